Source: an optimization exercise on an open RTL-to-GDS flow (aim: small area, a short achievable clock period and few clock cycles per item). Production flows keep margins and buffers that such runs may drop.
RTL that was checked went through simulation tests only; none was proved equivalent to the original.
Runs are listed by start time; runs that overlapped did not see each other's results, and the first one shown may already differ from the original design.
Some runs may be left out. An edit can pass the tests and still lose a function that they never use.
Function not checked in run 2: the RTL went through the layout flow alone.
No activity file was given, so power comes from the tool's default toggle rates.

==> flow/design.v <==
module processing_element #(
    parameter DATA_WIDTH = 16,
    parameter ACCUM_WIDTH = 40
) (
    input clk,
    input reset,
    input clear,
    input pe_enable,
    input signed [DATA_WIDTH-1:0] data_in_a,
    input signed [DATA_WIDTH-1:0] data_in_b,
    output reg signed [DATA_WIDTH-1:0] data_out_a,
    output reg signed [DATA_WIDTH-1:0] data_out_b,
    output [ACCUM_WIDTH-1:0] accum_out
);
    reg signed [ACCUM_WIDTH-1:0] accum_reg;
    wire signed [(2*DATA_WIDTH)-1:0] product;
    assign product = data_in_a * data_in_b;
    always @(posedge clk or posedge reset) begin
        if (reset) begin
            accum_reg <= 0;
        end else if (clear) begin
            accum_reg <= 0;
        end else if (pe_enable) begin
            accum_reg <= accum_reg + product;
        end
    end
    always @(posedge clk) begin
        data_out_a <= data_in_a;
        data_out_b <= data_in_b;
    end
    assign accum_out = accum_reg;
endmodule
module systolic_array #(
    parameter N = 4,
    parameter DATA_WIDTH = 16,
    parameter ACCUM_WIDTH = 40
) (
    input clk,
    input reset,
    input clear,
    input pe_enable,
    input signed [N*DATA_WIDTH-1:0] array_in_a_flat,
    input signed [N*DATA_WIDTH-1:0] array_in_b_flat,
    output signed [N*N*ACCUM_WIDTH-1:0] result_c_flat
);
    wire signed [DATA_WIDTH-1:0] array_in_a [0:N-1];
    wire signed [DATA_WIDTH-1:0] array_in_b [0:N-1];
    wire signed [ACCUM_WIDTH-1:0] result_c [0:N-1][0:N-1];
    wire signed [DATA_WIDTH-1:0] a_wires [0:N-1][0:N];
    wire signed [DATA_WIDTH-1:0] b_wires [0:N][0:N-1];
    genvar i, j;
    generate
        for (i = 0; i < N; i = i + 1) begin : unpack_inputs
            assign array_in_a[i] = array_in_a_flat[(i+1)*DATA_WIDTH-1 -: DATA_WIDTH];
            assign array_in_b[i] = array_in_b_flat[(i+1)*DATA_WIDTH-1 -: DATA_WIDTH];
        end
        for (i = 0; i < N; i = i + 1) begin : pack_outputs_rows
            for (j = 0; j < N; j = j + 1) begin : pack_outputs_cols
                assign result_c_flat[((i*N+j)+1)*ACCUM_WIDTH-1 -: ACCUM_WIDTH] = result_c[i][j];
            end
        end
    endgenerate
    genvar k;
    for (k = 0; k < N; k = k + 1) begin : assign_inputs
        assign a_wires[k][0] = array_in_a[k];
        assign b_wires[0][k] = array_in_b[k];
    end
    genvar row, col;
    generate
        for (row = 0; row < N; row = row + 1) begin : pe_rows
            for (col = 0; col < N; col = col + 1) begin : pe_cols
                processing_element #(
                    .DATA_WIDTH(DATA_WIDTH),
                    .ACCUM_WIDTH(ACCUM_WIDTH)
                ) pe_inst (
                    .clk(clk),
                    .reset(reset),
                    .clear(clear),
                    .pe_enable(pe_enable),
                    .data_in_a(a_wires[row][col]),
                    .data_in_b(b_wires[row][col]),
                    .data_out_a(a_wires[row][col+1]),
                    .data_out_b(b_wires[row+1][col]),
                    .accum_out(result_c[row][col])
                );
            end
        end
    endgenerate
endmodule
module control_unit #(
    parameter N = 4
) (
    input clk,
    input reset,
    input start,
    output reg done,
    output reg load_enable,
    output reg pe_enable,
    output reg [31:0] cycle_counter
);
    localparam S_IDLE      = 3'b001;
    localparam S_LOADING   = 3'b010;
    localparam S_COMPUTING = 3'b100;
    reg [2:0] current_state, next_state;
    reg [31:0] counter;
    localparam LOADING_CYCLES = (2 * N) - 1;
    localparam COMPUTING_CYCLES = N;
    always @(*) begin
        next_state = current_state;
        case (current_state)
            S_IDLE:      if (start) next_state = S_LOADING;
            S_LOADING:   if (counter == LOADING_CYCLES - 1) next_state = S_COMPUTING;
            S_COMPUTING: if (counter == COMPUTING_CYCLES - 1) next_state = S_IDLE;
            default:     next_state = S_IDLE;
        endcase
    end
    always @(posedge clk or posedge reset) begin
        if (reset) begin
            current_state <= S_IDLE;
            counter <= 0;
        end else begin
            current_state <= next_state;
            if ((current_state == S_IDLE && next_state == S_LOADING) ||
                (current_state == S_LOADING && next_state == S_COMPUTING)) begin
                counter <= 0;
            end else begin
                counter <= counter + 1;
            end
        end
    end
    always @(*) begin
        load_enable   = (current_state == S_LOADING);
        pe_enable     = (current_state == S_LOADING || current_state == S_COMPUTING);
        done          = (current_state == S_COMPUTING && counter == COMPUTING_CYCLES - 1);
        cycle_counter = counter;
    end
endmodule
module top_level_accelerator #(
    parameter N = 4,
    parameter DATA_WIDTH = 16,
    parameter ACCUM_WIDTH = 40
) (
    input clk,
    input reset,
    input start,
    input load_a_b,
    input [7:0] write_addr,
    input signed [DATA_WIDTH-1:0] write_data_a,
    input signed [DATA_WIDTH-1:0] write_data_b,
    input [7:0] read_addr,
    output signed [ACCUM_WIDTH-1:0] read_data_c,
    output done
);
    reg signed [DATA_WIDTH-1:0] mem_a [0:N-1][0:N-1];
    reg signed [DATA_WIDTH-1:0] mem_b [0:N-1][0:N-1];
    wire signed [DATA_WIDTH-1:0] array_in_a [0:N-1];
    wire signed [DATA_WIDTH-1:0] array_in_b [0:N-1];
    wire signed [ACCUM_WIDTH-1:0] result_c [0:N-1][0:N-1];
    wire signed [N*DATA_WIDTH-1:0] array_in_a_flat;
    wire signed [N*DATA_WIDTH-1:0] array_in_b_flat;
    wire signed [N*N*ACCUM_WIDTH-1:0] result_c_flat;
    wire load_enable, pe_enable, pe_reset;
    wire [31:0] cycle_counter;
    control_unit #(.N(N)) ctrl_inst (
        .clk(clk),
        .reset(reset),
        .start(start),
        .done(done),
        .load_enable(load_enable),
        .pe_enable(pe_enable),
        .cycle_counter(cycle_counter)
    );
    assign pe_reset = reset;
    systolic_array #(.N(N), .DATA_WIDTH(DATA_WIDTH), .ACCUM_WIDTH(ACCUM_WIDTH)) sa_inst (
        .clk(clk), .reset(pe_reset), .clear(start), .pe_enable(pe_enable),
        .array_in_a_flat(array_in_a_flat),
        .array_in_b_flat(array_in_b_flat),
        .result_c_flat(result_c_flat)
    );
    always @(posedge clk) begin
        if (load_a_b) begin
            mem_a[write_addr / N][write_addr % N] <= write_data_a;
            mem_b[write_addr / N][write_addr % N] <= write_data_b;
        end
    end
    assign read_data_c = result_c[read_addr / N][read_addr % N];
    genvar row_s, col_s;
    generate
        for (row_s = 0; row_s < N; row_s = row_s + 1) begin : a_input_gen
            reg signed [DATA_WIDTH-1:0] a_input_reg;
            always @(posedge clk) begin
                if (load_enable && cycle_counter >= row_s && cycle_counter < (row_s + N))
                    a_input_reg <= mem_a[row_s][cycle_counter - row_s];
                else a_input_reg <= 0;
            end
            assign array_in_a[row_s] = a_input_reg;
        end
        for (col_s = 0; col_s < N; col_s = col_s + 1) begin : b_input_gen
            reg signed [DATA_WIDTH-1:0] b_input_reg;
             always @(posedge clk) begin
                if (load_enable && cycle_counter >= col_s && cycle_counter < (col_s + N))
                    b_input_reg <= mem_b[cycle_counter - col_s][col_s];
                else b_input_reg <= 0;
            end
            assign array_in_b[col_s] = b_input_reg;
        end
    endgenerate
    genvar i, j;
    generate
        for (i = 0; i < N; i = i + 1) begin : pack_inputs
            assign array_in_a_flat[(i+1)*DATA_WIDTH-1 -: DATA_WIDTH] = array_in_a[i];
            assign array_in_b_flat[(i+1)*DATA_WIDTH-1 -: DATA_WIDTH] = array_in_b[i];
        end
        for (i = 0; i < N; i = i + 1) begin : unpack_outputs_rows
            for (j = 0; j < N; j = j + 1) begin : unpack_outputs_cols
                assign result_c[i][j] = result_c_flat[((i*N+j)+1)*ACCUM_WIDTH-1 -: ACCUM_WIDTH];
            end
        end
    endgenerate
endmodule
==> flow/run.sh <==
#!/bin/bash
# synth_recipe.tcl (not shown) runs the flow's synth.tcl, then flattens the netlist and writes it again
# the make line also repeats each setting of config.mk as NAME=value (left out here)
make -C /OpenROAD-flow-scripts/flow DESIGN_CONFIG=/design/flow/config.mk WORK_HOME=/design/flow/orfs CLKGATE_MAP_FILE= SYNTH_SCRIPT=/design/flow/synth_recipe.tcl finish
==> flow/config.mk <==
export PLATFORM = sky130hd
export DESIGN_NAME = top_level_accelerator
export DESIGN_NICKNAME = top_level_accelerator
export VERILOG_FILES = /design/flow/design.v
export SDC_FILE = /design/flow/constraint.sdc
export NUM_CORES = 4
export LEC_CHECK = 0
export CAP_MARGIN = 20
export CORE_MARGIN = 2
export CORE_UTILIZATION = 40
export PLACE_DENSITY = 0.6
export SLEW_MARGIN = 20
==> flow/constraint.sdc <==
create_clock -name core_clock -period 10.0 [get_ports {clk}]
set_input_delay 2.0000 -clock core_clock [delete_from_list [all_inputs] [get_ports {clk}]]
set_output_delay 2.0000 -clock core_clock [all_outputs]
set_load 0.01 [all_outputs]
==> flow_metrics.env, run 1 <==
export IMPL_dr_wl_met3_um=75410
export IMPL_dr_wl_met2_um=362400
export IMPL_route_detailed_drc=0
export IMPL_cts_num_sinks=1699
export IMPL_die_h_um=805.3
export IMPL_r2r_slack_ns=1.97
export IMPL_htreeDepth=4
export IMPL_fmax_ghz=0.1200
export IMPL_r2r_start="sa_inst.pe_rows[0].pe_cols[2].pe_inst.data_out_b[1]$_DFF_P_"
export IMPL_yosysSeqAreaShare=0.1655
export IMPL_synth_edf_count=512
export IMPL_cap_violations=0
export IMPL_layout_drive_gt1_share=0.04117
export IMPL_min_from="sa_inst.pe_rows[1].pe_cols[0].pe_inst.data_out_b[15]$_DFF_P_"
export IMPL_grt_util_all_layers=0.2566
export IMPL_power_switching_mw=11.86
export IMPL_syn_nets=32870
export IMPL_via_per_inst=5.184
export IMPL_worstSetupPathType="in2out"
export IMPL_grt_overflow_total=0
export IMPL_largest_reg_flops=640
export IMPL_layout_common_cells="inv_1 (6586), fa_1 (5280), nand2_1 (2773)"
export IMPL_grt_max_degree=167
export IMPL_crit_path_cell_trace="clkdlybuf4s50_1, nand2_1, nor2_4, a22oi_1, nand4_1, o22a_1, clkdlybuf4s50_1"
export IMPL_rsz0062_at_grt="false"
export IMPL_antenna_left=0
export IMPL_power_density_nw_per_um2=102.9
export IMPL_synth_ff_type="dfrtp_1"
export IMPL_num_io_pins=93
export IMPL_worst_pin_slew_ns=1.295
export IMPL_synth_distinct_cells=86
export IMPL_synthArstFlopShare=0.3973
export IMPL_cts_root_buffer="clkbuf_16"
export IMPL_vdd_drop_max_mv=0.2641
export IMPL_holdPathEnd="sa_inst.pe_rows[2].pe_cols[0].pe_inst.data_out_b[15]$_DFF_P_"
export IMPL_outcome="complete, no violations"
export IMPL_yosys_area_top_type="fa_1"
export IMPL_fin_skew_ns=0.1083
export IMPL_syn_area_um2=256900
export IMPL_antenna_found_initial=93
export IMPL_synth_ff_latch_count=1699
export IMPL_cts_resized=0
export IMPL_p_seq_frac=0.338
export IMPL_wl_um=815500
export IMPL_slew_viol_final=0
export IMPL_crit_fanout=28
export IMPL_layout_nets=32610
export IMPL_critPathMostFrequentCell="clkdlybuf4s50_1"
export IMPL_synth_top_area_frac=0.4115
export IMPL_critPathLaunchType="primary input"
export IMPL_slowest_delay_ns=0.94
export IMPL_grt_pass1_vias=191300
export IMPL_dr_first_iter_drc_count=12830
export IMPL_synth_area_top_cells="fa_1 (41%), inv_1 (9.6%), ha_1 (9.0%)"
export IMPL_core_um2=640400
export IMPL_portBuffers=84
export IMPL_cts_made_buffers=216
export IMPL_vias=177500
export IMPL_critical_path_slowest_cell="nor2_4"
export IMPL_fp_dieW_um=805.3
export IMPL_pwr_share_clk=0.296
export IMPL_p_leak_nw=143.9
export IMPL_period_needed_ns=8.332
export IMPL_row_count=294
export IMPL_timing_hold_ws_ns=0.4114
export IMPL_fin_crit_sh=0.8332
export IMPL_min_delay_path_class="reg2reg"
export IMPL_top_layer_used="met5"
export IMPL_layout_commonest_cell="inv_1"
export IMPL_post_synth_cell_area_avg_um2=9.997
export IMPL_wl_met1_um=329900
export IMPL_clkSlewWorstSetupHoldPaths_ns=0.06
export IMPL_setup_viol=0
export IMPL_intPower_mw=16.48
export IMPL_wl_per_cell_um=23.81
export IMPL_start_util=0.4011
export IMPL_dieArea_um2=648600
export IMPL_postCtsHoldBufs=0
export IMPL_reg2regPathDepth=23
export IMPL_clk_insertion_delay_late_ns=1.02
export IMPL_syn_inst=25690
export IMPL_cts_setup_buffers=0
export IMPL_area_growth_pct=7.255
export IMPL_dr_pass1_iters=10
export IMPL_critPathCaptureType="output pin"
export IMPL_crit_arrival_ns=6.33
export IMPL_holdPathStages=0
export IMPL_cts_tree="built"
export IMPL_max_slew_margin_rel=0.1368
export IMPL_place_congestion=1.009
export IMPL_cts_buffer_depth=4
export IMPL_finalHoldViolCount=0
export IMPL_swShare=0.4185
export IMPL_dpl_cell_area_um2=267900
export IMPL_finalInstanceArea_um2=275500
export IMPL_grt_pass1_wl_um=1243000
export IMPL_hpwl_um=665900
export IMPL_ys_warnings_count=4
export IMPL_pwr_share_comb=0.366
export IMPL_worstPathRequired_ns=8.00
==> logic make-up (layout without fill, tap and decap cells) <==
logic type | Yosys count | count (layout) | synth area share
flops | 1699 | 1699 | 0.1655
buf+inv | 7444 | 7375 | 0.1088
compound gates | 2580 | 2580 | 0.06580
mux | 310 | 310 | 0.02529
xor+xnor | 696 | 696 | 0.02373
fa+ha+maj | 7127 | 7127 | 0.5015
other cells | 0 | 41 | 0
simple gates | 5837 | 5837 | 0.1093
==> layer usage <==
| metal | track usage | vias up |
|---|---|---|
| met5 | 0 | - |
| met4 | 0.1180 | 10 |
| met3 | 0.06430 | 1262 |
| met2 | 0.4001 | 6137 |
| met1 | 0.3379 | 92870 |
| li1 | - | 77260 |
==> critical path: cells and delay by family <==
family / cells / cell delay [ns]
compound gates: 2 / 1.30
buf+inv: 2 / 1.47
simple gates: 3 / 1.51
==> per-stage QoR <==
| step | utilization | setup TNS, ns | setup WS, ns | power [mW] | instances |
|---|---|---|---|---|---|
| global route | 0.4300 | 0 | 1.525 | 29.82 | 34210 |
| detailed placement | 0.4183 | 0 | 1.761 | 19.96 | 33800 |
| CTS | 0.4300 | 0 | 1.753 | 28.48 | 34210 |
| finish | 0.4302 | 0 | 1.668 | 28.34 | 34250 |
| floorplan | - | -830.01 | -1.231 | 15.77 | 25690 |
| global placement | 0.4183 | 0 | 1.817 | 19.86 | 33800 |
==> final cells by class <==
type | instances | area [um2]
Antenna cell | 41 | 102.6
Sequential cell | 1699 | 42540
Clock inverter | 126 | 1394
Inverter | 6588 | 24730
Multi-Input combinational cell | 16550 | 186700
Timing Repair Buffer | 380 | 3196
Clock buffer | 281 | 6082
Tap cell | 8584 | 10740
Fill cell | 61380 | 364900
==> power by group through the flow <==
stage / clock network (mW) / registers [mW] / logic, mW
5_1_grt: 8.78 / 9.59 / 11.4
6_report: 8.39 / 9.57 / 10.4
3_5_place_dp: 0 / 9.64 / 10.3
2_1_floorplan: 0 / 8.16 / 7.62
3_3_place_gp: 0 / 9.62 / 10.2
4_1_cts: 8.55 / 9.50 / 10.4
==> cell usage after synthesis (226+ instances only) <==
library cell and instances:
xor2_1 294, a21o_1 317, nor2_1 539, a22oi_1 226
inv_1 6588, mux4_2 271, dfrtp_1 674, xnor2_1 402
fa_1 5280, ha_1 1847, o21ai_0 732, edfxtp_1 512
a21oi_1 494, nand2_1 2774, and2_1 1835, dfxtp_1 512
clkbuf_1 783
==> worst max path at each step <==
stage                                                                start                              to  slack [ns]
6_report                                                      read_addr[2]                 read_data_c[16]        1.67
5_1_grt        sa_inst.pe_rows[0].pe_cols[2].pe_inst.data_out_b[1]$_DFF_P_                       flip-flop        1.53
4_1_cts                                                       read_addr[2]                 read_data_c[37]        1.75
3_5_place_dp                                                  read_addr[2]                 read_data_c[37]        1.76
3_3_place_gp                                                  read_addr[2]                 read_data_c[37]        1.82
2_1_floorplan                                                        reset  ctrl_inst.counter[0]$_DFF_PP0_       -1.23
Testbench counts, summed over its fixed seeds: cycles 9,088, items 320.
==> run 2: too many edits to list; what changed since run 1 <==
flow/design.v: 220 -> 6095 lines; modules unchanged: 0
  dot4_tree: new, 5968 lines, shown in part
  systolic_array: edited, 57 -> 19 lines
  control_unit: edited, 48 -> 28 lines
  top_level_accelerator: edited, 83 -> 80 lines
  removed: processing_element
==> module dot4_tree as of run 2, first 74 of 5968 lines <==
module dot4_tree(input [15:0] a0, input [15:0] b0, input [15:0] a1, input [15:0] b1, input [15:0] a2, input [15:0] b2, input [15:0] a3, input [15:0] b3, output [33:0] r0, output [33:0] r1);
  wire pp1;
  assign pp1 = a0[0] & b0[0];
  wire pp2;
  assign pp2 = a0[0] & b0[1];
  wire pp3;
  assign pp3 = a0[0] & b0[2];
  wire pp4;
  assign pp4 = a0[0] & b0[3];
  wire pp5;
  assign pp5 = a0[0] & b0[4];
  wire pp6;
  assign pp6 = a0[0] & b0[5];
  wire pp7;
  assign pp7 = a0[0] & b0[6];
  wire pp8;
  assign pp8 = a0[0] & b0[7];
  wire pp9;
  assign pp9 = a0[0] & b0[8];
  wire pp10;
  assign pp10 = a0[0] & b0[9];
  wire pp11;
  assign pp11 = a0[0] & b0[10];
  wire pp12;
  assign pp12 = a0[0] & b0[11];
  wire pp13;
  assign pp13 = a0[0] & b0[12];
  wire pp14;
  assign pp14 = a0[0] & b0[13];
  wire pp15;
  assign pp15 = a0[0] & b0[14];
  wire pp16;
  assign pp16 = ~(a0[0] & b0[15]);
  wire pp17;
  assign pp17 = a0[1] & b0[0];
  wire pp18;
  assign pp18 = a0[1] & b0[1];
  wire pp19;
  assign pp19 = a0[1] & b0[2];
  wire pp20;
  assign pp20 = a0[1] & b0[3];
  wire pp21;
  assign pp21 = a0[1] & b0[4];
  wire pp22;
  assign pp22 = a0[1] & b0[5];
  wire pp23;
  assign pp23 = a0[1] & b0[6];
  wire pp24;
  assign pp24 = a0[1] & b0[7];
  wire pp25;
  assign pp25 = a0[1] & b0[8];
  wire pp26;
  assign pp26 = a0[1] & b0[9];
  wire pp27;
  assign pp27 = a0[1] & b0[10];
  wire pp28;
  assign pp28 = a0[1] & b0[11];
  wire pp29;
  assign pp29 = a0[1] & b0[12];
  wire pp30;
  assign pp30 = a0[1] & b0[13];
  wire pp31;
  assign pp31 = a0[1] & b0[14];
  wire pp32;
  assign pp32 = ~(a0[1] & b0[15]);
  wire pp33;
  assign pp33 = a0[2] & b0[0];
  wire pp34;
  assign pp34 = a0[2] & b0[1];
  wire pp35;
  assign pp35 = a0[2] & b0[2];
  wire pp36;
  assign pp36 = a0[2] & b0[3];
  wire pp37;
==> module systolic_array as of run 2 <==
module systolic_array (
    input             clk,
    input      [15:0] a0, a1, a2, a3,
    input      [15:0] b0, b1, b2, b3,
    output     [33:0] c_out
);
    wire [33:0] r0, r1;
    reg  [33:0] s0, s1;
    dot4_tree tree (
        .a0(a0), .b0(b0), .a1(a1), .b1(b1),
        .a2(a2), .b2(b2), .a3(a3), .b3(b3),
        .r0(r0), .r1(r1)
    );
    always @(posedge clk) begin
        s0 <= r0;
        s1 <= r1;
    end
    assign c_out = s0 + s1;
endmodule
==> module control_unit as of run 2 <==
module control_unit (
    input            clk,
    input            reset,
    input            start,
    output           active,     
    output reg [3:0] idx,        
    output reg       wr_en,      
    output reg [1:0] wr_row,     
    output reg       done
);
    reg busy;
    assign active = start | busy;
    always @(posedge clk or posedge reset) begin
        if (reset) begin
            busy   <= 1'b0;
            idx    <= 4'd0;
            wr_en  <= 1'b0;
            wr_row <= 2'd0;
            done   <= 1'b0;
        end else begin
            if (active) idx <= idx + 4'd1;
            busy   <= active & (idx != 4'd15);
            wr_en  <= active;
            wr_row <= idx[3:2];
            done   <= active & (idx == 4'd15);
        end
    end
endmodule
==> module top_level_accelerator as of run 2 <==
module top_level_accelerator #(
    parameter N = 4,
    parameter DATA_WIDTH = 16,
    parameter ACCUM_WIDTH = 40
) (
    input clk,
    input reset,
    input start,
    input load_a_b,
    input [7:0] write_addr,
    input signed [DATA_WIDTH-1:0] write_data_a,
    input signed [DATA_WIDTH-1:0] write_data_b,
    input [7:0] read_addr,
    output signed [ACCUM_WIDTH-1:0] read_data_c,
    output done
);
    localparam CW = 34;
    reg [15:0]   ap [0:3][0:3];
    reg [15:0]   bp [0:3][0:3];
    reg [CW-1:0] cp [0:3][0:3];
    reg [1:0]    m;
    wire          active;
    wire [3:0]    t;
    wire          wr_en;
    wire [1:0]    wr_row;
    wire [CW-1:0] c_new;
    control_unit ctrl_inst (
        .clk(clk), .reset(reset), .start(start),
        .active(active), .idx(t), .wr_en(wr_en), .wr_row(wr_row),
        .done(done)
    );
    systolic_array dot_inst (
        .clk(clk),
        .a0(ap[0][0]), .a1(ap[0][1]), .a2(ap[0][2]), .a3(ap[0][3]),
        .b0(bp[0][0]), .b1(bp[1][0]), .b2(bp[2][0]), .b3(bp[3][0]),
        .c_out(c_new)
    );
    always @(posedge clk or posedge reset) begin
        if (reset) m <= 2'd0;
        else       m <= m + 2'd1;
    end
    wire       wr_ok  = load_a_b && (write_addr[7:4] == 4'd0);
    wire [1:0] wr_i   = write_addr[3:2];
    wire [1:0] wr_j   = write_addr[1:0];
    wire [1:0] wr_bp  = wr_j - m - 2'd1;      
    wire       rot_a  = active && (t[1:0] == 2'd3);
    integer p, k;
    always @(posedge clk) begin
        for (p = 0; p < 4; p = p + 1)
            for (k = 0; k < 4; k = k + 1) begin
                if (wr_ok && wr_i == p && wr_j == k)
                    ap[p][k] <= write_data_a;
                else if (rot_a)
                    ap[p][k] <= ap[(p + 1) % 4][k];
                if (wr_ok && wr_i == k && wr_bp == p)
                    bp[k][p] <= write_data_b;
                else
                    bp[k][p] <= bp[k][(p + 1) % 4];
            end
        for (p = 0; p < 4; p = p + 1) begin
            cp[p][0] <= cp[p][1];
            cp[p][1] <= cp[p][2];
            cp[p][3] <= cp[p][0];
            if (wr_en && wr_row == p)
                cp[p][2] <= c_new;
            else
                cp[p][2] <= cp[p][3];
        end
    end
    wire [1:0]    rd_p = read_addr[1:0] - m;
    wire [CW-1:0] c_row [0:3];
    genvar q;
    generate
        for (q = 0; q < 4; q = q + 1) begin : rd_row
            assign c_row[q] = cp[read_addr[3:2]][q];
        end
    endgenerate
    wire [CW-1:0] c_rd = c_row[rd_p];
    assign read_data_c = {{(ACCUM_WIDTH-CW){c_rd[CW-1]}}, c_rd};
endmodule
--- a/flow/config.mk
+++ b/flow/config.mk
@@ -11,2 +11,3 @@
 export PLACE_DENSITY = 0.6
+export SETUP_SLACK_MARGIN = 4.0
 export SLEW_MARGIN = 20
==> run 2 against run 1 <==
  * Setup slack gained 2.4 ns
  * Largest power group unchanged
  * Register-to-register slack improved by 2.1 ns
  * Final cell count is 76% lower
  * Synthesized cell count decreased by 78%
  * Maximum frequency rose by 40%
  * Non-clock buffer count decreased by 134
  * Die area is 73% lower
  * First-iteration DRC count down 69%
  * Largest cell class unchanged
==> flow_metrics.env, run 2 <==
export IMPL_synth_area_top_cells="fa_1 (28%), dfxtp_1 (25%), edfxtp_1 (11%)"
export IMPL_core_um2=169300
export IMPL_intPower_mw=13.01
export IMPL_worst_pin_slew_ns=1.173
export IMPL_finalHoldViolCount=0
export IMPL_layout_common_cells="fa_1 (959), inv_1 (929), dfxtp_1 (864)"
export IMPL_synthSimpleGateAreaFrac=0.09826
export IMPL_p_total_mw=21.97
export IMPL_syn_nets=6797
export IMPL_clk_insertion_delay_late_ns=0.77
export IMPL_power_density_nw_per_um2=289.3
export IMPL_fin_cells=8107
export IMPL_route_detailed_drc=0
export IMPL_cts_made_buffers=109
export IMPL_setup_viol=0
export IMPL_synth_top_family_by_area="adder cells"
export IMPL_outcome="complete, no violations"
export IMPL_fin_setup_tns_ns=0
export IMPL_place_congestion=0.9403
export IMPL_layout_commonest_cell="fa_1"
export IMPL_yosysSeqAreaShare=0.3710
export IMPL_critical_path_slowest_cell="fa_1"
export IMPL_pwr_share_clk=0.191
export IMPL_fin_crit_sh=0.5970
export IMPL_max_slew_margin_rel=0.2158
export IMPL_worstSetupPathType="reg2reg"
export IMPL_syn_inst=5729
export IMPL_cts_num_sinks=1133
export IMPL_postCtsHoldBufs=0
export IMPL_crit_path_cell_trace="buf_4, nand2_1, fa_1, fa_1, fa_1, fa_1, fa_1, inv_1, fa_1, inv_1, fa_1, fa_1, inv_1, fa_1"
export IMPL_antenna_found_initial=19
export IMPL_hpwl_um=139400
export IMPL_fp_dieW_um=416.9
export IMPL_fin_ws_ns=4.030
export IMPL_clkSlewWorstSetupHoldPaths_ns=0.06
export IMPL_p_leak_nw=31.22
export IMPL_dr_first_iter_drc_count=3945
export IMPL_cts_buffer_depth=3
export IMPL_synthArstFlopShare=0.009709
export IMPL_syn_area_um2=68190
export IMPL_synthXorXnorAreaFrac=0.004734
export IMPL_via_per_inst=5.316
export IMPL_layout_nets=6862
export IMPL_vias=43100
export IMPL_grt_util_all_layers=0.2367
export IMPL_slowest_delay_ns=0.72
export IMPL_htreeDepth=3
export IMPL_crit_arrival_ns=6.57
export IMPL_start_util=0.4028
export IMPL_power_switching_mw=8.962
export IMPL_cap_violations=0
export IMPL_critPathLaunchType="flip-flop"
export IMPL_die_h_um=416.9
export IMPL_cts_root_buffer="clkbuf_16"
export IMPL_yosys_area_share_adder=0.2920
export IMPL_cts_tree="built"
export IMPL_wl_per_cell_um=25.11
export IMPL_synth_top_area_frac=0.2815
export IMPL_placedCellCount=7880
export IMPL_min_delay_path_class="reg2reg"
export IMPL_wl_um=203600
export IMPL_area_growth_pct=11.35
export IMPL_crit_fanout=10
export IMPL_pre_cts_slack_ns=2.864
export IMPL_synth_distinct_cells=74
export IMPL_fmax_ghz=0.1675
export IMPL_pwr_share_comb=0.472
export IMPL_synth_mux_area_frac=0.1420
export IMPL_synth_most_common_cell="fa_1"
export IMPL_num_io_pins=93
export IMPL_synth_ff_latch_count=1133
export IMPL_synth_edf_count=256
export IMPL_synth_common_cells="fa_1 (959), inv_1 (930), dfxtp_1 (866)"
export IMPL_largest_reg_flops=544
export IMPL_vdd_drop_max_mv=0.3027
export IMPL_rsz0062_at_grt="true"
export IMPL_synth_ff_type="dfxtp_1"
export IMPL_reg2regPathDepth=14
export IMPL_period_needed_ns=5.970
export IMPL_grt_pass1_wl_um=301600
export IMPL_layout_drive_gt1_share=0.1656
export IMPL_dieArea_um2=173800
export IMPL_dr_pass1_iters=5
export IMPL_row_count=151
export IMPL_critPathCaptureType="flip-flop"
export IMPL_grt_pass1_vias=45800
export IMPL_slew_viol_final=0
export IMPL_antenna_left=0
export IMPL_holdPathStages=0
export IMPL_fin_skew_ns=0.05540
export IMPL_yosys_area_top_type="fa_1"
export IMPL_worstPathRequired_ns=10.60
export IMPL_grt_max_degree=70
export IMPL_grt_overflow_total=0
export IMPL_critPathMostFrequentCell="fa_1"
export IMPL_ys_warnings_count=9
export IMPL_swShare=0.4079
export IMPL_p_seq_frac=0.337
export IMPL_post_synth_cell_area_avg_um2=11.90
export IMPL_portBuffers=88
export IMPL_synth_compound_area_frac=0.02314
[run 2: cell count changes after synthesis, moves of 663 or more]
cell / change
nand2_1: -2065
dfrtp_1: -663
fa_1: -4321
and2_1: -1317
ha_1: -1790
inv_1: -5658
[run 2: layer usage]
metal  vias up  global-route usage  part of all wire
met5         -            0.003334           0.00055
met4         6             0.09783             0.051
met3       652             0.07158              0.11
met2      2237              0.3650              0.44
met1     22100              0.3103              0.40
li1      18100                   -                 -
[run 2: power by group through the flow]
stage                     clock network (mW)  registers [mW]  logic (mW)
after floorplan                            0            7.24        6.36
after global placement                     0            7.47        10.1
after detailed placement                   0            7.53        10.2
after CTS                               4.28            7.43        10.2
after global routing                    4.45            7.57        11.6
final                                   4.19            7.40        10.4
[run 2: what timing repair did]
action,in CTS,in global routing
buffers inserted,12,3
cloned,5,1
pin swaps,1,0
setup endpoints to repair,44,20
resized for setup,113,5
[run 2: logic make-up after synthesis]
kind of cell / count (synthesis)
xor+xnor: 36
buf+inv: 1222
compound gates: 266
mux: 684
flops: 1133
simple gates: 1372
fa+ha+maj: 1016
[run 2: layout make-up]
class	count	area (um2)
diodes	8	20.02
repair buffers	246	2342
clock inverters	43	513.0
multi-input cells	3374	38300
fillers	15550	93350
inverters	930	3493
clock buffers	155	3183
well taps	2218	2775
flip-flops and latches	1133	25300
[run 2: stage by stage]
stage | utilization | instance area, um2 | hold WS [ns]
after CTS | 0.4478 | 75810 | 0.3208
after floorplan | - | 68200 | 0.3259
after global routing | 0.4484 | 75910 | 0.3378
final | 0.4486 | 75930 | 0.3285
after detailed placement | 0.4238 | 71750 | 0.3309
after global placement | 0.4237 | 71730 | 0.3285
[run 2: worst max-delay path, delay by kind of cell, from the launching register on]
kind / cells / cell delay (ns)
simple gates: 1 / 0.11
buf+inv: 4 / 0.56
flops: 1 / 0.70
fa+ha+maj: 9 / 4.47
[run 2: final timing paths]
kind / startpoint / endpoint / slack, ns
setup / recovery: bp[8][13]$_DFF_P_ / dot_inst.s1[16]$_DFF_P_ / 4.03
hold / removal: cp[9][24]$_DFF_P_ / cp[8][24]$_DFF_P_ / 0.33
setup reg to reg: bp[8][13]$_DFF_P_ / dot_inst.s1[16]$_DFF_P_ / 4.03
hold reg to reg: cp[9][24]$_DFF_P_ / cp[8][24]$_DFF_P_ / 0.33
max in group asynchronous: reset / ctrl_inst.wr_row[1]$_DFF_PP0_ / 8.11
min in group asynchronous: reset / ctrl_inst.idx[0]$_DFFE_PP0N_ / 1.61
==> inputs of run 3 (changes only) <==
--- a/flow/design.v
+++ b/flow/design.v
@@ -1,2 +1,2 @@
-module dot4_tree(input [15:0] a0, input [15:0] b0, input [15:0] a1, input [15:0] b1, input [15:0] a2, input [15:0] b2, input [15:0] a3, input [15:0] b3, output [33:0] r0, output [33:0] r1);
+module dot4_tree(input [15:0] a0, input [15:0] b0, input [15:0] a1, input [15:0] b1, input [15:0] a2, input [15:0] b2, input [15:0] a3, input [15:0] b3, output [33:0] r0, output [33:0] r1, output [33:0] r2);
   wire pp1;
@@ -5837,132 +5837,5 @@
   assign c2918 = (c2734 & c2736) | (c2734 & c2852) | (c2736 & c2852);
-  wire s2919;
-  wire c2920;
-  assign s2919 = pp513 ^ pp769;
-  assign c2920 = pp513 & pp769;
-  wire s2921;
-  wire c2922;
-  assign s2921 = c2856 ^ s2737 ^ s2857;
-  assign c2922 = (c2856 & s2737) | (c2856 & s2857) | (s2737 & s2857);
-  wire s2923;
-  wire c2924;
-  assign s2923 = s2739 ^ c2858 ^ s2859;
-  assign c2924 = (s2739 & c2858) | (s2739 & s2859) | (c2858 & s2859);
-  wire s2925;
-  wire c2926;
-  assign s2925 = c2860 ^ s2745 ^ s2861;
-  assign c2926 = (c2860 & s2745) | (c2860 & s2861) | (s2745 & s2861);
-  wire s2927;
-  wire c2928;
-  assign s2927 = c2862 ^ s2749 ^ s2863;
-  assign c2928 = (c2862 & s2749) | (c2862 & s2863) | (s2749 & s2863);
-  wire s2929;
-  wire c2930;
-  assign s2929 = c2864 ^ s2753 ^ s2865;
-  assign c2930 = (c2864 & s2753) | (c2864 & s2865) | (s2753 & s2865);
-  wire s2931;
-  wire c2932;
-  assign s2931 = c2866 ^ s2757 ^ s2867;
-  assign c2932 = (c2866 & s2757) | (c2866 & s2867) | (s2757 & s2867);
-  wire s2933;
-  wire c2934;
-  assign s2933 = c2868 ^ s2761 ^ s2869;
-  assign c2934 = (c2868 & s2761) | (c2868 & s2869) | (s2761 & s2869);
-  wire s2935;
-  wire c2936;
-  assign s2935 = s2765 ^ c2870 ^ s2871;
-  assign c2936 = (s2765 & c2870) | (s2765 & s2871) | (c2870 & s2871);
-  wire s2937;
-  wire c2938;
-  assign s2937 = c2872 ^ s2769 ^ s2873;
-  assign c2938 = (c2872 & s2769) | (c2872 & s2873) | (s2769 & s2873);
-  wire s2939;
-  wire c2940;
-  assign s2939 = c2874 ^ s2773 ^ s2875;
-  assign c2940 = (c2874 & s2773) | (c2874 & s2875) | (s2773 & s2875);
-  wire s2941;
-  wire c2942;
-  assign s2941 = s2777 ^ c2876 ^ s2877;
-  assign c2942 = (s2777 & c2876) | (s2777 & s2877) | (c2876 & s2877);
-  wire s2943;
-  wire c2944;
-  assign s2943 = s2781 ^ c2878 ^ s2879;
-  assign c2944 = (s2781 & c2878) | (s2781 & s2879) | (c2878 & s2879);
-  wire s2945;
-  wire c2946;
-  assign s2945 = s2785 ^ c2880 ^ s2881;
-  assign c2946 = (s2785 & c2880) | (s2785 & s2881) | (c2880 & s2881);
-  wire s2947;
-  wire c2948;
-  assign s2947 = c2882 ^ s2789 ^ s2883;
-  assign c2948 = (c2882 & s2789) | (c2882 & s2883) | (s2789 & s2883);
-  wire s2949;
-  wire c2950;
-  assign s2949 = s2793 ^ c2884 ^ s2885;
-  assign c2950 = (s2793 & c2884) | (s2793 & s2885) | (c2884 & s2885);
-  wire s2951;
-  wire c2952;
-  assign s2951 = s2797 ^ c2886 ^ s2887;
-  assign c2952 = (s2797 & c2886) | (s2797 & s2887) | (c2886 & s2887);
-  wire s2953;
-  wire c2954;
-  assign s2953 = s2801 ^ c2888 ^ s2889;
-  assign c2954 = (s2801 & c2888) | (s2801 & s2889) | (c2888 & s2889);
-  wire s2955;
-  wire c2956;
-  assign s2955 = s2805 ^ c2890 ^ s2891;
-  assign c2956 = (s2805 & c2890) | (s2805 & s2891) | (c2890 & s2891);
-  wire s2957;
-  wire c2958;
-  assign s2957 = s2809 ^ c2892 ^ s2893;
-  assign c2958 = (s2809 & c2892) | (s2809 & s2893) | (c2892 & s2893);
-  wire s2959;
-  wire c2960;
-  assign s2959 = s2813 ^ c2894 ^ s2895;
-  assign c2960 = (s2813 & c2894) | (s2813 & s2895) | (c2894 & s2895);
-  wire s2961;
-  wire c2962;
-  assign s2961 = s2817 ^ c2896 ^ s2897;
-  assign c2962 = (s2817 & c2896) | (s2817 & s2897) | (c2896 & s2897);
-  wire s2963;
-  wire c2964;
-  assign s2963 = s2821 ^ c2898 ^ s2899;
-  assign c2964 = (s2821 & c2898) | (s2821 & s2899) | (c2898 & s2899);
-  wire s2965;
-  wire c2966;
-  assign s2965 = s2825 ^ c2900 ^ s2901;
-  assign c2966 = (s2825 & c2900) | (s2825 & s2901) | (c2900 & s2901);
-  wire s2967;
-  wire c2968;
-  assign s2967 = s2829 ^ c2902 ^ s2903;
-  assign c2968 = (s2829 & c2902) | (s2829 & s2903) | (c2902 & s2903);
-  wire s2969;
-  wire c2970;
-  assign s2969 = c2830 ^ s2905 ^ c2904;
-  assign c2970 = (c2830 & s2905) | (c2830 & c2904) | (s2905 & c2904);
-  wire s2971;
-  wire c2972;
-  assign s2971 = s2837 ^ c2906 ^ s2907;
-  assign c2972 = (s2837 & c2906) | (s2837 & s2907) | (c2906 & s2907);
-  wire s2973;
-  wire c2974;
-  assign s2973 = s2841 ^ c2908 ^ s2909;
-  assign c2974 = (s2841 & c2908) | (s2841 & s2909) | (c2908 & s2909);
-  wire s2975;
-  wire c2976;
-  assign s2975 = s2845 ^ c2910 ^ s2911;
-  assign c2976 = (s2845 & c2910) | (s2845 & s2911) | (c2910 & s2911);
-  wire s2977;
-  wire c2978;
-  assign s2977 = c2846 ^ s2913 ^ c2912;
-  assign c2978 = (c2846 & s2913) | (c2846 & c2912) | (s2913 & c2912);
-  wire s2979;
-  wire c2980;
-  assign s2979 = s2853 ^ c2914 ^ s2915;
-  assign c2980 = (s2853 & c2914) | (s2853 & s2915) | (c2914 & s2915);
-  wire s2981;
-  wire c2982;
-  assign s2981 = s2917 ^ c2854 ^ c2916;
-  assign c2982 = (s2917 & c2854) | (s2917 & c2916) | (c2854 & c2916);
-  assign r0 = {1'b1, c2918, c2980, c2978, c2976, c2974, c2972, c2970, c2968, c2966, c2964, c2962, c2960, c2958, c2956, c2954, c2952, c2950, c2948, c2946, c2944, c2942, c2940, c2938, c2936, c2934, c2932, c2930, c2928, c2926, c2924, c2922, c2920, s2855};
-  assign r1 = {1'b0, c2982, s2981, s2979, s2977, s2975, s2973, s2971, s2969, s2967, s2965, s2963, s2961, s2959, s2957, s2955, s2953, s2951, s2949, s2947, s2945, s2943, s2941, s2939, s2937, s2935, s2933, s2931, s2929, s2927, s2925, s2923, s2921, s2919};
+  assign r0 = {1'b1, c2918, c2854, s2853, c2846, s2845, s2841, s2837, c2830, s2829, s2825, s2821, s2817, s2813, s2809, s2805, s2801, s2797, s2793, s2789, s2785, s2781, s2777, s2773, s2769, s2765, s2761, s2757, s2753, s2749, s2745, s2739, s2737, pp513};
+  assign r1 = {1'b0, 1'b0, c2916, c2914, c2912, c2910, c2908, c2906, c2904, c2902, c2900, c2898, c2896, c2894, c2892, c2890, c2888, c2886, c2884, c2882, c2880, c2878, c2876, c2874, c2872, c2870, c2868, c2866, c2864, c2862, c2860, c2858, c2856, pp769};
+  assign r2 = {1'b0, 1'b0, s2917, s2915, s2913, s2911, s2909, s2907, s2905, s2903, s2901, s2899, s2897, s2895, s2893, s2891, s2889, s2887, s2885, s2883, s2881, s2879, s2877, s2875, s2873, s2871, s2869, s2867, s2865, s2863, s2861, s2859, s2857, s2855};
 endmodule
@@ -5974,4 +5847,4 @@
 );
-    wire [33:0] r0, r1;
-    reg  [33:0] s0, s1;
+    wire [33:0] r0, r1, r2;
+    reg  [33:0] s0, s1, s2;
     dot4_tree tree (
@@ -5979,3 +5852,3 @@
         .a2(a2), .b2(b2), .a3(a3), .b3(b3),
-        .r0(r0), .r1(r1)
+        .r0(r0), .r1(r1), .r2(r2)
     );
@@ -5984,4 +5857,7 @@
         s1 <= r1;
+        s2 <= r2;
     end
-    assign c_out = s0 + s1;
+    wire [33:0] u = s0 ^ s1 ^ s2;
+    wire [33:0] v = (s0 & s1) | (s0 & s2) | (s1 & s2);
+    assign c_out = u + {v[32:0], 1'b0};
 endmodule
@@ -6084,11 +5960,19 @@
     end
-    wire [1:0]    rd_p = read_addr[1:0] - m;
-    wire [CW-1:0] c_row [0:3];
+    wire [3:0]    rd_j = 4'b0001 << read_addr[1:0];
+    wire [CW-1:0] c_ring [0:3];
+    wire [3:0]    rd_sel;
+    reg  [CW-1:0] c_rd;
+    integer       r;
     genvar q;
     generate
-        for (q = 0; q < 4; q = q + 1) begin : rd_row
-            assign c_row[q] = cp[read_addr[3:2]][q];
+        for (q = 0; q < 4; q = q + 1) begin : rd
+            assign c_ring[q] = cp[read_addr[3:2]][q];
+            assign rd_sel[q] = rd_j[(q + m) % 4];
         end
     endgenerate
-    wire [CW-1:0] c_rd = c_row[rd_p];
+    always @(*) begin
+        c_rd = {CW{1'b0}};
+        for (r = 0; r < 4; r = r + 1)
+            c_rd = c_rd | ({CW{rd_sel[r]}} & c_ring[r]);
+    end
     assign read_data_c = {{(ACCUM_WIDTH-CW){c_rd[CW-1]}}, c_rd};
--- a/flow/config.mk
+++ b/flow/config.mk
@@ -11,3 +11,3 @@
 export PLACE_DENSITY = 0.6
-export SETUP_SLACK_MARGIN = 4.0
+export SETUP_SLACK_MARGIN = 4.6
 export SLEW_MARGIN = 20
==> run 3 against run 2 <==
  * Synthesized area up 0.68%
  * Count of clock-buffer cells in the layout rose by 14
  * Die area grew 0.68%
  * Core utilization is 0.61 points higher
  * Power shrank 0.56%
  * Largest cell class unchanged
  * Setup slack gained 0.40 ns
  * Still clean
  * Highest routed layer unchanged
  * Clock skew up 0.012 ns
==> flow_metrics.env, run 3 <==
export IMPL_outcome="complete, no violations"
export IMPL_p_leak_nw=32.26
export IMPL_pwr_share_comb=0.447
export IMPL_critPathBufInv=4
export IMPL_start_util=0.4015
export IMPL_crit_arrival_ns=3.57
export IMPL_rsz0062_at_grt="true"
export IMPL_holdPathStages=0
export IMPL_yosysSeqAreaShare=0.3775
export IMPL_synth_ff_type="dfxtp_1"
export IMPL_synth_mux_area_frac=0.1297
export IMPL_grt_overflow_total=0
export IMPL_synth_top_area_frac=0.2799
export IMPL_worst_pin_slew_ns=1.135
export IMPL_fmax_ghz=0.1795
export IMPL_setup_viol=0
export IMPL_layout_nets=6995
export IMPL_antenna_found_initial=24
export IMPL_timing_hold_ws_ns=0.3353
export IMPL_htreeDepth=3
export IMPL_grt_pass1_wl_um=307900
export IMPL_hpwl_um=141900
export IMPL_cts_buffer_depth=3
export IMPL_crit_fanout=7
export IMPL_largest_reg_flops=544
export IMPL_met2_usage=0.3839
export IMPL_num_io_pins=93
export IMPL_layout_drive_gt1_share=0.2026
export IMPL_worstSetupPathType="in2out"
export IMPL_antenna_left=0
export IMPL_multiInputGateArea_um2=38500
export IMPL_vdd_drop_max_mv=0.1887
export IMPL_portBuffers=88
export IMPL_grt_busiest_layer="met2"
export IMPL_synth_distinct_cells=68
export IMPL_syn_inst=5801
export IMPL_synth_top_family_by_area="adder cells"
export IMPL_grt_pass1_vias=46660
export IMPL_synth_area_top_cells="fa_1 (28%), dfxtp_1 (26%), edfxtp_1 (11%)"
export IMPL_row_count=152
export IMPL_grt_use_met3=0.05995
export IMPL_syn_area_um2=68650
export IMPL_clk_insertion_delay_late_ns=0.78
export IMPL_vias=43970
export IMPL_regArea_um2=25940
export IMPL_area_growth_pct=13.22
export IMPL_layout_common_cells="fa_1 (960), inv_1 (907), dfxtp_1 (881)"
export IMPL_fin_crit_sh=0.5571
export IMPL_cts_root_buffer="clkbuf_16"
export IMPL_nFillCells=15500
export IMPL_intPower_mw=13.07
export IMPL_clkSlewWorstSetupHoldPaths_ns=0.06
export IMPL_wl_um=208400
export IMPL_swShare=0.4019
export IMPL_r2r_slack_ns=4.71
export IMPL_critPathCaptureType="output pin"
export IMPL_grt_max_degree=71
export IMPL_max_slew_margin_rel=0.2431
export IMPL_cp_depth=8
export IMPL_reg2regPathDepth=12
export IMPL_syn_nets=6867
export IMPL_layout_commonest_cell="fa_1"
export IMPL_grt_util_all_layers=0.2408
export IMPL_core_um2=171000
export IMPL_synth_compound_area_frac=0.03111
export IMPL_grtUsageMet1=0.3085
export IMPL_synth_common_cells="fa_1 (960), inv_1 (908), dfxtp_1 (897)"
export IMPL_dr_first_iter_drc_count=3945
export IMPL_power_density_nw_per_um2=281.1
export IMPL_post_synth_cell_area_avg_um2=11.83
export IMPL_critical_path_slowest_cell="mux2_4"
export IMPL_via_per_inst=5.320
export IMPL_p_seq_frac=0.348
export IMPL_wl_per_cell_um=25.22
export IMPL_cts_num_sinks=1164
export IMPL_ys_warnings_count=9
export IMPL_dr_pass1_iters=5
export IMPL_slowest_delay_ns=0.41
export IMPL_power_switching_mw=8.781
export IMPL_crit_path_cell_trace="buf_12, xor2_4, mux2_4, buf_12, a22oi_2, nand2_4, buf_6, buf_6"
export IMPL_cts_tree="built"
export IMPL_synthSimpleGateAreaFrac=0.1012
export IMPL_cts_made_buffers=114
export IMPL_synthArstFlopShare=0.009450
export IMPL_postCtsHoldBufs=0
export IMPL_critPathLaunchType="primary input"
export IMPL_min_delay_path_class="reg2reg"
export IMPL_synthXorXnorAreaFrac=0.003189
export IMPL_period_needed_ns=5.571
export IMPL_place_congestion=0.9509
export IMPL_cap_violations=0
export IMPL_slew_viol_final=0
export IMPL_finalHoldViolCount=0
export IMPL_worstPathRequired_ns=8.00
export IMPL_yosys_area_top_type="fa_1"
export IMPL_fp_dieW_um=418.3
export IMPL_cp_top_family="buffers and inverters"
export IMPL_synth_ff_latch_count=1164
export IMPL_fin_skew_ns=0.06710
export IMPL_route_detailed_drc=0
export IMPL_synth_most_common_cell="fa_1"
export IMPL_yosys_area_share_adder=0.2898
export IMPL_synth_edf_count=256
export IMPL_pwr_share_clk=0.205
export IMPL_dieArea_um2=175000
export IMPL_die_h_um=418.3
export IMPL_fin_setup_tns_ns=0
run 3: changes by cell type after synthesis, moves of 31 or more:
cell     delta
mux2_1    -105
a22oi_1    +67
mux4_2     -34
o21ai_1    -48
o31ai_1    +33
mux2_2    +125
dfxtp_1    +31
run 3: final cells by class:
class / instances / share of cell area
diodes: 8 / 0.0002576
clock buffers: 169 / 0.04359
clock inverters: 41 / 0.007598
inverters: 908 / 0.04385
multi-input cells: 3433 / 0.4953
flip-flops and latches: 1164 / 0.3337
well taps: 2233 / 0.03594
repair buffers: 308 / 0.03976
run 3: per-layer routing:
layer	wire (um)	up-vias
met1	82750	22700
li1	-	18560
met3	19720	572
met5	103	-
met2	95120	2127
met4	10700	6
run 3: metrics by stage:
step | worst slack, ns | instance area, um2 | utilization | total power, mW | cells
floorplan | 4.611 | 68730 | - | 13.33 | 5801
global placement | 2.921 | 72200 | 0.4223 | 16.91 | 7959
detailed placement | 2.896 | 72200 | 0.4223 | 17.16 | 7959
CTS | 4.441 | 77440 | 0.4529 | 21.77 | 8240
global route | 4.405 | 77710 | 0.4545 | 23.25 | 8258
finish | 4.429 | 77730 | 0.4546 | 21.85 | 8264
run 3: path summary, 6_finish.rpt:
kind / startpoint / endpoint
worst max-delay path: read_addr[1] / read_data_c[33]
worst min-delay path: cp[6][30]$_DFF_P_ / cp[5][30]$_DFF_P_
worst max register to register: bp[8][1]$_DFF_P_ / dot_inst.s2[18]$_DFF_P_
worst min register to register: cp[6][30]$_DFF_P_ / cp[5][30]$_DFF_P_
min in group asynchronous: reset / ctrl_inst.done$_DFF_PP0_
max in group asynchronous: reset / ctrl_inst.idx[1]$_DFFE_PP0N_
run 3: cell families after synthesis:
logic type               count (synthesis)
AO/OA/AOI/OAI                          324
XOR/XNOR                                25
adder cells (fa/ha/maj)               1014
buffers and inverters                 1206
flip-flops                            1164
multiplexers                           655
AND/OR/NAND/NOR                       1413
run 3: worst reg2reg max path, stage by stage (launching register included):
cell and delay [ns]:
dfxtp_1 1.02, nand2_1 0.18, fa_1 0.50, fa_1 0.39
fa_1 0.49, inv_1 0.05, fa_1 0.50, inv_1 0.06
fa_1 0.47, inv_1 0.05, fa_1 0.50, fa_1 0.54
fa_1 0.44
run 3: repair_timing:
action,CTS,global route
cloned,19,1
setup endpoints to repair,50,57
setup buffers,52,15
resized for setup,280,44
pin swaps,32,24
run 3: power groups by stage:
stage               Combinational [mW]  Clock (mW)  Sequential, mW
floorplan                         5.93           0            7.40
global placement                  9.24           0            7.67
detailed placement                9.44           0            7.72
CTS                               9.60        4.57            7.60
global route                      10.7        4.76            7.76
finish                            9.76        4.49            7.60
Testbench counts for the RTL of run 3, summed over its fixed seeds: cycles 10,688, items 320.
==> inputs of run 4 (changes only) <==
==> flow/flow/run.sh (new file) <==
#!/bin/bash
# Own layout flow: the standard flow, with one step between synthesis and
# floorplan: flow/polarity.py picks the polarity of the full adders and simple
# gates in the synthesized netlist so that fewer inverters are needed (the
# netlist's function, registers and ports are unchanged).
set -euo pipefail
R=orfs/results/${FLOW_PLATFORM}/top_level_accelerator/base

bash standard.sh synth > synth.log 2>&1
cp $R/1_2_yosys.v $R/1_2_yosys.orig.v
python3 flow/polarity.py $R/1_2_yosys.orig.v $R/1_2_yosys.v > polarity.log 2>&1
bash standard.sh > layout.log 2>&1
==> flow/flow/polarity.py (new file) <==
#!/usr/bin/env python3
"""Remove inverters from a sky130hd gate netlist by choosing the polarity of
full adders and of simple gates.

A full adder is self-dual: FA(~a, ~b, ~c) = (~sum, ~carry). So each full adder
may work on complemented inputs and give complemented outputs. A 2-input AND
may become a NAND (and so on) and give its output complemented. This script
collapses every inverter between internal nets, picks a polarity for every
full adder and such gate by local search to need as few inverters as
possible, and writes the netlist back with the inverters that remain needed.
Flip-flops, ports and all other cells keep their names and functions.

usage: polarity.py IN.v OUT.v
"""
import re
import sys
from collections import defaultdict

INV_COST = 3.7536
# cell base -> (complement base, area of base, area of complement) for _1 drive
FLIP = {
    "and2": ("nand2", 6.256, 3.7536), "nand2": ("and2", 3.7536, 6.256),
    "or2": ("nor2", 6.256, 3.7536), "nor2": ("or2", 3.7536, 6.256),
    "and3": ("nand3", 6.256, 5.0048), "nand3": ("and3", 5.0048, 6.256),
    "or3": ("nor3", 6.256, 5.0048), "nor3": ("or3", 5.0048, 6.256),
    "and4": ("nand4", 7.5072, 6.256), "nand4": ("and4", 6.256, 7.5072),
    "or4": ("nor4", 7.5072, 6.256), "nor4": ("or4", 6.256, 7.5072),
    "xor2": ("xnor2", 8.7584, 8.7584), "xnor2": ("xor2", 8.7584, 8.7584),
}
OUT_PINS = {"X", "Y", "Q", "Q_N", "SUM", "COUT", "HI", "LO"}
PFX = "sky130_fd_sc_hd__"

CELL_RE = re.compile(r"^(\s*)(" + PFX + r"\w+)\s+(\S+)\s*\((.*?)\);\s*$", re.S | re.M)
PIN_RE = re.compile(r"\.(\w+)\(([^()]*)\)")


def split_type(t):
    m = re.match(PFX + r"(\w+?)_(\d+)$", t)
    return (m.group(1), m.group(2)) if m else (t[len(PFX):], "")


def esc(n):
    """A net as written: escaped identifiers end with a space."""
    return n + " " if n.startswith("\\") else n


def main(src, dst):
    text = open(src).read()
    mod_end = text.rindex("endmodule")
    cells = []
    for m in CELL_RE.finditer(text):
        pins = [(p, n.strip()) for p, n in PIN_RE.findall(m.group(4))]
        cells.append({"type": m.group(2), "name": m.group(3), "pins": pins,
                      "span": m.span()})
    ports = set()
    for m in re.finditer(r"^\s*(input|output|inout)\s+(\[[^\]]*\]\s*)?([^;]+);", text, re.M):
        for n in m.group(3).split(","):
            ports.add(n.strip())

    def is_port(net):
        base = net.split("[")[0].strip()
        return base in ports or net in ports

    assigned = set()
    for m in re.finditer(r"^\s*assign\s+(.*?)\s*=\s*(.*?);", text, re.M):
        assigned.add(m.group(1).strip())
        assigned.add(m.group(2).strip())

    driver = {}
    loads = defaultdict(list)
    for ci, c in enumerate(cells):
        for pi, (p, n) in enumerate(c["pins"]):
            if p in OUT_PINS:
                driver[n] = (ci, p)
            else:
                loads[n].append((ci, pi))

    def inv_cell(c):
        b, _ = split_type(c["type"])
        return b in ("inv", "clkinv")

    # collapsible inverters: internal input and output nets
    removed = set()
    for ci, c in enumerate(cells):
        if inv_cell(c):
            a = dict(c["pins"])["A"]
            y = dict(c["pins"])["Y"]
            if is_port(a) or is_port(y) or a in assigned or y in assigned:
                continue
            if a.startswith(("1'", "0'")):
                continue
            removed.add(ci)

    def root(net):
        """(root net, parity) through removed inverters."""
        par = 0
        seen = 0
        while net in driver and driver[net][0] in removed:
            net = dict(cells[driver[net][0]]["pins"])["A"]
            par ^= 1
            seen += 1
            assert seen < 1000
        return net, par

    # variables
    var_of_cell = {}
    cost0 = {}
    cost1 = {}
    for ci, c in enumerate(cells):
        if ci in removed:
            continue
        b, drive = split_type(c["type"])
        if b == "fa":
            var_of_cell[ci] = len(var_of_cell)
            cost0[ci] = cost1[ci] = 0.0
        elif b in FLIP and drive == "1":
            var_of_cell[ci] = len(var_of_cell)
            cost0[ci] = FLIP[b][1]
            cost1[ci] = FLIP[b][2]
    nv = len(var_of_cell)
    cell_of_var = {v: ci for ci, v in var_of_cell.items()}

    # consumers: for each root net, list of (cell index, pin index, parity, var or None)
    cons = defaultdict(list)
    for ci, c in enumerate(cells):
        if ci in removed:
            continue
        b, _ = split_type(c["type"])
        for pi, (p, n) in enumerate(c["pins"]):
            if p in OUT_PINS:
                continue
            r, par = root(n)
            v = var_of_cell.get(ci) if b == "fa" else None
            cons[r].append((ci, pi, par, v))
    # root nets driven by a variable cell
    drv_var = {}
    for ci, v in var_of_cell.items():
        for p, n in cells[ci]["pins"]:
            if p in OUT_PINS:
                drv_var[n] = v
    # nets each variable touches
    touch = defaultdict(set)
    for r, lst in cons.items():
        if r in drv_var:
            touch[drv_var[r]].add(r)
        for (_, _, _, v) in lst:
            if v is not None:
                touch[v].add(r)

    y = [0] * nv

    def need_inv(r):
        xr = y[drv_var[r]] if r in drv_var else 0
        for (_, _, par, v) in cons[r]:
            want = par ^ (y[v] if v is not None else 0)
            if want != xr:
                return True
        return False

    def total():
        s = sum(INV_COST for r in cons if need_inv(r))
        s += sum(cost1[cell_of_var[v]] if y[v] else cost0[cell_of_var[v]] for v in range(nv))
        return s

    def local(v):
        ci = cell_of_var[v]
        s = cost1[ci] if y[v] else cost0[ci]
        s += sum(INV_COST for r in touch[v] if need_inv(r))
        return s

    start = total()

    def search():
        improved = True
        passes = 0
        while improved and passes < 50:
            improved = False
            passes += 1
            for v in range(nv):
                before = local(v)
                y[v] ^= 1
                after = local(v)
                if after < before - 1e-9:
                    improved = True
                else:
                    y[v] ^= 1

    best = None
    parent = list(range(nv))
    rel = [0] * nv          # parity to parent

    def find(v):
        path = []
        while parent[v] != v:
            path.append(v)
            v = parent[v]
        # compress
        for u in reversed(path):
            p = parent[u]
            if p != v:
                rel[u] ^= rel[p]
                parent[u] = v
        return v

    def parity(v):
        find(v)
        return rel[v] if parent[v] != v else 0

    conflicts = 0
    for r, lst in cons.items():
        if r not in drv_var:
            continue
        g = drv_var[r]
        for (_, _, par, v) in lst:
            if v is None:
                continue
            a, b = find(g), find(v)
            pa, pb = parity(g), parity(v)
            if a == b:
                if pa ^ pb != par:
                    conflicts += 1
                continue
            parent[a] = b
            rel[a] = pa ^ pb ^ par
    groups = defaultdict(list)
    for v in range(nv):
        groups[find(v)].append((v, parity(v)))
    gtouch = {}
    for gid, members in groups.items():
        ts = set()
        for v, _ in members:
            ts |= touch[v]
        gtouch[gid] = ts

    def glocal(gid):
        s = 0.0
        for v, _ in groups[gid]:
            ci = cell_of_var[v]
            s += cost1[ci] if y[v] else cost0[ci]
        s += sum(INV_COST for r in gtouch[gid] if need_inv(r))
        return s

    def gsearch():
        improved = True
        passes = 0
        while improved and passes < 50:
            improved = False
            passes += 1
            for gid, members in groups.items():
                before = glocal(gid)
                for v, _ in members:
                    y[v] ^= 1
                after = glocal(gid)
                if after < before - 1e-9:
                    improved = True
                else:
                    for v, _ in members:
                        y[v] ^= 1

    for init in (0, 1):
        for gid, members in groups.items():
            for v, p in members:
                y[v] = p ^ init
        gsearch()
        search()
        t = total()
        if best is None or t < best[0]:
            best = (t, list(y))
    print("groups %d, conflicts %d" % (len(groups), conflicts))
    for init in (0, 1):
        for v in range(nv):
            b, _ = split_type(cells[cell_of_var[v]]["type"])
            if b == "fa":
                y[v] = init
            elif b in ("and2", "or2", "and3", "or3", "and4", "or4"):
                y[v] = init
            else:
                y[v] = 0
        search()
        t = total()
        if best is None or t < best[0]:
            best = (t, list(y))
    y[:] = best[1]
    final = best[0]

    # rewrite
    new_nets = []
    new_cells = []
    inv_net = {}

    def inverted(r):
        if r not in inv_net:
            nn = "_pinv_%d_" % len(inv_net)
            inv_net[r] = nn
            new_nets.append(nn)
            new_cells.append("  %sinv_1 _pinvc_%d_ (\n    .A(%s),\n    .Y(%s)\n  );\n"
                             % (PFX, len(new_cells), esc(r), nn))
        return inv_net[r]

    conn = {}
    for r, lst in cons.items():
        xr = y[drv_var[r]] if r in drv_var else 0
        for (ci, pi, par, v) in lst:
            want = par ^ (y[v] if v is not None else 0)
            conn[(ci, pi)] = r if want == xr else inverted(r)

    out = []
    pos = 0
    for ci, c in enumerate(cells):
        s, e = c["span"]
        out.append(text[pos:s])
        pos = e
        if ci in removed:
            continue
        t = c["type"]
        v = var_of_cell.get(ci)
        b, drive = split_type(t)
        if v is not None and y[v] and b in FLIP:
            t = PFX + FLIP[b][0] + "_" + drive
        pins = []
        nb, _ = split_type(t)
        for pi, (p, n) in enumerate(c["pins"]):
            if t != c["type"] and p in ("X", "Y"):
                p = "Y" if nb.startswith(("nand", "nor", "xnor")) else "X"
            pins.append("    .%s(%s)" % (p, esc(conn.get((ci, pi), n) if p not in OUT_PINS else n)))
        out.append("  %s %s (\n%s\n  );" % (t, c["name"], ",\n".join(pins)))
    tail = text[pos:]
    me = tail.rindex("endmodule")
    out.append(tail[:me])
    for nn in new_nets:
        out.append("  wire %s;\n" % nn)
    out.extend(new_cells)
    out.append(tail[me:])
    open(dst, "w").write("".join(out))
    nfl = sum(1 for v in range(nv) if y[v])
    print("polarity: %d inverters collapsed, %d variables (%d flipped), %d inverters added;"
          " cost %.0f -> %.0f um2" % (len(removed), nv, nfl, len(inv_net), start, final))


if __name__ == "__main__":
    main(sys.argv[1], sys.argv[2])
==> flow/standard.sh (new file) <==
#!/bin/bash
# synth_recipe.tcl (not shown) runs the flow's synth.tcl, then flattens the netlist and writes it again
# the make line also repeats each setting of config.mk as NAME=value (left out here)
make -C /OpenROAD-flow-scripts/flow DESIGN_CONFIG=/design/flow/config.mk WORK_HOME=/design/flow/orfs CLKGATE_MAP_FILE= SYNTH_SCRIPT=/design/flow/synth_recipe.tcl "${@:-finish}"
--- a/flow/config.mk
+++ b/flow/config.mk
@@ -9,5 +9,7 @@
 export CORE_MARGIN = 2
-export CORE_UTILIZATION = 40
-export PLACE_DENSITY = 0.6
-export SETUP_SLACK_MARGIN = 4.6
+export CORE_UTILIZATION = 55
+export CTS_CLUSTER_DIAMETER = 60
+export CTS_CLUSTER_SIZE = 30
+export PLACE_DENSITY = 0.72
+export SETUP_SLACK_MARGIN = 4.7
 export SLEW_MARGIN = 20
removed: flow/run.sh
==> run 4 against run 3 <==
  * Still clean
  * Design area decreased by 7.3%
  * Via count fell by 4.7%
  * Power down 2.1%
  * Register-to-register slack about the same
  * Clock power is about 20% lower
  * Non-clock buffer count down 20
  * Critical path type unchanged
  * Critical endpoint is now read_data_c[19]
==> flow_metrics.env, run 4 <==
export IMPL_vias=41910
export IMPL_fp_dieW_um=347.5
export IMPL_critPathCaptureType="output pin"
export IMPL_outcome="complete, no violations"
export IMPL_post_synth_cell_area_avg_um2=12.84
export IMPL_finalHoldViolCount=0
export IMPL_wl_um=192900
export IMPL_num_io_pins=93
export IMPL_antenna_left=0
export IMPL_multiInputGateArea_um2=37490
export IMPL_syn_inst=5052
export IMPL_pre_cts_slack_ns=3.200
export IMPL_route_detailed_drc=0
export IMPL_p_total_mw=21.38
export IMPL_slew_viol_final=0
export IMPL_p_leak_nw=24.16
export IMPL_worstPathRequired_ns=8.00
export IMPL_final_util=0.6124
export IMPL_layout_commonest_cell="nand2_1"
export IMPL_start_util=0.5517
export IMPL_critPathLaunchType="primary input"
export IMPL_grt_overflow_total=0
export IMPL_layout_drive_gt1_share=0.2241
export IMPL_dr_pass1_iters=7
export IMPL_syn_nets=6118
export IMPL_critPathBufInv=6
export IMPL_fin_setup_tns_ns=0
export IMPL_layout_common_cells="nand2_1 (1085), fa_1 (960), dfxtp_1 (867)"
export IMPL_clk_insertion_delay_late_ns=0.72
export IMPL_core_um2=117600
export IMPL_postCtsHoldBufs=0
export IMPL_grt_pass1_wl_um=286000
export IMPL_grt_pass1_vias=44860
export IMPL_crit_arrival_ns=3.55
export IMPL_syn_area_um2=64880
export IMPL_htreeDepth=3
export IMPL_critical_path_slowest_cell="mux2_4"
export IMPL_dieArea_um2=120700
export IMPL_finalInstanceArea_um2=72020
export IMPL_slowest_delay_ns=0.34
export IMPL_regArea_um2=25960
export IMPL_worst_pin_slew_ns=1.205
export IMPL_vdd_drop_max_mv=0.2594
export IMPL_crit_path_cell_trace="buf_8, xor2_4, buf_4, inv_4, mux2_4, buf_12, buf_16, a22oi_2, nand2_1, buf_2"
export IMPL_placedCellCount=6505
export IMPL_ys_warnings_count=9
export IMPL_period_needed_ns=5.549
export IMPL_place_congestion=1.014
export IMPL_clkSlewWorstSetupHoldPaths_ns=0.11
export IMPL_dpl_cell_area_um2=67470
export IMPL_cts_tree="built"
export IMPL_crit_fanout=8
export IMPL_grt_util_all_layers=0.3232
export IMPL_die_h_um=347.5
export IMPL_grt_max_degree=71
export IMPL_fin_ws_ns=4.451
export IMPL_cp_top_family="buffers and inverters"
export IMPL_wl_per_cell_um=28.68
export IMPL_row_count=126
export IMPL_portBuffers=88
export IMPL_cts_root_buffer="clkbuf_16"
export IMPL_cts_num_sinks=1164
export IMPL_via_per_inst=6.232
export IMPL_rsz0062_at_grt="true"
export IMPL_largest_reg_flops=544
export IMPL_worstSetupPathType="in2out"
export IMPL_r2r_slack_ns=4.71
export IMPL_fmax_ghz=0.1802
export IMPL_area_growth_pct=11.00
export IMPL_fin_cells=6725
export IMPL_antenna_found_initial=4
export IMPL_nFillCells=8909
export IMPL_max_slew_margin_rel=0.1959
export IMPL_timing_hold_ws_ns=0.3163
export IMPL_power_density_nw_per_um2=296.9
export IMPL_cap_violations=0
export IMPL_fin_crit_sh=0.5549
export IMPL_cts_buffer_depth=3
export IMPL_dr_first_iter_drc_count=4768
export IMPL_layout_nets=6187
export IMPL_cts_made_buffers=77
export IMPL_min_delay_path_class="reg2reg"
export IMPL_setup_viol=0
export IMPL_fin_skew_ns=0.05278
export IMPL_hpwl_um=127100
[run 4: cell type report]
class | instances | share of cell area
inverters | 159 | 0.008322
well taps | 1536 | 0.02668
multi-input cells | 3431 | 0.5206
repair buffers | 288 | 0.04319
clock buffers | 88 | 0.02847
clock inverters | 56 | 0.01216
flip-flops and latches | 1164 | 0.3605
diodes | 3 | 0.0001042
[run 4: worst register-to-register path: stages (launching register included)]
cell and delay [ns]:
dfxtp_2 0.83, nand2_1 0.20, fa_1 0.53, fa_1 0.53, fa_1 0.44, fa_1 0.62, fa_1 0.45, fa_1 0.45
fa_1 0.51, fa_1 0.56, inv_1 0.05
[run 4: final timing paths]
check | startpoint | cells past startpoint | end
max | read_addr[1] | 10 | read_data_c[19]
min | cp[8][29]$_DFF_P_ | 0 | cp[11][29]$_DFF_P_
max reg2reg | bp[8][8]$_DFF_P_ | 10 | dot_inst.s2[19]$_DFF_P_
min reg2reg | cp[8][29]$_DFF_P_ | 0 | cp[11][29]$_DFF_P_
max in group asynchronous | reset | 2 | m[0]$_DFF_PP0_
min in group asynchronous | reset | 2 | m[1]$_DFF_PP0_
[run 4: report_power, final]
part           total [mW]  switching, mW  internal (mW)
registers            7.63          0.843           6.79
clock network        3.60           1.91           1.69
logic                10.2           6.22           3.93
[run 4: what timing repair did]
item	in CTS	in global routing
gates resized for setup	311	26
buffers inserted	46	6
cloned	18	3
setup endpoints to repair	56	50
pin swaps	34	13
[run 4: routing by layer]
metal  vias up  wire length [um]  GRT usage  share of wire
li1      16910                 -          -              -
met1     21150             67970     0.3938           0.35
met2      2907             85900     0.5039           0.45
met3       941             25050     0.1181           0.13
met4         8             13800     0.1710          0.072
met5         -               189   0.007203        0.00098
==> inputs of run 5 (changes only) <==
--- a/flow/design.v
+++ b/flow/design.v
@@ -5960,3 +5960,3 @@
     end
-    wire [3:0]    rd_j = 4'b0001 << read_addr[1:0];
+    reg  [1:0]    rd_t [0:3];
     wire [CW-1:0] c_ring [0:3];
@@ -5968,4 +5968,8 @@
         for (q = 0; q < 4; q = q + 1) begin : rd
+            always @(posedge clk or posedge reset) begin
+                if (reset) rd_t[q] <= q;
+                else       rd_t[q] <= rd_t[q] + 2'd1;
+            end
             assign c_ring[q] = cp[read_addr[3:2]][q];
-            assign rd_sel[q] = rd_j[(q + m) % 4];
+            assign rd_sel[q] = (read_addr[1:0] == rd_t[q]);
         end
--- a/flow/config.mk
+++ b/flow/config.mk
@@ -9,7 +9,7 @@
 export CORE_MARGIN = 2
-export CORE_UTILIZATION = 55
+export CORE_UTILIZATION = 65
 export CTS_CLUSTER_DIAMETER = 60
 export CTS_CLUSTER_SIZE = 30
-export PLACE_DENSITY = 0.72
-export SETUP_SLACK_MARGIN = 4.7
+export PLACE_DENSITY = 0.8
+export SETUP_SLACK_MARGIN = 4.6
 export SLEW_MARGIN = 20
==> run 5 against run 4 <==
  * Synthesized area rose by 0.90%
  * Hold slack improved by 0.017 ns
  * Sequential cell count up 8
  * First-iteration DRC count increased by 17%
  * Highest routed layer unchanged
  * Non-clock buffer count up 17
  * Wire length increased by 2.7%
  * Power rose by 0.57%
  * Clock power is 4% higher
  * Still clean on timing, DRC and antenna
==> flow_metrics.env, run 5 <==
export IMPL_dr_first_iter_drc_count=5582
export IMPL_timing_hold_ws_ns=0.3337
export IMPL_grt_util_all_layers=0.3915
export IMPL_post_synth_cell_area_avg_um2=12.81
export IMPL_max_slew_margin_rel=0.1582
export IMPL_core_um2=100000
export IMPL_nFillCells=6319
export IMPL_fin_setup_tns_ns=0
export IMPL_dpl_cell_area_um2=67710
export IMPL_antenna_found_initial=4
export IMPL_critPathLaunchType="primary input"
export IMPL_fp_dieW_um=321.4
export IMPL_vdd_drop_max_mv=0.2480
export IMPL_critPathCaptureType="output pin"
export IMPL_wl_per_cell_um=30.20
export IMPL_clk_insertion_delay_late_ns=0.73
export IMPL_crit_path_cell_trace="clkbuf_16, buf_16, buf_12, mux4_2, a32oi_1, nand3_1, buf_2"
export IMPL_cts_tree="built"
export IMPL_largest_reg_flops=544
export IMPL_holdPathStages=0
export IMPL_crit_arrival_ns=3.52
export IMPL_r2r_start="ap[3][6]$_DFFE_PP_"
export IMPL_fin_crit_sh=0.5516
export IMPL_layout_drive_gt1_share=0.2137
export IMPL_die_h_um=321.4
export IMPL_antenna_left=0
export IMPL_crit_fanout=8
export IMPL_finalHoldViolCount=0
export IMPL_via_per_inst=6.659
export IMPL_placedCellCount=6325
export IMPL_reg2regPathDepth=10
export IMPL_portBuffers=88
export IMPL_power_density_nw_per_um2=298.2
export IMPL_cts_root_buffer="clkbuf_16"
export IMPL_fmax_ghz=0.1813
export IMPL_dr_wl_met3_um=27690
export IMPL_cts_made_buffers=78
export IMPL_syn_inst=5112
export IMPL_worstPathRequired_ns=8.00
export IMPL_route_detailed_drc=0
export IMPL_slew_viol_final=0
export IMPL_top_layer_used="met5"
export IMPL_r2r_slack_ns=4.54
export IMPL_critical_path_slowest_cell="mux4_2"
export IMPL_p_leak_nw=24.45
export IMPL_htreeDepth=3
export IMPL_dieArea_um2=103300
export IMPL_ys_warnings_count=11
export IMPL_fin_skew_ns=0.05405
export IMPL_dr_pass1_iters=9
export IMPL_num_io_pins=93
export IMPL_slowest_delay_ns=0.49
export IMPL_rsz0062_at_grt="true"
export IMPL_hpwl_um=127200
export IMPL_outcome="complete, no violations"
export IMPL_cts_buffer_depth=3
export IMPL_grt_pass1_vias=46750
export IMPL_min_delay_path_class="reg2reg"
export IMPL_grt_max_degree=64
export IMPL_period_needed_ns=5.516
export IMPL_p_total_mw=21.50
export IMPL_dr_wl_met2_um=88090
export IMPL_layout_commonest_cell="nand2_1"
export IMPL_worst_pin_slew_ns=1.261
export IMPL_wl_um=198000
export IMPL_cts_num_sinks=1172
export IMPL_cap_violations=0
export IMPL_grt_pass1_wl_um=293300
export IMPL_place_congestion=1.006
export IMPL_fin_cells=6558
export IMPL_holdPathEnd="cp[11][28]$_DFF_P_"
export IMPL_start_util=0.6547
export IMPL_setup_viol=0
export IMPL_area_growth_pct=10.16
export IMPL_layout_common_cells="nand2_1 (1055), fa_1 (960), dfxtp_1 (879)"
export IMPL_clkSlewWorstSetupHoldPaths_ns=0.10
export IMPL_min_from="cp[8][28]$_DFF_P_"
export IMPL_worstSetupPathType="in2out"
export IMPL_r2r_end="dot_inst.s2[18]$_DFF_P_"
export IMPL_row_count=116
export IMPL_layout_nets=6258
export IMPL_wl_met1_um=66250
export IMPL_finalInstanceArea_um2=72120
export IMPL_syn_area_um2=65470
export IMPL_grt_overflow_total=0
export IMPL_vias=43670
export IMPL_syn_nets=6178
==> run 5: cell types whose count changed in the layout (fill, tap and decap cells not counted), moves of 16 or more <==
cell | before | now
a32oi_1 | 0 | 26
mux2_4 | 2 | 18
a22oi_2 | 48 | 0
mux2_2 | 513 | 490
buf_4 | 150 | 175
nand3_1 | 32 | 124
nand2_1 | 1085 | 1055
o21ai_0 | 105 | 127
o31ai_1 | 35 | 7
a22oi_1 | 20 | 0
==> run 5: worst max-delay path by stage <==
stage | from | to | slack [ns]
finish | read_addr[2] | read_data_c[29] | 4.48
global route | read_addr[2] | read_data_c[29] | 4.48
floorplan | read_addr[3] | read_data_c[34] | 4.61
detailed placement | read_addr[2] | read_data_c[38] | 3.10
CTS | read_addr[2] | read_data_c[38] | 4.47
global placement | read_addr[2] | read_data_c[39] | 3.16
==> run 5: metal layers <==
layer	up-vias	track usage
met5	-	0.01939
met4	6	0.2343
met1	21930	0.4580
li1	17120	-
met2	3413	0.6048
met3	1205	0.1621
==> run 5: cell type report <==
cell class,count,area [um2],area share
Clock inverter,56,920.9,0.01277
Clock buffer,87,2111,0.02927
Multi-Input combinational cell,3480,37620,0.5216
Tap cell,1298,1624,0.02252
Inverter,155,581.8,0.008068
Timing Repair Buffer,305,3102,0.04301
Sequential cell,1172,26150,0.3626
Antenna cell,5,12.51,0.0001735
==> run 5: per-stage QoR <==
stage	worst slack, ns	utilization
after floorplan	4.610	-
after global placement	3.160	0.6771
after detailed placement	3.098	0.6771
after CTS	4.468	0.7178
after global routing	4.481	0.7211
final	4.484	0.7212
==> run 5: critical path, delay by kind of cell <==
kind,cells,cell delay (ns)
AOI/OAI and AO/OA,1,0.23
buffers and inverters,4,0.58
muxes,1,0.49
and+or+nand+nor,1,0.19
==> run 5: power by group <==
part	total, mW	internal [mW]	switching, mW
combinational	10.0	3.87	6.15
clock	3.74	1.83	1.92
sequential	7.73	6.81	0.919
total	21.5	12.5	8.99
==> run 5: timing repair <==
| item | in CTS | in global routing |
|---|---|---|
| endpoints found under the setup margin | 51 | 49 |
| setup buffers | 49 | 20 |
| pin swaps | 24 | 26 |
| gates cloned | 15 | 1 |
| resized for setup | 184 | 55 |
| hold buffers | 0 | 0 |
Testbench counts for the RTL of run 5, summed over its fixed seeds: cycles 10,688, items 320.
==> inputs of run 6 (changes only) <==
--- a/flow/design.v
+++ b/flow/design.v
@@ -5861,3 +5861,161 @@
     wire [33:0] v = (s0 & s1) | (s0 & s2) | (s1 & s2);
-    assign c_out = u + {v[32:0], 1'b0};
+    bk34 cpa (.a(u), .b({v[32:0], 1'b0}), .s(c_out));
+endmodule
+module bk34(input [33:0] a, input [33:0] b, output [33:0] s);
+  wire [33:0] p0 = a ^ b;
+  wire [33:0] g0 = a & b;
+  wire G1 = g0[1] | (p0[1] & g0[0]);
+  wire P1 = p0[1] & p0[0];
+  wire G2 = g0[3] | (p0[3] & g0[2]);
+  wire P2 = p0[3] & p0[2];
+  wire G3 = g0[5] | (p0[5] & g0[4]);
+  wire P3 = p0[5] & p0[4];
+  wire G4 = g0[7] | (p0[7] & g0[6]);
+  wire P4 = p0[7] & p0[6];
+  wire G5 = g0[9] | (p0[9] & g0[8]);
+  wire P5 = p0[9] & p0[8];
+  wire G6 = g0[11] | (p0[11] & g0[10]);
+  wire P6 = p0[11] & p0[10];
+  wire G7 = g0[13] | (p0[13] & g0[12]);
+  wire P7 = p0[13] & p0[12];
+  wire G8 = g0[15] | (p0[15] & g0[14]);
+  wire P8 = p0[15] & p0[14];
+  wire G9 = g0[17] | (p0[17] & g0[16]);
+  wire P9 = p0[17] & p0[16];
+  wire G10 = g0[19] | (p0[19] & g0[18]);
+  wire P10 = p0[19] & p0[18];
+  wire G11 = g0[21] | (p0[21] & g0[20]);
+  wire P11 = p0[21] & p0[20];
+  wire G12 = g0[23] | (p0[23] & g0[22]);
+  wire P12 = p0[23] & p0[22];
+  wire G13 = g0[25] | (p0[25] & g0[24]);
+  wire P13 = p0[25] & p0[24];
+  wire G14 = g0[27] | (p0[27] & g0[26]);
+  wire P14 = p0[27] & p0[26];
+  wire G15 = g0[29] | (p0[29] & g0[28]);
+  wire P15 = p0[29] & p0[28];
+  wire G16 = g0[31] | (p0[31] & g0[30]);
+  wire P16 = p0[31] & p0[30];
+  wire G17 = g0[33] | (p0[33] & g0[32]);
+  wire P17 = p0[33] & p0[32];
+  wire G18 = G2 | (P2 & G1);
+  wire P18 = P2 & P1;
+  wire G19 = G4 | (P4 & G3);
+  wire P19 = P4 & P3;
+  wire G20 = G6 | (P6 & G5);
+  wire P20 = P6 & P5;
+  wire G21 = G8 | (P8 & G7);
+  wire P21 = P8 & P7;
+  wire G22 = G10 | (P10 & G9);
+  wire P22 = P10 & P9;
+  wire G23 = G12 | (P12 & G11);
+  wire P23 = P12 & P11;
+  wire G24 = G14 | (P14 & G13);
+  wire P24 = P14 & P13;
+  wire G25 = G16 | (P16 & G15);
+  wire P25 = P16 & P15;
+  wire G26 = G19 | (P19 & G18);
+  wire P26 = P19 & P18;
+  wire G27 = G21 | (P21 & G20);
+  wire P27 = P21 & P20;
+  wire G28 = G23 | (P23 & G22);
+  wire P28 = P23 & P22;
+  wire G29 = G25 | (P25 & G24);
+  wire P29 = P25 & P24;
+  wire G30 = G27 | (P27 & G26);
+  wire P30 = P27 & P26;
+  wire G31 = G29 | (P29 & G28);
+  wire P31 = P29 & P28;
+  wire G32 = G31 | (P31 & G30);
+  wire P32 = P31 & P30;
+  wire G33 = G28 | (P28 & G30);
+  wire P33 = P28 & P30;
+  wire G34 = G20 | (P20 & G26);
+  wire P34 = P20 & P26;
+  wire G35 = G22 | (P22 & G30);
+  wire P35 = P22 & P30;
+  wire G36 = G24 | (P24 & G33);
+  wire P36 = P24 & P33;
+  wire G37 = G3 | (P3 & G18);
+  wire P37 = P3 & P18;
+  wire G38 = G5 | (P5 & G26);
+  wire P38 = P5 & P26;
+  wire G39 = G7 | (P7 & G34);
+  wire P39 = P7 & P34;
+  wire G40 = G9 | (P9 & G30);
+  wire P40 = P9 & P30;
+  wire G41 = G11 | (P11 & G35);
+  wire P41 = P11 & P35;
+  wire G42 = G13 | (P13 & G33);
+  wire P42 = P13 & P33;
+  wire G43 = G15 | (P15 & G36);
+  wire P43 = P15 & P36;
+  wire G44 = G17 | (P17 & G32);
+  wire P44 = P17 & P32;
+  wire G45 = g0[2] | (p0[2] & G1);
+  wire P45 = p0[2] & P1;
+  wire G46 = g0[4] | (p0[4] & G18);
+  wire P46 = p0[4] & P18;
+  wire G47 = g0[6] | (p0[6] & G37);
+  wire P47 = p0[6] & P37;
+  wire G48 = g0[8] | (p0[8] & G26);
+  wire P48 = p0[8] & P26;
+  wire G49 = g0[10] | (p0[10] & G38);
+  wire P49 = p0[10] & P38;
+  wire G50 = g0[12] | (p0[12] & G34);
+  wire P50 = p0[12] & P34;
+  wire G51 = g0[14] | (p0[14] & G39);
+  wire P51 = p0[14] & P39;
+  wire G52 = g0[16] | (p0[16] & G30);
+  wire P52 = p0[16] & P30;
+  wire G53 = g0[18] | (p0[18] & G40);
+  wire P53 = p0[18] & P40;
+  wire G54 = g0[20] | (p0[20] & G35);
+  wire P54 = p0[20] & P35;
+  wire G55 = g0[22] | (p0[22] & G41);
+  wire P55 = p0[22] & P41;
+  wire G56 = g0[24] | (p0[24] & G33);
+  wire P56 = p0[24] & P33;
+  wire G57 = g0[26] | (p0[26] & G42);
+  wire P57 = p0[26] & P42;
+  wire G58 = g0[28] | (p0[28] & G36);
+  wire P58 = p0[28] & P36;
+  wire G59 = g0[30] | (p0[30] & G43);
+  wire P59 = p0[30] & P43;
+  wire G60 = g0[32] | (p0[32] & G32);
+  wire P60 = p0[32] & P32;
+  assign s[0] = p0[0];
+  assign s[1] = p0[1] ^ g0[0];
+  assign s[2] = p0[2] ^ G1;
+  assign s[3] = p0[3] ^ G45;
+  assign s[4] = p0[4] ^ G18;
+  assign s[5] = p0[5] ^ G46;
+  assign s[6] = p0[6] ^ G37;
+  assign s[7] = p0[7] ^ G47;
+  assign s[8] = p0[8] ^ G26;
+  assign s[9] = p0[9] ^ G48;
+  assign s[10] = p0[10] ^ G38;
+  assign s[11] = p0[11] ^ G49;
+  assign s[12] = p0[12] ^ G34;
+  assign s[13] = p0[13] ^ G50;
+  assign s[14] = p0[14] ^ G39;
+  assign s[15] = p0[15] ^ G51;
+  assign s[16] = p0[16] ^ G30;
+  assign s[17] = p0[17] ^ G52;
+  assign s[18] = p0[18] ^ G40;
+  assign s[19] = p0[19] ^ G53;
+  assign s[20] = p0[20] ^ G35;
+  assign s[21] = p0[21] ^ G54;
+  assign s[22] = p0[22] ^ G41;
+  assign s[23] = p0[23] ^ G55;
+  assign s[24] = p0[24] ^ G33;
+  assign s[25] = p0[25] ^ G56;
+  assign s[26] = p0[26] ^ G42;
+  assign s[27] = p0[27] ^ G57;
+  assign s[28] = p0[28] ^ G36;
+  assign s[29] = p0[29] ^ G58;
+  assign s[30] = p0[30] ^ G43;
+  assign s[31] = p0[31] ^ G59;
+  assign s[32] = p0[32] ^ G32;
+  assign s[33] = p0[33] ^ G60;
 endmodule
--- a/flow/config.mk
+++ b/flow/config.mk
@@ -7,2 +7,3 @@
 export LEC_CHECK = 0
+export ABC_AREA = 1
 export CAP_MARGIN = 20
==> run 6 against run 5 <==
  * Synthesized cell count is 22% higher
  * Sequential power hardly changed
  * Hold slack worse by 0.014 ns
  * Largest cell class unchanged
  * Highest routed layer unchanged
==> flow_metrics.env, run 6 <==
export IMPL_outcome="complete, no violations"
export IMPL_power_density_nw_per_um2=287.0
export IMPL_clkSlewWorstSetupHoldPaths_ns=0.10
export IMPL_cts_num_sinks=1172
export IMPL_cts_buffer_depth=3
export IMPL_dr_pass1_iters=10
export IMPL_fin_cells=7513
export IMPL_nFillCells=6348
export IMPL_layout_commonest_cell="nand2_1"
export IMPL_htreeDepth=3
export IMPL_layout_common_cells="nand2_1 (1725), fa_1 (975), dfxtp_1 (877)"
export IMPL_grt_pass1_vias=49690
export IMPL_fin_crit_sh=0.5561
export IMPL_area_growth_pct=10.71
export IMPL_cts_made_buffers=75
export IMPL_crit_fanout=10
export IMPL_cts_tree="built"
export IMPL_placedCellCount=7223
export IMPL_p_leak_nw=24.69
export IMPL_fin_skew_ns=0.04314
export IMPL_setup_viol=0
export IMPL_min_delay_path_class="reg2reg"
export IMPL_grt_util_all_layers=0.3949
export IMPL_fin_setup_tns_ns=0
export IMPL_cap_violations=0
export IMPL_start_util=0.6544
export IMPL_vias=49400
export IMPL_fmax_ghz=0.1798
export IMPL_grt_overflow_total=0
export IMPL_post_synth_cell_area_avg_um2=10.26
export IMPL_wl_um=206200
export IMPL_layout_nets=7241
export IMPL_via_per_inst=6.575
export IMPL_worst_pin_slew_ns=1.133
export IMPL_critPathLaunchType="primary input"
export IMPL_portBuffers=88
export IMPL_core_um2=98130
export IMPL_cts_root_buffer="clkbuf_16"
export IMPL_finalHoldViolCount=0
export IMPL_route_detailed_drc=0
export IMPL_grt_pass1_wl_um=297500
export IMPL_timing_hold_ws_ns=0.3198
export IMPL_crit_path_cell_trace="buf_16, clkinv_16, or2_4, buf_8, inv_16, buf_16, a21oi_1, a31oi_1, a21oi_1, nand2_1, buf_2"
export IMPL_layout_drive_gt1_share=0.08970
export IMPL_slew_viol_final=0
export IMPL_largest_reg_flops=544
export IMPL_antenna_found_initial=5
export IMPL_die_h_um=318.3
export IMPL_worstSetupPathType="in2out"
export IMPL_fp_dieW_um=318.3
export IMPL_wl_per_cell_um=27.45
export IMPL_clk_insertion_delay_late_ns=0.70
export IMPL_dieArea_um2=101300
export IMPL_crit_arrival_ns=3.56
export IMPL_period_needed_ns=5.561
export IMPL_slowest_delay_ns=0.28
export IMPL_max_slew_margin_rel=0.2390
export IMPL_antenna_left=0
export IMPL_grt_max_degree=115
export IMPL_rsz0062_at_grt="true"
export IMPL_ys_warnings_count=11
export IMPL_place_congestion=1.010
export IMPL_vdd_drop_max_mv=0.2098
export IMPL_row_count=115
export IMPL_syn_nets=7337
export IMPL_syn_inst=6257
export IMPL_postCtsHoldBufs=0
export IMPL_worstPathRequired_ns=8.00
export IMPL_critical_path_slowest_cell="or2_4"
export IMPL_dr_first_iter_drc_count=7582
export IMPL_hpwl_um=124000
export IMPL_critPathCaptureType="output pin"
export IMPL_num_io_pins=93
export IMPL_syn_area_um2=64220
## run 6: what timing repair did
item	in CTS	in global routing
pin swaps	29	33
resized for setup	311	139
gates cloned	23	11
endpoints found under the setup margin	47	53
endpoints found under the hold margin	0	0
buffers inserted	52	61
## run 6: path summary, 6_finish.rpt
check / from / to / slack (ns) / cells after the start
setup / recovery: read_addr[2] / read_data_c[31] / 4.44 / 11
hold / removal: cp[6][30]$_DFF_P_ / cp[5][30]$_DFF_P_ / 0.32 / 0
setup reg to reg: ap[0][7]$_DFFE_PP_ / dot_inst.s2[16]$_DFF_P_ / 4.64 / 11
hold reg to reg: cp[6][30]$_DFF_P_ / cp[5][30]$_DFF_P_ / 0.32 / 0
max in group asynchronous: reset / ctrl_inst.idx[1]$_DFFE_PP0N_ / 7.61 / 2
min in group asynchronous: reset / ctrl_inst.busy$_DFF_PP0_ / 1.82 / 2
## run 6: routing by layer
layer	GRT usage	up-vias	wire (um)
li1	-	19700	-
met1	0.4683	23770	65730
met2	0.5875	4432	87510
met3	0.1701	1487	33000
met4	0.2580	18	19460
met5	0.02364	-	494
## run 6: power by group
group,internal (mW),total [mW],switching [mW]
clock,1.59,3.56,1.97
combinational,3.27,9.11,5.84
sequential,6.84,7.74,0.895
## run 6: cell type report
type                       instances  area [um2]  area share
multi-input combinational       4239       35380      0.4977
clock buffer                      78        1931     0.02716
tap                             1287        1610     0.02265
timing repair buffer             329        3610     0.05077
inverter                         334        1309     0.01841
antenna                            5       12.51   0.0001760
sequential                      1172       26150      0.3678
timing repair inverter            10       156.4    0.002200
clock inverter                    59       935.9     0.01316
## run 6: per-stage QoR
step                instance area, um2  setup WS, ns    util  total power [mW]
floorplan                        64250         4.603       -             12.85
global placement                 65530         2.408  0.6677             15.56
detailed placement               65530         2.329  0.6677             16.03
CTS                              69840         4.501  0.7117             19.68
global route                     71080         4.413  0.7244             21.46
finish                           71090         4.439  0.7245             20.41
## run 6: worst max-delay path, delay by kind of cell
family	cells	cell delay, ns
compound gates	3	0.34
buf+inv	6	0.77
simple gates	2	0.43
Testbench counts for the RTL of run 6, summed over its fixed seeds: cycles 10,688, items 320.
==> inputs of run 7 (changes only) <==
--- a/flow/design.v
+++ b/flow/design.v
@@ -6119,6 +6119,7 @@
     reg  [1:0]    rd_t [0:3];
-    wire [CW-1:0] c_ring [0:3];
+    wire [3:0]    rd_i = 4'b0001 << read_addr[3:2];
+    reg  [CW-1:0] c_ring [0:3];
     wire [3:0]    rd_sel;
     reg  [CW-1:0] c_rd;
-    integer       r;
+    integer       r, r2;
     genvar q;
@@ -6130,3 +6131,2 @@
             end
-            assign c_ring[q] = cp[read_addr[3:2]][q];
             assign rd_sel[q] = (read_addr[1:0] == rd_t[q]);
@@ -6135,2 +6135,7 @@
     always @(*) begin
+        for (r2 = 0; r2 < 4; r2 = r2 + 1) begin
+            c_ring[r2] = {CW{1'b0}};
+            for (r = 0; r < 4; r = r + 1)
+                c_ring[r2] = c_ring[r2] | ({CW{rd_i[r]}} & cp[r][r2]);
+        end
         c_rd = {CW{1'b0}};
--- a/flow/config.mk
+++ b/flow/config.mk
@@ -14,3 +14,3 @@
 export PLACE_DENSITY = 0.8
-export SETUP_SLACK_MARGIN = 4.6
+export SETUP_SLACK_MARGIN = 4.8
 export SLEW_MARGIN = 20
==> run 7 against run 6 <==
  * Still clean
  * Global-route usage decreased by 0.34 points
  * Sequential cell count unchanged
  * Sequential power decreased by 1%
  * Synthesized cell count increased by 1.6%
==> flow_metrics.env, run 7 <==
export IMPL_layout_drive_gt1_share=0.09307
export IMPL_critPathCaptureType="output pin"
export IMPL_clk_insertion_delay_late_ns=0.74
export IMPL_finalHoldViolCount=0
export IMPL_row_count=115
export IMPL_reg2regPathDepth=10
export IMPL_dr_first_iter_drc_count=7143
export IMPL_postCtsHoldBufs=0
export IMPL_power_switching_mw=8.527
export IMPL_layout_nets=7367
export IMPL_num_io_pins=93
export IMPL_dr_pass1_iters=7
export IMPL_critical_path_slowest_cell="nand4_1"
export IMPL_critPathLaunchType="primary input"
export IMPL_setup_viol=0
export IMPL_fin_setup_tns_ns=0
export IMPL_r2r_slack_ns=4.78
export IMPL_core_um2=98420
export IMPL_start_util=0.6562
export IMPL_grt_pass1_wl_um=295700
export IMPL_cts_tree="built"
export IMPL_grt_overflow_total=0
export IMPL_via_per_inst=6.453
export IMPL_layout_common_cells="nand2_1 (1688), fa_1 (975), dfxtp_1 (864)"
export IMPL_route_detailed_drc=0
export IMPL_worstSetupPathType="in2out"
export IMPL_period_needed_ns=5.473
export IMPL_largest_reg_flops=544
export IMPL_clkSlewWorstSetupHoldPaths_ns=0.08
export IMPL_vias=49310
export IMPL_vdd_drop_max_mv=0.1922
export IMPL_rsz0062_at_grt="true"
export IMPL_fmax_ghz=0.1827
export IMPL_grt_max_degree=107
export IMPL_cts_buffer_depth=3
export IMPL_grt_pass1_vias=49730
export IMPL_wl_um=202000
export IMPL_hpwl_um=124300
export IMPL_cts_made_buffers=76
export IMPL_swShare=0.4167
export IMPL_crit_fanout=11
export IMPL_pwr_share_comb=0.451
export IMPL_slowest_delay_ns=0.28
export IMPL_syn_area_um2=64580
export IMPL_max_slew_margin_rel=0.2813
export IMPL_place_congestion=0.9972
export IMPL_p_seq_frac=0.373
export IMPL_ys_warnings_count=13
export IMPL_antenna_found_initial=10
export IMPL_slew_viol_final=0
export IMPL_portBuffers=88
export IMPL_final_util=0.7275
export IMPL_crit_path_cell_trace="buf_16, clkinv_16, buf_12, nand2_8, buf_6, o22ai_1, o21ai_0, nand4_1, buf_2"
export IMPL_min_delay_path_class="reg2reg"
export IMPL_wl_per_cell_um=26.43
export IMPL_nFillCells=6417
export IMPL_layout_commonest_cell="nand2_1"
export IMPL_cap_violations=0
export IMPL_worstPathRequired_ns=8.00
export IMPL_fin_crit_sh=0.5473
export IMPL_pwr_share_clk=0.177
export IMPL_p_leak_nw=24.89
export IMPL_crit_arrival_ns=3.47
export IMPL_htreeDepth=3
export IMPL_die_h_um=319.2
export IMPL_antenna_left=0
export IMPL_fin_skew_ns=0.04153
export IMPL_syn_inst=6359
export IMPL_holdPathStages=0
export IMPL_power_density_nw_per_um2=285.8
export IMPL_outcome="complete, no violations"
export IMPL_syn_nets=7439
export IMPL_cts_num_sinks=1172
export IMPL_dieArea_um2=101900
export IMPL_intPower_mw=11.94
export IMPL_post_synth_cell_area_avg_um2=10.16
export IMPL_worst_pin_slew_ns=1.076
export IMPL_area_growth_pct=10.87
export IMPL_grt_util_all_layers=0.3915
export IMPL_fp_dieW_um=319.2
export IMPL_cts_root_buffer="clkbuf_16"
-- run 7: power groups by stage --
stage	clock, mW	sequential (mW)	combinational [mW]
floorplan	0	7.37	5.56
global placement	0	7.87	7.75
detailed placement	0	7.95	8.13
CTS	3.62	7.59	8.78
global route	3.81	7.76	10.0
finish	3.62	7.63	9.22
-- run 7: worst max-delay path, delay by kind of cell --
| kind | cells | cell delay [ns] |
|---|---|---|
| buf+inv | 5 | 0.76 |
| simple gates | 2 | 0.35 |
| compound gates | 2 | 0.34 |
-- run 7: what timing repair did --
item,CTS,global route
gates resized for setup,301,82
buffers inserted,144,33
pin swaps,17,17
cloned,20,6
setup endpoints to repair,60,58
-- run 7: area by class of cell --
class | instances | area (um2) | share of cell area
tap | 1287 | 1610 | 0.02249
clock inverter | 61 | 958.4 | 0.01339
sequential | 1172 | 26190 | 0.3658
clock buffer | 80 | 1958 | 0.02735
antenna | 4 | 10.01 | 0.0001398
timing repair buffer | 377 | 4105 | 0.05734
timing repair inverter | 6 | 62.56 | 0.0008737
multi-input combinational | 4319 | 35370 | 0.4939
inverter | 335 | 1335 | 0.01865
-- run 7: stage by stage --
stage / std cells / cell area, um2 / worst slack, ns / power, mW / hold WS, ns
2_1_floorplan: 6359 / 64900 / 4.800 / 12.93 / 0.3314
3_3_place_gp: 7291 / 65750 / 2.686 / 15.61 / 0.3326
3_5_place_dp: 7291 / 65750 / 2.664 / 16.08 / 0.3351
4_1_cts: 7596 / 70840 / 4.599 / 19.99 / 0.3362
5_1_grt: 7638 / 71590 / 4.532 / 21.60 / 0.3475
6_report: 7641 / 71600 / 4.527 / 20.47 / 0.3408
-- run 7: layer usage --
metal  vias to the layer above  GRT usage  share of wire
met5                         -    0.02128         0.0022
met4                        20     0.2298          0.081
met1                     23840     0.4692           0.33
met2                      4071     0.5941           0.43
met3                      1225     0.1614           0.15
li1                      20150          -              -
-- run 7: final timing paths --
path | startpoint | end
setup / recovery | read_addr[2] | read_data_c[14]
hold / removal | cp[9][20]$_DFF_P_ | cp[8][20]$_DFF_P_
setup reg to reg | bp[8][7]$_DFF_P_ | dot_inst.s2[18]$_DFF_P_
hold reg to reg | cp[9][20]$_DFF_P_ | cp[8][20]$_DFF_P_
max in group asynchronous | reset | ctrl_inst.busy$_DFF_PP0_
min in group asynchronous | reset | rd_t[0][1]$_DFF_PP0_
Testbench counts for the RTL of run 7, summed over its fixed seeds: cycles 10,688, items 320.
==> inputs of run 8 (changes only) <==
--- a/flow/config.mk
+++ b/flow/config.mk
@@ -14,3 +14,3 @@
 export PLACE_DENSITY = 0.8
-export SETUP_SLACK_MARGIN = 4.8
+export SETUP_SLACK_MARGIN = 4.6
 export SLEW_MARGIN = 20
==> run 8 against run 7 <==
  * Still clean
  * Register-to-register slack lost 0.18 ns
  * Synthesized cell count is the same
  * Via count decreased by 1.8%
  * Sequential power about the same
  * Core utilization is 0.81 points lower
  * Critical endpoint is now read_data_c[30]
==> flow_metrics.env, run 8 <==
export IMPL_antenna_found_initial=6
export IMPL_worstSetupPathType="in2out"
export IMPL_layout_commonest_cell="nand2_1"
export IMPL_intPower_mw=11.78
export IMPL_dieArea_um2=101900
export IMPL_cts_buffer_depth=3
export IMPL_largest_reg_flops=544
export IMPL_grt_pass1_vias=49600
export IMPL_power_switching_mw=8.330
export IMPL_cts_root_buffer="clkbuf_16"
export IMPL_wl_um=193400
export IMPL_grt_util_all_layers=0.3822
export IMPL_reg2regPathDepth=10
export IMPL_crit_start="read_addr[2]"
export IMPL_portBuffers=88
export IMPL_start_util=0.6562
export IMPL_cts_num_sinks=1172
export IMPL_ys_warnings_count=13
export IMPL_dpl_cell_area_um2=65780
export IMPL_pwr_share_comb=0.448
export IMPL_worstPathRequired_ns=8.00
export IMPL_wl_per_cell_um=25.53
export IMPL_hpwl_um=122500
export IMPL_crit_fanout=20
export IMPL_grt_overflow_total=0
export IMPL_critPathLaunchType="primary input"
export IMPL_slowest_delay_ns=0.27
export IMPL_r2r_end="dot_inst.s2[18]$_DFF_P_"
export IMPL_outcome="complete, no violations"
export IMPL_p_leak_nw=24.51
export IMPL_cp_depth=7
export IMPL_pre_cts_slack_ns=2.753
export IMPL_worst_pin_slew_ns=1.207
export IMPL_pwr_share_clk=0.173
export IMPL_critPathBufInv=3
export IMPL_p_seq_frac=0.379
export IMPL_critical_path_slowest_cell="buf_8"
export IMPL_layout_drive_gt1_share=0.08144
export IMPL_grt_pass1_wl_um=290400
export IMPL_cts_tree="built"
export IMPL_area_growth_pct=9.631
export IMPL_min_delay_path_class="reg2reg"
export IMPL_row_count=115
export IMPL_power_density_nw_per_um2=284.0
export IMPL_setup_viol=0
export IMPL_final_util=0.7194
export IMPL_r2r_start="bp[8][1]$_DFF_P_"
export IMPL_place_congestion=1.031
export IMPL_syn_inst=6359
export IMPL_fin_crit_sh=0.5457
export IMPL_period_needed_ns=5.457
export IMPL_htreeDepth=3
export IMPL_postCtsHoldBufs=0
export IMPL_die_h_um=319.2
export IMPL_cts_made_buffers=74
export IMPL_fmax_ghz=0.1832
export IMPL_antenna_left=0
export IMPL_fin_ws_ns=4.543
export IMPL_swShare=0.4143
export IMPL_cp_endpoint="read_data_c[30]"
export IMPL_num_io_pins=93
export IMPL_clkSlewWorstSetupHoldPaths_ns=0.10
export IMPL_vdd_drop_max_mv=0.3089
export IMPL_crit_path_cell_trace="buf_16, nand2_4, buf_8, o22ai_1, o21ai_0, nand4_1, buf_2"
export IMPL_via_per_inst=6.391
export IMPL_layout_nets=7306
export IMPL_post_synth_cell_area_avg_um2=10.16
export IMPL_finalHoldViolCount=0
export IMPL_core_um2=98420
export IMPL_syn_nets=7439
export IMPL_r2r_slack_ns=4.60
export IMPL_crit_arrival_ns=3.46
export IMPL_vias=48420
export IMPL_syn_area_um2=64580
export IMPL_fin_skew_ns=0.05372
export IMPL_slew_viol_final=0
export IMPL_critPathCaptureType="output pin"
export IMPL_finalInstanceArea_um2=70800
export IMPL_cp_top_family="buffers and inverters"
export IMPL_layout_common_cells="nand2_1 (1691), fa_1 (975), dfxtp_1 (867)"
export IMPL_clk_insertion_delay_late_ns=0.73
export IMPL_dr_pass1_iters=9
export IMPL_route_detailed_drc=0
export IMPL_fp_dieW_um=319.2
export IMPL_grt_max_degree=113
export IMPL_max_slew_margin_rel=0.1942
export IMPL_dr_first_iter_drc_count=6424
export IMPL_rsz0062_at_grt="true"
export IMPL_cap_violations=0
export IMPL_fin_setup_tns_ns=0
## run 8: cell types whose count changed in the layout (fill, tap and decap cells not counted), moves of 6 or more
| cell | previous run | this run |
|---|---|---|
| dfxtp_2 | 22 | 30 |
| buf_6 | 27 | 14 |
| buf_12 | 46 | 34 |
| dfxtp_4 | 11 | 0 |
| nor2_2 | 10 | 4 |
| nor2_1 | 22 | 28 |
| buf_2 | 36 | 22 |
| clkbuf_2 | 0 | 9 |
| buf_4 | 191 | 161 |
## run 8: worst register-to-register path: stages (launching register included)
cell and delay (ns):
dfxtp_1 1.04, nand2_1 0.17, fa_1 0.55, fa_1 0.47
fa_1 0.42, fa_1 0.47, fa_1 0.58, fa_1 0.44
fa_1 0.55, fa_1 0.54, inv_1 0.04
## run 8: worst min path at each step
stage               cells after the start  slack [ns]               start                 end
CTS                                     0        0.30  cp[10][17]$_DFF_P_   cp[9][17]$_DFF_P_
detailed placement                      0        0.34    cp[0][1]$_DFF_P_    cp[3][1]$_DFF_P_
global route                            0        0.31  cp[14][17]$_DFF_P_  cp[13][17]$_DFF_P_
finish                                  0        0.30  cp[10][17]$_DFF_P_   cp[9][17]$_DFF_P_
floorplan                               0        0.33    cp[1][0]$_DFF_P_    cp[0][0]$_DFF_P_
global placement                        0        0.33   cp[2][11]$_DFF_P_   cp[1][11]$_DFF_P_
## run 8: power groups by stage
stage	logic (mW)	registers (mW)	clock network [mW]
final	9.01	7.61	3.48
after global routing	9.82	7.75	3.68
after CTS	8.55	7.63	3.50
after detailed placement	8.13	7.90	0
after global placement	7.76	7.81	0
after floorplan	5.55	7.37	0
## run 8: layout make-up
cell class              count  area [um2]
clock inverters            56       828.3
repair inverters            3       28.78
repair buffers            321        3583
fillers                  6603       27620
flip-flops and latches   1172       26160
well taps                1287        1610
inverters                 335        1310
clock buffers              81        1941
multi-input cells        4319       35330
diodes                      2       5.005
## run 8: repair_timing
| action | 4_1_cts | 5_1_grt |
|---|---|---|
| endpoints found under the setup margin | 50 | 52 |
| gates resized for setup | 259 | 73 |
| buffers inserted | 89 | 26 |
| pin swaps | 11 | 18 |
| gates cloned | 22 | 4 |
## run 8: routing by layer
| metal | track usage | routed length [um] |
|---|---|---|
| met5 | 0.02128 | 376 |
| met4 | 0.2450 | 16370 |
| met2 | 0.5724 | 83910 |
| met1 | 0.4631 | 64150 |
| met3 | 0.1477 | 28630 |
## run 8: per-stage QoR
step	hold slack, ns	cells	power [mW]
3_3_place_gp	0.3335	7295	15.57
5_1_grt	0.3061	7576	21.26
4_1_cts	0.3000	7543	19.68
3_5_place_dp	0.3351	7295	16.03
6_report	0.2971	7576	20.11
2_1_floorplan	0.3314	6359	12.91
==> inputs of run 9 (changes only) <==
--- a/flow/config.mk
+++ b/flow/config.mk
@@ -16 +16,2 @@
 export SLEW_MARGIN = 20
+export TNS_END_PERCENT = 10
==> run 9 against run 8 <==
  * Still clean on timing, DRC and antenna
  * Hold slack got worse by 0.0020 ns
  * Via count up 0.37%
  * Wire length about the same
  * Highest routed layer unchanged
==> flow_metrics.env, run 9 <==
export IMPL_vdd_drop_max_mv=0.3354
export IMPL_dr_pass1_iters=14
export IMPL_antenna_left=0
export IMPL_grt_max_degree=113
export IMPL_portBuffers=88
export IMPL_fin_setup_tns_ns=0
export IMPL_htreeDepth=3
export IMPL_layout_nets=7302
export IMPL_crit_path_cell_trace="buf_16, inv_16, nand2_8, buf_12, o22ai_1, o21ai_0, nand4_1, buf_2"
export IMPL_setup_viol=0
export IMPL_fp_dieW_um=319.2
export IMPL_cts_tree="built"
export IMPL_reg2regPathDepth=11
export IMPL_fin_crit_sh=0.5501
export IMPL_regArea_um2=26160
export IMPL_syn_nets=7439
export IMPL_max_slew_margin_rel=0.1948
export IMPL_pre_cts_slack_ns=2.753
export IMPL_start_util=0.6562
export IMPL_crit_arrival_ns=3.50
export IMPL_wl_per_cell_um=25.52
export IMPL_slew_viol_final=0
export IMPL_critPathLaunchType="primary input"
export IMPL_grt_util_all_layers=0.3823
export IMPL_period_needed_ns=5.501
export IMPL_cts_buffer_depth=3
export IMPL_slowest_delay_ns=0.24
export IMPL_placedCellCount=7295
export IMPL_syn_inst=6359
export IMPL_final_util=0.7176
export IMPL_p_leak_nw=24.42
export IMPL_worstSetupPathType="in2out"
export IMPL_min_delay_path_class="reg2reg"
export IMPL_timing_hold_ws_ns=0.2951
export IMPL_clk_insertion_delay_late_ns=0.73
export IMPL_cap_violations=0
export IMPL_wl_um=193300
export IMPL_area_growth_pct=9.358
export IMPL_vias=48590
export IMPL_layout_commonest_cell="nand2_1"
export IMPL_worst_pin_slew_ns=1.206
export IMPL_dpl_cell_area_um2=65780
export IMPL_outcome="complete, no violations"
export IMPL_finalInstanceArea_um2=70620
export IMPL_nFillCells=6625
export IMPL_fin_cells=7575
export IMPL_finalHoldViolCount=0
export IMPL_place_congestion=1.031
export IMPL_antenna_found_initial=6
export IMPL_via_per_inst=6.415
export IMPL_largest_reg_flops=544
export IMPL_layout_drive_gt1_share=0.07783
export IMPL_hpwl_um=122500
export IMPL_holdPathStages=0
export IMPL_critPathCaptureType="output pin"
export IMPL_row_count=115
export IMPL_grt_pass1_wl_um=290500
export IMPL_fin_ws_ns=4.499
export IMPL_cts_num_sinks=1172
export IMPL_rsz0062_at_grt="true"
export IMPL_route_detailed_drc=0
export IMPL_core_um2=98420
export IMPL_multiInputGateArea_um2=35260
export IMPL_num_io_pins=93
export IMPL_dieArea_um2=101900
export IMPL_die_h_um=319.2
export IMPL_grt_overflow_total=0
export IMPL_dr_first_iter_drc_count=6457
export IMPL_p_total_mw=20.10
export IMPL_layout_common_cells="nand2_1 (1699), fa_1 (975), dfxtp_1 (866)"
export IMPL_cts_made_buffers=74
export IMPL_cts_root_buffer="clkbuf_16"
export IMPL_fmax_ghz=0.1818
export IMPL_critical_path_slowest_cell="nand4_1"
export IMPL_clkSlewWorstSetupHoldPaths_ns=0.11
export IMPL_post_synth_cell_area_avg_um2=10.16
export IMPL_crit_fanout=31
export IMPL_syn_area_um2=64580
export IMPL_grt_pass1_vias=49590
export IMPL_power_density_nw_per_um2=284.7
export IMPL_ys_warnings_count=13
export IMPL_worstPathRequired_ns=8.00
export IMPL_fin_skew_ns=0.05483
## run 9: changes by cell type in the layout (fill, tap and decap cells not counted), moves of 4 or more
cell             previous run  this run
buf_4                     161       165
nand2_1                  1691      1699
clkbuf_2                    9         4
clkdlybuf4s15_1             1         5
o21ai_2                     5         0
nand2_2                    27        22
o21ai_0                   537       542
## run 9: layer usage
layer | track usage | wire, um
met5 | 0.02364 | 291
met4 | 0.2476 | 16580
met3 | 0.1494 | 28630
met2 | 0.5722 | 83100
met1 | 0.4612 | 64720
## run 9: report_power, final
| part | leakage (nW) | switching (mW) | internal [mW] |
|---|---|---|---|
| sequential | 10.1 | 0.782 | 6.84 |
| combinational | 13.0 | 5.70 | 3.30 |
| clock | 1.33 | 1.86 | 1.62 |
| total | 24.4 | 8.34 | 11.8 |
## run 9: worst max-delay path: cells and delay by family
family | cells | cell delay (ns)
compound gates | 2 | 0.29
simple gates | 2 | 0.39
buf+inv | 4 | 0.75
## run 9: cell type report
class / instances / share of cell area
tap: 1287 / 0.02280
inverter: 335 / 0.01855
timing repair inverter: 5 / 0.0006909
clock buffer: 81 / 0.02748
sequential: 1172 / 0.3705
timing repair buffer: 315 / 0.04884
antenna: 5 / 0.0001772
clock inverter: 56 / 0.01173
multi-input combinational: 4319 / 0.4993
## run 9: path summary, 6_finish.rpt
| kind | start | to | slack, ns |
|---|---|---|---|
| min | cp[14][17]$_DFF_P_ | cp[13][17]$_DFF_P_ | 0.30 |
| max reg2reg | ap[2][7]$_DFFE_PP_ | dot_inst.s2[19]$_DFF_P_ | 4.54 |
| min reg2reg | cp[14][17]$_DFF_P_ | cp[13][17]$_DFF_P_ | 0.30 |
| max | read_addr[2] | read_data_c[30] | 4.50 |
| max in group asynchronous | reset | m[0]$_DFF_PP0_ | 7.65 |
| min in group asynchronous | reset | rd_t[0][1]$_DFF_PP0_ | 1.77 |
## run 9: timing repair
item	in CTS	in global routing
endpoints found under the setup margin	50	55
hold buffers	0	0
gates cloned	22	3
resized for setup	251	30
setup buffers	76	37
pin swaps	11	4
==> inputs of run 10 (changes only) <==
--- a/flow/config.mk
+++ b/flow/config.mk
@@ -14,4 +14,3 @@
 export PLACE_DENSITY = 0.8
-export SETUP_SLACK_MARGIN = 4.6
+export SETUP_SLACK_MARGIN = 4.45
 export SLEW_MARGIN = 20
-export TNS_END_PERCENT = 10
==> run 10 against run 9 <==
  * Power is 0.94% lower
  * Non-clock buffer count shrank 38
  * Combinational power decreased by 3.6%
  * Critical endpoint is now read_data_c[35]
  * Largest power group unchanged
==> flow_metrics.env, run 10 <==
export IMPL_fmax_ghz=0.1767
export IMPL_period_needed_ns=5.661
export IMPL_layout_nets=7261
export IMPL_wl_um=192400
export IMPL_clk_insertion_delay_late_ns=0.73
export IMPL_critPathCaptureType="output pin"
export IMPL_nFillCells=6672
export IMPL_worstSetupPathType="in2out"
export IMPL_regArea_um2=26140
export IMPL_fin_crit_sh=0.5661
export IMPL_htreeDepth=3
export IMPL_reg2regPathDepth=10
export IMPL_cts_tree="built"
export IMPL_pwr_share_clk=0.176
export IMPL_postCtsHoldBufs=0
export IMPL_grt_pass1_wl_um=285400
export IMPL_clkSlewWorstSetupHoldPaths_ns=0.09
export IMPL_max_slew_margin_rel=0.1633
export IMPL_area_growth_pct=8.478
export IMPL_setup_viol=0
export IMPL_p_seq_frac=0.388
export IMPL_critPathLaunchType="primary input"
export IMPL_pre_cts_slack_ns=2.944
export IMPL_slew_viol_final=0
export IMPL_die_h_um=319.2
export IMPL_crit_fanout=45
export IMPL_p_leak_nw=24.11
export IMPL_wl_per_cell_um=25.54
export IMPL_layout_commonest_cell="nand2_1"
export IMPL_syn_inst=6359
export IMPL_row_count=115
export IMPL_dr_pass1_iters=14
export IMPL_crit_arrival_ns=3.66
export IMPL_start_util=0.6562
export IMPL_holdPathStages=0
export IMPL_largest_reg_flops=544
export IMPL_vias=47890
export IMPL_cts_buffer_depth=3
export IMPL_worstPathRequired_ns=8.00
export IMPL_route_detailed_drc=0
export IMPL_num_io_pins=93
export IMPL_antenna_found_initial=5
export IMPL_fin_ws_ns=4.339
export IMPL_vdd_drop_max_mv=0.1971
export IMPL_ys_warnings_count=13
export IMPL_cts_root_buffer="clkbuf_16"
export IMPL_rsz0062_at_grt="true"
export IMPL_fp_dieW_um=319.2
export IMPL_portBuffers=88
export IMPL_worst_pin_slew_ns=1.253
export IMPL_outcome="complete, no violations"
export IMPL_syn_area_um2=64580
export IMPL_via_per_inst=6.357
export IMPL_fin_setup_tns_ns=0
export IMPL_cap_violations=0
export IMPL_dr_first_iter_drc_count=6298
export IMPL_grt_pass1_vias=48720
export IMPL_multiInputGateArea_um2=35270
export IMPL_syn_nets=7439
export IMPL_intPower_mw=11.63
export IMPL_power_density_nw_per_um2=284.3
export IMPL_post_synth_cell_area_avg_um2=10.16
export IMPL_finalHoldViolCount=0
export IMPL_swShare=0.4161
export IMPL_cts_made_buffers=73
export IMPL_dieArea_um2=101900
export IMPL_place_congestion=1.046
export IMPL_fin_cells=7534
export IMPL_core_um2=98420
export IMPL_power_switching_mw=8.286
export IMPL_pwr_share_comb=0.436
export IMPL_layout_common_cells="nand2_1 (1700), fa_1 (975), dfxtp_1 (882)"
export IMPL_layout_drive_gt1_share=0.06698
export IMPL_grt_overflow_total=0
export IMPL_min_delay_path_class="reg2reg"
export IMPL_timing_hold_ws_ns=0.3128
export IMPL_cts_num_sinks=1172
export IMPL_hpwl_um=123400
export IMPL_antenna_left=0
export IMPL_grt_max_degree=98
export IMPL_grt_util_all_layers=0.3774
export IMPL_placedCellCount=7302
export IMPL_fin_skew_ns=0.06206
[run 10: cell type report]
cell class / count / share of cell area
clock inverter: 56 / 0.01289
timing repair inverter: 3 / 0.0003751
tap: 1287 / 0.02299
timing repair buffer: 277 / 0.04161
antenna: 6 / 0.0002143
multi-input combinational: 4319 / 0.5034
inverter: 335 / 0.01863
sequential: 1172 / 0.3732
clock buffer: 79 / 0.02670
[run 10: path summary, 6_finish.rpt]
check	end	startpoint	slack, ns
worst max-delay path	read_data_c[35]	read_addr[2]	4.34
worst min-delay path	cp[12][2]$_DFF_P_	cp[13][2]$_DFF_P_	0.31
worst max register to register	dot_inst.s2[19]$_DFF_P_	ap[2][10]$_DFFE_PP_	4.39
worst min register to register	cp[12][2]$_DFF_P_	cp[13][2]$_DFF_P_	0.31
max in group asynchronous	ctrl_inst.idx[1]$_DFFE_PP0N_	reset	7.63
min in group asynchronous	rd_t[1][1]$_DFF_PP0_	reset	1.80
[run 10: routing by layer]
layer  share of wire  routed length, um  GRT usage
met1            0.34              64840     0.4568
met2            0.43              83680     0.5741
met3            0.14              27790     0.1445
met4           0.082              15700     0.2261
met5          0.0022                419    0.02222
[run 10: what timing repair did]
item,CTS,global route
resized for setup,186,46
pin swaps,11,7
setup endpoints to repair,41,40
cloned,15,5
setup buffers,19,51
[run 10: critical path, cell delays in order]
cell,delay [ns]
buf_16,0.18
inv_16,0.11
buf_16,0.23
nand3_1,0.13
nand4_1,0.10
nand2_1,0.11
nand4_1,0.25
buf_4,0.24
buf_6,0.11
buf_6,0.11
[run 10: through the flow]
stage	instance area [um2]	utilization	power [mW]
4_1_cts	69350	0.7047	19.50
6_report	70060	0.7118	19.91
2_1_floorplan	64580	-	12.91
3_5_place_dp	65830	0.6689	16.02
3_3_place_gp	65830	0.6689	15.57
5_1_grt	70040	0.7117	21.05
[run 10: power by group through the flow]
stage	logic [mW]	registers, mW	clock network, mW
global placement	7.76	7.81	0
detailed placement	8.13	7.89	0
floorplan	5.55	7.37	0
CTS	8.17	7.79	3.53
finish	8.68	7.73	3.51
global route	9.49	7.86	3.70

## re-timing with driven ports
How much do the figures lean on ideal ports? The routed layouts below were timed once more, with nothing changed but the port constraints.
Step 1: set_driving_cell puts a clkbuf_16 on clk and a buf_2 on each other input, an assumption about the parent block.
Step 2 times the ports against the registers' clock, not the clock port: input delays grow and output delays shrink by t, the midpoint of the rising clock arrivals with the driver on.
Slacks: ideal / step 1 / step 2; pairs: ideal / step 1.
run	t (ns)	setup slack, ns	clock arrival spread, ns
run 1	1.085	1.668 / 1.335 / 1.335	0.141 / 0.141
run 2	0.823	4.030 / 3.949 / 3.949	0.059 / 0.059
run 3	0.834	4.429 / 4.326 / 4.326	0.068 / 0.067
run 4	0.774	4.451 / 4.256 / 4.256	0.053 / 0.053
run 5	0.768	4.484 / 4.128 / 4.128	0.059 / 0.058
run 6	0.748	4.439 / 4.185 / 4.185	0.055 / 0.055
run 7	0.786	4.527 / 4.308 / 4.308	0.042 / 0.043
run 8	0.776	4.543 / 4.324 / 4.324	0.058 / 0.058
run 9	0.772	4.499 / 4.342 / 4.342	0.056 / 0.056
run 10	0.774	4.339 / 4.121 / 4.121	0.064 / 0.064
After both steps setup and hold are still met in every run listed. For run 5, which loses most, drivers alone change the setup slack by -0.356 ns; drivers and shift together by -0.356 ns.
